Background: an optimization exercise with open tools, aiming at small area, a short achievable clock period and few clock cycles per item. Do not read the settings as production practice. Only simulation tests tie the RTL to the original design; equivalence was not proved. Runs are listed by start time; runs that overlapped did not see each other's results, and the first one shown may already differ from the original design. Not every run is shown, and edits may drop behaviour that the tests do not exercise.

$ cat run.sh
#!/bin/bash
# synth_recipe.tcl (not shown) runs the flow's synth.tcl, then flattens the netlist and writes it again
# the make line also repeats each setting of config.mk as NAME=value (left out here)
make -C /OpenROAD-flow-scripts/flow DESIGN_CONFIG=/design/flow/config.mk WORK_HOME=/design/flow/orfs CLKGATE_MAP_FILE= SYNTH_SCRIPT=/design/flow/synth_recipe.tcl finish
$ cat config.mk
export PLATFORM = sky130hd
export DESIGN_NAME = JAM
export DESIGN_NICKNAME = JAM
export VERILOG_FILES = /design/flow/design.v
export SDC_FILE = /design/flow/constraint.sdc
export NUM_CORES = 4
export LEC_CHECK = 0
export CAP_MARGIN = 20
export CORE_MARGIN = 2
export CORE_UTILIZATION = 40
export SLEW_MARGIN = 20
$ cat constraint.sdc
create_clock -name core_clock -period 6.0 [get_ports {CLK}]
set_input_delay 1.2000 -clock core_clock [delete_from_list [all_inputs] [get_ports {CLK}]]
set_output_delay 1.2000 -clock core_clock [all_outputs]
set_load 0.01 [all_outputs]
$ cat design.v
module JAM (
input CLK,
input RST,
output reg [2:0] W,
output reg [2:0] J,
input [6:0] Cost,
output reg [3:0] MatchCount,
output reg [9:0] MinCost,
output reg Valid );
localparam IDLE = 2'D0, SORT = 2'D2, OUTPUT = 2'D3;
localparam get_com = 2'D0, get_cost = 2'D1,comp_cost = 2'd2; 
integer map_i,i,j;
reg [1:0]top_state,top_state_n;
reg access_finish,sort_finish,access_finish_n,sort_finish_n;
reg [2:0]W_n,J_n;
reg [1:0]sort_state,sort_state_n;
reg comb_finish,comb_finish_n;
reg [2:0]combination[0:7];
reg [2:0]combination_n[0:7];
reg [9:0]now_cost, now_cost_n;
reg [9:0]MinCost_n;
reg [3:0]MatchCount_n;
reg [2:0]cost_cnt,cost_cnt_n;
reg first_perm;  
always@* begin
    case(top_state)
    IDLE: begin    
        top_state_n = SORT;
    end
    SORT: begin
        if(~sort_finish) begin
            top_state_n = SORT;
        end 
        else begin
            top_state_n = OUTPUT;
        end 
    end
    OUTPUT: begin
        top_state_n = OUTPUT; 
    end
    default: begin
        top_state_n = IDLE;
    end
    endcase
end
always@(posedge CLK) begin
    if(RST) begin
        top_state <= IDLE;
    end    
    else begin
        top_state <= top_state_n;
    end    
end
always @* begin
    case(top_state)
    SORT: begin
        case(sort_state)
        get_com: begin
            sort_state_n = get_cost; 
            cost_cnt_n = 0;
            sort_finish_n = 0;
        end
        get_cost: begin
            if(cost_cnt == 7) begin
                sort_state_n = comp_cost; 
                cost_cnt_n = 0;
                sort_finish_n = 0;
            end
            else begin
                sort_state_n = sort_state; 
                cost_cnt_n = cost_cnt + 1;
                sort_finish_n = 0;
            end
        end
        comp_cost: begin
            if(comb_finish) begin 
                sort_state_n = sort_state;
                cost_cnt_n = 0;
                sort_finish_n = 1;
            end 
            else begin
                sort_state_n = get_com;
                cost_cnt_n = 0;
                sort_finish_n = 0;
            end
        end
        default: begin
            sort_state_n = get_com;
            cost_cnt_n = 0;
            sort_finish_n = 0;
        end
        endcase 
    end
    default: begin
        sort_state_n = get_com;
        cost_cnt_n = 0;
        sort_finish_n = 0;
    end
    endcase
end
always @* begin
    case(top_state)
    SORT: begin
        case(sort_state)
        get_com: begin
            if (first_perm) begin
                comb_finish_n = 0;
                for (j = 0;j < 8;j = j + 1) begin
                    combination_n[j] = combination[j];
                end
            end
            else if (combination[7] > combination[6]) begin
                comb_finish_n = 0;
                for (j = 0;j < 6;j = j + 1) begin
                    combination_n[j] = combination[j];
                end
                combination_n[6] = combination[7];
                combination_n[7] = combination[6];
            end
            else if (combination[6] > combination[5]) begin
                comb_finish_n = 0;
                for (j = 0;j < 5;j = j + 1) begin
                    combination_n[j] = combination[j];
                end
                if (combination[7] > combination[5]) begin
                    combination_n[5] = combination[7];
                    combination_n[6] = combination[5];
                    combination_n[7] = combination[6];
                end
                else begin
                    combination_n[5] = combination[6];
                    combination_n[6] = combination[7];
                    combination_n[7] = combination[5];
                end
            end
            else if (combination[5] > combination[4]) begin
                comb_finish_n = 0;
                for (j = 0;j < 4;j = j + 1) begin
                    combination_n[j] = combination[j];
                end
                if (combination[7] > combination[4]) begin
                    combination_n[4] = combination[7];
                    combination_n[5] = combination[4];
                    combination_n[6] = combination[6];
                    combination_n[7] = combination[5];
                end
                else if (combination[6] > combination[4]) begin
                    combination_n[4] = combination[6];
                    combination_n[5] = combination[7];
                    combination_n[6] = combination[4];
                    combination_n[7] = combination[5];
                end
                else begin
                    combination_n[4] = combination[5];
                    combination_n[5] = combination[7];
                    combination_n[6] = combination[6];
                    combination_n[7] = combination[4];
                end
            end
            else if (combination[4] > combination[3]) begin
                comb_finish_n = 0;
                for (j = 0;j < 3;j = j + 1) begin
                    combination_n[j] = combination[j];
                end
                if (combination[7] > combination[3]) begin
                    combination_n[3] = combination[7];
                    combination_n[4] = combination[3];
                    combination_n[5] = combination[6];
                    combination_n[6] = combination[5];
                    combination_n[7] = combination[4];
                end
                else if (combination[6] > combination[3]) begin
                    combination_n[3] = combination[6];
                    combination_n[4] = combination[7];
                    combination_n[5] = combination[3];
                    combination_n[6] = combination[5];
                    combination_n[7] = combination[4];
                end
                else if (combination[5] > combination[3]) begin
                    combination_n[3] = combination[5];
                    combination_n[4] = combination[7];
                    combination_n[5] = combination[6];
                    combination_n[6] = combination[3];
                    combination_n[7] = combination[4];
                end
                else begin
                    combination_n[3] = combination[4];
                    combination_n[4] = combination[7];
                    combination_n[5] = combination[6];
                    combination_n[6] = combination[5];
                    combination_n[7] = combination[3];
                end
            end
            else if (combination[3] > combination[2]) begin
                comb_finish_n = 0;
                for (j = 0;j < 2;j = j + 1) begin
                    combination_n[j] = combination[j];
                end
                if (combination[7] > combination[2]) begin
                    combination_n[2] = combination[7];
                    combination_n[3] = combination[2];
                    combination_n[4] = combination[6];
                    combination_n[5] = combination[5];
                    combination_n[6] = combination[4];
                    combination_n[7] = combination[3];
                end
                else if (combination[6] > combination[2]) begin
                    combination_n[2] = combination[6];
                    combination_n[3] = combination[7];
                    combination_n[4] = combination[2];
                    combination_n[5] = combination[5];
                    combination_n[6] = combination[4];
                    combination_n[7] = combination[3];
                end
                else if (combination[5] > combination[2]) begin
                    combination_n[2] = combination[5];
                    combination_n[3] = combination[7];
                    combination_n[4] = combination[6];
                    combination_n[5] = combination[2];
                    combination_n[6] = combination[4];
                    combination_n[7] = combination[3];
                end
                else if (combination[4] > combination[2]) begin
                    combination_n[2] = combination[4];
                    combination_n[3] = combination[7];
                    combination_n[4] = combination[6];
                    combination_n[5] = combination[5];
                    combination_n[6] = combination[2];
                    combination_n[7] = combination[3];
                end
                else begin
                    combination_n[2] = combination[3];
                    combination_n[3] = combination[7];
                    combination_n[4] = combination[6];
                    combination_n[5] = combination[5];
                    combination_n[6] = combination[4];
                    combination_n[7] = combination[2];
                end
            end
            else if (combination[2] > combination[1]) begin
                comb_finish_n = 0;
                combination_n[0] = combination[0];
                if (combination[7] > combination[1]) begin
                    combination_n[1] = combination[7];
                    combination_n[2] = combination[1];
                    combination_n[3] = combination[6];
                    combination_n[4] = combination[5];
                    combination_n[5] = combination[4];
                    combination_n[6] = combination[3];
                    combination_n[7] = combination[2];
                end
                else if (combination[6] > combination[1]) begin
                    combination_n[1] = combination[6];
                    combination_n[2] = combination[7];
                    combination_n[3] = combination[1];
                    combination_n[4] = combination[5];
                    combination_n[5] = combination[4];
                    combination_n[6] = combination[3];
                    combination_n[7] = combination[2];
                end
                else if (combination[5] > combination[1]) begin
                    combination_n[1] = combination[5];
                    combination_n[2] = combination[7];
                    combination_n[3] = combination[6];
                    combination_n[4] = combination[1];
                    combination_n[5] = combination[4];
                    combination_n[6] = combination[3];
                    combination_n[7] = combination[2];
                end
                else if (combination[4] > combination[1]) begin
                    combination_n[1] = combination[4];
                    combination_n[2] = combination[7];
                    combination_n[3] = combination[6];
                    combination_n[4] = combination[5];
                    combination_n[5] = combination[1];
                    combination_n[6] = combination[3];
                    combination_n[7] = combination[2];
                end
                else if (combination[3] > combination[1]) begin
                    combination_n[1] = combination[3];
                    combination_n[2] = combination[7];
                    combination_n[3] = combination[6];
                    combination_n[4] = combination[5];
                    combination_n[5] = combination[4];
                    combination_n[6] = combination[1];
                    combination_n[7] = combination[2];
                end
                else begin
                    combination_n[1] = combination[2];
                    combination_n[2] = combination[7];
                    combination_n[3] = combination[6];
                    combination_n[4] = combination[5];
                    combination_n[5] = combination[4];
                    combination_n[6] = combination[3];
                    combination_n[7] = combination[1];
                end
            end
            else if (combination[1] > combination[0]) begin
                comb_finish_n = 0;
                if (combination[7] > combination[0]) begin
                    combination_n[0] = combination[7];
                    combination_n[1] = combination[0];
                    combination_n[2] = combination[6];
                    combination_n[3] = combination[5];
                    combination_n[4] = combination[4];
                    combination_n[5] = combination[3];
                    combination_n[6] = combination[2];
                    combination_n[7] = combination[1];
                end
                else if (combination[6] > combination[0]) begin
                    combination_n[0] = combination[6];
                    combination_n[1] = combination[7];
                    combination_n[2] = combination[0];
                    combination_n[3] = combination[5];
                    combination_n[4] = combination[4];
                    combination_n[5] = combination[3];
                    combination_n[6] = combination[2];
                    combination_n[7] = combination[1];
                end
                else if (combination[5] > combination[0]) begin
                    combination_n[0] = combination[5];
                    combination_n[1] = combination[7];
                    combination_n[2] = combination[6];
                    combination_n[3] = combination[0];
                    combination_n[4] = combination[4];
                    combination_n[5] = combination[3];
                    combination_n[6] = combination[2];
                    combination_n[7] = combination[1];
                end
                else if (combination[4] > combination[0]) begin
                    combination_n[0] = combination[4];
                    combination_n[1] = combination[7];
                    combination_n[2] = combination[6];
                    combination_n[3] = combination[5];
                    combination_n[4] = combination[0];
                    combination_n[5] = combination[3];
                    combination_n[6] = combination[2];
                    combination_n[7] = combination[1];
                end
                else if (combination[3] > combination[0]) begin
                    combination_n[0] = combination[3];
                    combination_n[1] = combination[7];
                    combination_n[2] = combination[6];
                    combination_n[3] = combination[5];
                    combination_n[4] = combination[4];
                    combination_n[5] = combination[0];
                    combination_n[6] = combination[2];
                    combination_n[7] = combination[1];
                end
                else if (combination[2] > combination[0]) begin
                    combination_n[0] = combination[2];
                    combination_n[1] = combination[7];
                    combination_n[2] = combination[6];
                    combination_n[3] = combination[5];
                    combination_n[4] = combination[4];
                    combination_n[5] = combination[3];
                    combination_n[6] = combination[0];
                    combination_n[7] = combination[1];
                end
                else begin
                    combination_n[0] = combination[1];
                    combination_n[1] = combination[7];
                    combination_n[2] = combination[6];
                    combination_n[3] = combination[5];
                    combination_n[4] = combination[4];
                    combination_n[5] = combination[3];
                    combination_n[6] = combination[2];
                    combination_n[7] = combination[0];
                end
            end
            else begin
                comb_finish_n = 1;
                for (j = 0;j < 8;j = j + 1) begin
                    combination_n[j] = combination[j];
                end
            end
        end
        default: begin
            comb_finish_n = comb_finish;
            for (j = 0;j < 8;j = j + 1) begin
                combination_n[j] = combination[j];
            end
        end
        endcase
    end
    default: begin
        comb_finish_n = 0;
        for (j = 0;j < 8;j = j + 1) begin
            combination_n[j] = combination[j];
        end
    end
    endcase
end
always @* begin
    case(top_state)
    SORT: begin
        case(sort_state)
            get_com: begin
                W_n = 0;
                J_n = combination_n[0];
            end
            get_cost: begin
                if(W < 8) begin
                    W_n = W + 1;
                    J_n = combination[W_n];
                end
                else begin
                    W_n = 0;
                    J_n = combination[0];
                end
            end
            comp_cost: begin
                W_n = 0;
                J_n = combination_n[0]; 
            end
            default: begin
                W_n = 0;
                J_n = combination_n[0]; 
            end
        endcase
    end
    default: begin
        W_n = 0;
        J_n = combination_n[0];
    end
    endcase
end
always @* begin
    case(top_state)
    SORT: begin
        case(sort_state)
            get_com: begin
                now_cost_n = 0;
            end
            get_cost: begin
                now_cost_n = now_cost + Cost;
            end
            comp_cost: begin
                now_cost_n = now_cost; 
            end
            default: begin
                now_cost_n = now_cost; 
            end
        endcase
    end 
    default: begin
        now_cost_n = now_cost;
    end
    endcase
end
always @* begin
    case(top_state)
    SORT: begin
        case(sort_state)
            get_com: begin
                MinCost_n = MinCost;
                MatchCount_n = MatchCount;
            end
            get_cost: begin
                MinCost_n = MinCost;
                MatchCount_n = MatchCount;
            end
            comp_cost: begin
                if(comb_finish) begin
                    MinCost_n = MinCost;
                    MatchCount_n = MatchCount;
                end
                else if(now_cost < MinCost) begin
                    MinCost_n = now_cost;
                    MatchCount_n = 1; 
                end
                else if (now_cost == MinCost) begin
                    MinCost_n = MinCost;
                    MatchCount_n = MatchCount + 1;
                end
                else begin
                    MinCost_n = MinCost;
                    MatchCount_n = MatchCount; 
                end 
            end
            default: begin
                MinCost_n = MinCost;
                MatchCount_n = MatchCount;
            end
        endcase
    end 
    default: begin
        MinCost_n = MinCost;
        MatchCount_n = MatchCount;
    end
    endcase
end
always @(posedge CLK) begin
    if (RST) begin
        sort_state <= get_com;
        combination[0] <= 3'D0;
        combination[1] <= 3'D1;
        combination[2] <= 3'D2;
        combination[3] <= 3'D3;
        combination[4] <= 3'D4;
        combination[5] <= 3'D5;
        combination[6] <= 3'D6;
        combination[7] <= 3'D7;
        MinCost <= ~10'D0;
        MatchCount <= 0;
        comb_finish <= 0;
        first_perm <= 1'b1;
        sort_finish <= 0;
        now_cost <= 0;
        cost_cnt <= 0;
        W <= 0;
        J <= 0;
    end
    else begin
        sort_state <= sort_state_n;
        for (j = 0;j < 8;j = j + 1) begin
            combination[j] <= combination_n[j];
        end
        MinCost <= MinCost_n;
        MatchCount <= MatchCount_n;
        comb_finish <= comb_finish_n;
        if (top_state == SORT && sort_state == get_com)
            first_perm <= 1'b0;
        sort_finish <= sort_finish_n;
        now_cost <= now_cost_n;
        cost_cnt <= cost_cnt_n;
        W <= W_n;
        J <= J_n;
    end
end
always @(posedge CLK) begin
    if (RST) begin
        Valid <= 0;
    end
    else if(top_state == OUTPUT) begin
        Valid <= 1;
    end
    else begin
        Valid <= 0;
    end
end
endmodule
==> flow_metrics.py, run 1 <==
metrics = {
    "synthesis": {
        "synth_edf_count": 0,
        "ys_warn_count": 3,
        "synth_top_area_frac": 0.1900,
        "syn_area_per_cell_um2": 7.951,
        "synth.distinct_cells": 80,
        "synth_ff_type": "dfxtp_1",
        "synth_area_um2": 7179,
        "ys_ff_latch": 65,
        "synth_top_area_cell": "ha_1",
        "synth.area.top_cells": "ha_1 (19%), dfxtp_1 (18%), mux2i_1 (7.7%)",
        "yosysSeqAreaShare": 0.1812,
        "yosysMostFrequentCell": "ha_1",
        "syn_nets": 1022,
        "synth-async-reset-ratio": 0,
        "synthCells": 903,
        "ys_top_cells_by_count": "ha_1 (109), dfxtp_1 (65), o21ai_0 (62)",
    },
    "sta": {
        "rsz0062_at_grt": "no",
        "fin_crit_sh": 0.6574,
        "fmax_ghz": 0.2535,
        "final_max_slew_viol_count": 0,
        "relSlewSlack": 0.3005,
        "skew_ns": 0.006990,
        "worstMarginPinSlew_ns": 1.036,
        "finalSetupTns_ns": 0,
        "finalHoldViolations": 0,
        "finalSetupViolCount": 0,
        "fin_ws_ns": 2.055,
        "period_needed_ns": 3.945,
    },
    "cts": {
        "clockRootBuffer": "clkbuf_16",
        "postCtsResizedCells": 0,
        "cts.sinks": 65,
        "cts_setup_buffers": 0,
        "insertion_delay_ns": 0.34,
        "cts_inserted_buffers": 9,
        "cts_max_level": 3,
        "cts_tree": "yes",
        "cts_buffer_depth": 2,
        "hold_buffers": 0,
        "clk_pin_slew_ns": 0.06,
    },
    "critical_path": {
        "cpMostUsedCell": "nand2_1",
        "cp_data_arrival_time_ns": 4.18,
        "slowest_delay_ns": 0.88,
        "crit_type": "reg -> reg",
        "r2r_slack_ns": 2.06,
        "timing.critical_path.to_type": "flip-flop",
        "rr_worst_depth": 10,
        "cp_max_fo": 16,
        "crit_required_ns": 6.23,
        "path_cells": "inv_1 -> ha_1 -> a21oi_1 -> a32o_1 -> nand2_1 -> nor3_2 -> nand2_1 -> nor3_4 -> o2111ai_1 -> o211a_1",
        "slowest_stage": "dfxtp_1",
        "critPathLaunchType": "flip-flop",
    },
    "place": {
        "gp_congestion": 0.9840,
        "dp_slack_ns": 2.179,
        "io_buffers": 29,
        "place_hpwl_um": 16820,
    },
    "finish": {
        "area_growth_pct": 10.72,
        "insertedDiodeCount": 0,
        "nets": 1025,
        "multi_input_area_um2": 5475,
        "drive_gt1_frac": 0.06476,
        "fill_cells": 1764,
        "seq_area_um2": 1301,
    },
    "detailed_routing": {
        "first_pass_iters": 6,
        "ant_nets": 0,
        "viasPerCell": 6.406,
        "drc_errors": 0,
        "wirelength_um": 24110,
        "vias": 7277,
        "drt-wirelength-per-cell_um": 21.23,
        "initialDrtViolationCount": 825,
    },
    "die": {
        "rows": 48,
        "die_y_um": 138.0,
        "start_util": 0.4122,
        "ioPinCount": 30,
        "dieArea_um2": 19040,
        "coreArea_um2": 17420,
        "die_x_um": 138.0,
    },
    "global_route": {
        "grt-ovfl-total": 0,
        "grt_first_pass_wirelength_um": 37490,
        "grt_use_total": 0.2585,
        "antenna_found_initial": 0,
        "grt_max_degree": 36,
        "grt_pass1_vias": 6514,
    },
    "outcome": {
        "status": "complete, no violations",
    },
    "worst_hold_path": {
        "hold_path_depth": 1,
        "hold_path.class": "reg -> reg",
    },
    "flow_run": {
        "drv_cap": 0,
    },
}
layer usage:
layer / part of all wire / vias up / GRT usage
met5: 0 / - / 0
met2: 0.42 / 372 / 0.3718
met3: 0.091 / 58 / 0.04349
li1: - / 3460 / -
met1: 0.46 / 3387 / 0.3827
met4: 0.030 / 0 / 0.09467
stage by stage:
stage               hold WS (ns)  instances  cell area [um^2]  utilization
finish                    0.4417       1136              7949       0.4564
global route              0.4684       1136              7949       0.4564
CTS                       0.4433       1135              7934       0.4555
detailed placement        0.4360       1119              7660       0.4398
global placement          0.4292       1119              7660       0.4398
floorplan                 0.4072        903              7179            -
sequential cells by signal, summed over array words and instances (netlist names), 2 cells and up:
name	count
sort_state	2
top_state	2
combination	24
MinCost	10
now_cost	10
cost_cnt	3
J	3
W	3
MatchCount	4
final cells by class:
type / count / area share
multi-input cells: 730 / 0.6888
flip-flops and latches: 65 / 0.1637
repair buffers: 43 / 0.05068
well taps: 225 / 0.03542
clock buffers: 10 / 0.02881
inverters: 57 / 0.02692
clock inverters: 6 / 0.005667
worst max-delay path: cells and delay by family, from the launching register on:
family	cells	cell delay (ns)
AOI/OAI and AO/OA	4	1.00
adders and majority gates	1	0.44
buffers and inverters	1	0.37
DFF	1	0.88
and+or+nand+nor	4	1.15
worst paths after layout:
path                                                startpoint                      endpoint
worst max-delay path            combination[5][2]$_SDFFE_PP1P_  combination[0][0]$_SDFF_PP0_
worst min-delay path                    cost_cnt[0]$_SDFF_PP0_        cost_cnt[0]$_SDFF_PP0_
worst max register to register  combination[5][2]$_SDFFE_PP1P_  combination[0][0]$_SDFF_PP0_
worst min register to register          cost_cnt[0]$_SDFF_PP0_        cost_cnt[0]$_SDFF_PP0_
cell families after synthesis:
kind of cell               share of synthesized area
xor gates and xnor gates                     0.01098
DFF                                           0.1812
buffers and inverters                        0.05681
and+or+nand+nor                               0.1650
adders and majority gates                     0.1928
AOI/OAI and AO/OA                             0.3134
muxes                                        0.07982
layout by cell type (no fill, tap or decap), types with 6 or more instances in the layout:
cell               n
nor2b_1           19
o211ai_1          24
o31ai_1            8
and3_1             6
inv_1             57
a22oi_1           12
ha_1             109
nor2_1            59
o21ai_0           62
dfxtp_1           65
a221oi_1          13
nor3_1            15
nand3_1           31
mux2i_1           55
a211oi_1          22
o221ai_1          10
a31oi_1           12
o22ai_1            9
o21a_1            12
a311oi_1           7
buf_4             13
a21oi_1           59
clkdlybuf4s50_1   29
clkbuf_16          9
nand2_1           58
a32oi_1            6
o21ai_1            6
Testbench counts, summed over its fixed seeds: cycles 12,902,848, jobs 32.
Power of run 1 is not shown: the default activity estimate is doubtful for this run.
==> run 2: changes to the inputs <==
==> design.v (replaced) <==
module JAM (
input CLK,
input RST,
output reg [2:0] W,
output reg [2:0] J,
input [6:0] Cost,
output [3:0] MatchCount,
output reg [9:0] MinCost,
output reg Valid );
localparam ST_SCAN = 3'd0, ST_POST = 3'd1, ST_AUG = 3'd2, ST_EQ = 3'd3,
           ST_ELIM = 3'd4, ST_RYS = 3'd5, ST_FIN = 3'd6, ST_DONE = 3'd7;
integer k, m;
reg [2:0] st;
reg [7:0] p  [0:7];    
reg [7:0] K  [0:7];    
reg [2:0] way[0:7];    
reg [7:0] wayS;        
reg [2:0] pm [0:7];    
reg [7:0] matched, used;
reg [2:0] r, i0, j0, jc, j1;
reg       j0s, first, eqhead;
reg signed [9:0] U;    
reg [7:0] runmin;
reg [6:0] Dprev;
reg [7:0] Pc, Kc, Pj1;   
reg [7:0] Rm, S;   
reg [3:0] acc, prodP;
assign MatchCount = acc;
reg       parP;
reg [2:0] jq;
reg       hq;
reg [2:0] rq;    
reg [2:0] jn; reg ld, ld_corr, ld_zero;
wire [7:0] pn = p[jn];
wire [7:0] kn = K[jn];
wire [6:0] c_D = (st == ST_POST) ? runmin[6:0] : Dprev;
wire [7:0] pcor = pn + {1'b0, c_D} - kn;
wire       cpos = {1'b0, c_D} > kn;
wire [7:0] pnew = ld_zero ? 8'd0 : ((ld_corr & cpos) ? pcor : pn);
wire signed [10:0] Pc_s = {3'b0, Pc};
wire signed [10:0] U_s  = {U[9], U};
wire signed [10:0] Kc_s = {3'b0, Kc};
wire signed [10:0] rm_s = {3'b0, runmin};
wire signed [10:0] P1_s = {3'b0, Pj1};
wire signed [10:0] Q  = Pc_s - U_s;
wire signed [10:0] cs = {4'b0, Cost};
wire signed [10:0] t  = cs + Q;
wire signed [10:0] Y1 = Kc_s - Q;
wire signed [10:0] Y2 = rm_s - Q;
wire [7:0] tsat = (t[10:8] != 3'b000) ? 8'hFF : t[7:0];
wire lt  = first | (cs < Y1);
wire rmt = cs < Y2;
wire rmk = Kc < runmin;
wire rm_lt = lt ? rmt : rmk;
wire [7:0] above = ~used & (8'hFE << jq);
reg [2:0] jnext; reg has_next;
always @* begin
    jnext = 3'd0; has_next = |above;
    for (k = 7; k >= 0; k = k - 1)
        if (above[k]) jnext = k;
end
wire [7:0] used_j1 = used | (8'd1 << j1);
reg [2:0] f0r, f1r, f2r; reg h1r, h2r;
reg [2:0] g0, g1, g2; reg hg1, hg2;
always @* begin
    g0 = 3'd0;
    for (k = 7; k >= 0; k = k - 1) if (!used_j1[k]) g0 = k;
    g1 = 3'd0; hg1 = 1'b0;
    for (k = 7; k >= 0; k = k - 1) if (!used_j1[k] && k > g0) begin g1 = k; hg1 = 1'b1; end
    g2 = 3'd0; hg2 = 1'b0;
    for (k = 7; k >= 0; k = k - 1) if (!used_j1[k] && k > g1) begin g2 = k; hg2 = 1'b1; end
end
wire j1_f0 = (j1 == f0r);
wire j1_f01 = j1_f0 | (j1 == f1r);
wire [2:0] jfirst  = j1_f0 ? f1r : f0r;
wire [2:0] jsecond = j1_f01 ? f2r : f1r;
wire has_second = j1_f01 ? h2r : h1r;
wire [2:0] pm_j1 = pm[j1];
wire [2:0] way_j1 = way[j1];
wire       wayS_j1 = wayS[j1];
wire [2:0] pm_new = wayS_j1 ? r : pm[way_j1];
wire signed [10:0] U_post = cs + P1_s - rm_s;
wire [8:0] cp = {2'b0, Cost} + {1'b0, Pc};
wire       eq_wrap = (jq + 3'd1 == rq);
wire [2:0] jq_n = eq_wrap ? jq + 3'd2 : jq + 3'd1;
wire [2:0] rq_n = eq_wrap ? rq + 3'd1 : rq;
wire aug = (st == ST_POST && !matched[j1]) || st == ST_AUG;
wire phase_end = aug && wayS_j1;
always @* begin
    if (st == ST_POST) begin W = pm_j1; J = j1; end
    else begin W = i0; J = jc; end
end
reg [7:0] Af [0:7];    
reg [7:0] rowo, colo, rem;
always @* begin
    for (m = 0; m < 8; m = m + 1)
        for (k = 0; k < 8; k = k + 1)
            Af[m][k] = K[m][(k - m) & 7];
    for (m = 0; m < 8; m = m + 1) begin
        rowo[m] = 1'b0; colo[m] = 1'b0;
        for (k = 0; k < 8; k = k + 1)
            if (k != m) begin
                rowo[m] = rowo[m] | (Af[m][k] & Rm[k]);
                colo[m] = colo[m] | (Af[k][m] & Rm[k]);
            end
        rem[m] = Rm[m] & ~(rowo[m] & colo[m]);
    end
end
function [1:0] fa(input a, input b, input c);
    fa = {(a & b) | (c & (a ^ b)), a ^ b ^ c};
endfunction
function [3:0] pop8(input [7:0] x);
    reg [1:0] A, B, C, D, E, F;
    begin
        A = fa(x[0], x[1], x[2]);
        B = fa(x[3], x[4], x[5]);
        C = {x[6] & x[7], x[6] ^ x[7]};
        D = fa(A[0], B[0], C[0]);
        E = fa(A[1], B[1], C[1]);
        F = {E[0] & D[1], E[0] ^ D[1]};
        pop8 = {E[1] & F[1], E[1] ^ F[1], F[0], D[0]};
    end
endfunction
reg [3:0] rsum;
reg [7:0] rz, ra, rb0, rb1, re0, re1;
reg [3:0] ne0, ne1, nb0;
reg [4:0] esum;
reg [1:0] bb;
reg [3:0] term;
always @* begin
    for (m = 0; m < 8; m = m + 1) begin
        rsum = pop8(Af[m] & S);
        rz[m] = 1'b0; re0[m] = 1'b0; re1[m] = 1'b0; ra[m] = 1'b0; rb0[m] = 1'b0; rb1[m] = 1'b0;
        case (rsum)
        4'd0: rz[m] = 1'b1;
        4'd2: re0[m] = 1'b1;
        4'd3: begin ra[m] = 1'b1; rb0[m] = 1'b1; rb1[m] = 1'b1; end
        4'd4: re1[m] = 1'b1;
        4'd5: rb0[m] = 1'b1;
        4'd6: begin re0[m] = 1'b1; ra[m] = 1'b1; rb0[m] = 1'b1; rb1[m] = 1'b1; end
        4'd7: begin ra[m] = 1'b1; rb1[m] = 1'b1; end
        4'd8: begin re0[m] = 1'b1; re1[m] = 1'b1; end
        default: ;
        endcase
    end
    ne0 = pop8(re0 & Rm);
    ne1 = pop8(re1 & Rm);
    nb0 = pop8(rb0 & Rm);
    esum = {1'b0, ne0} + {ne1, 1'b0};
    bb = nb0[1:0] + {^(rb1 & Rm), 1'b0};
    term = {bb, 2'b01};                  
    if (^(ra & Rm)) term = 4'd0 - term;
    term = term << esum[1:0];
    if (|(rz & Rm) || esum > 5'd3) term = 4'd0;
end
wire [3:0] acc_n = parP ? acc - prodP : acc + prodP;
wire [7:0] S_n = ((S | ~Rm) + 8'd1) & Rm;
always @* begin
    jn = jq; ld = 1'b0; ld_corr = 1'b0; ld_zero = 1'b0;
    case (st)
    ST_SCAN: begin
        jn = jq; ld = hq;
        ld_corr = first & hq; ld_zero = first & hq & (r == 3'd0);
    end
    ST_POST, ST_AUG: begin
        jn = (st == ST_POST && matched[j1]) ? jfirst : jq;    
        if (st == ST_POST && matched[j1]) ld = 1'b1;
        else if (phase_end) begin ld = 1'b1; ld_corr = 1'b1; end
    end
    ST_EQ: begin
        jn = jq; ld = 1'b1; ld_corr = (rq == 3'd0);
    end
    default: ;
    endcase
end
always @(posedge CLK) begin
    if (ld_corr | ld_zero) p[jn] <= pnew;
    if (ld) begin Pc <= pnew; Kc <= kn; end
    if (RST) begin
        p[0] <= 8'd0; Pc <= 8'd0;
        st <= ST_SCAN;
        Valid <= 1'b0;
        matched <= 8'd0;
        used <= 8'd0;
        r <= 3'd0; i0 <= 3'd0; jc <= 3'd0; j0 <= 3'd0; j1 <= 3'd0; jq <= 3'd1; hq <= 1'b1;
        f0r <= 3'd0; f1r <= 3'd1; f2r <= 3'd2; h1r <= 1'b1; h2r <= 1'b1;
        j0s <= 1'b1; first <= 1'b1;
        U <= 10'sd0;
        runmin <= 8'hFF;
        Dprev <= 7'd0;
    end else begin
        case (st)
        ST_SCAN: begin
            if (lt) begin
                K[jc] <= tsat;
                way[jc] <= j0;
                wayS[jc] <= j0s;
            end
            if (rm_lt) begin
                runmin <= lt ? tsat : Kc;
                j1 <= jc;
                Pj1 <= Pc;
            end
            if (hq) begin
                jc <= jq; jq <= jnext; hq <= has_next;
            end else begin
                st <= ST_POST; jq <= 3'd0;
            end
        end
        ST_POST, ST_AUG: begin
            if (st == ST_POST && matched[j1]) begin
                U <= U_post[9:0];
                used <= used_j1;
                i0 <= pm_j1;
                j0 <= j1; j0s <= 1'b0;
                first <= 1'b0;
                runmin <= 8'hFF;
                jc <= jfirst; jq <= jsecond; hq <= has_second;
                f0r <= g0; f1r <= g1; f2r <= g2; h1r <= hg1; h2r <= hg2;
                st <= ST_SCAN;
            end else begin
                if (st == ST_POST) Dprev <= runmin[6:0];
                pm[j1] <= pm_new;
                matched[j1] <= 1'b1;
                if (wayS_j1) begin
                    if (r == 3'd7) begin
                        st <= ST_EQ; r <= 3'd0; jc <= 3'd0; jq <= 3'd1; rq <= 3'd0;
                        i0 <= (j1 == 3'd0) ? pm_new : pm[0];
                        eqhead <= 1'b1; MinCost <= 10'd0;
                    end else begin
                        r <= r + 3'd1; i0 <= r + 3'd1;
                        j0s <= 1'b1; first <= 1'b1; U <= 10'sd0;
                        used <= 8'd0; runmin <= 8'hFF; jc <= 3'd0; jq <= 3'd1; hq <= 1'b1;
                        f0r <= 3'd0; f1r <= 3'd1; f2r <= 3'd2; h1r <= 1'b1; h2r <= 1'b1;
                        st <= ST_SCAN;
                    end
                end else begin
                    j1 <= way_j1;
                    st <= ST_AUG;
                end
            end
        end
        ST_EQ: begin
            if (eqhead) begin
                U <= {1'b0, cp};
                MinCost <= MinCost + {3'b0, Cost};
                K[r] <= {1'b1, K[r][7:1]};
                eqhead <= 1'b0;
                jc <= jq; jq <= jq_n; rq <= rq_n;
            end else begin
                K[r] <= {(cp == U[8:0]), K[r][7:1]};
                if (jc + 3'd1 == r) begin
                    if (r == 3'd7) begin
                        st <= ST_ELIM; Rm <= 8'hFF;
                    end else begin
                        r <= r + 3'd1; i0 <= pm[r + 3'd1];
                        eqhead <= 1'b1;
                        jc <= jq; jq <= jq_n; rq <= rq_n;
                    end
                end else begin
                    jc <= jq; jq <= jq_n; rq <= rq_n;
                end
            end
        end
        ST_ELIM: begin
            if (rem == 8'd0) begin
                st <= ST_RYS; S <= 8'd0; acc <= 4'd0; prodP <= 4'd0; parP <= 1'b0;
            end else begin
                Rm <= Rm & ~rem;
            end
        end
        ST_RYS: begin
            prodP <= term;
            parP <= ^(Rm ^ S);
            acc <= acc_n;
            S <= S_n;
            if (S == Rm) st <= ST_FIN;
        end
        ST_FIN: begin
            acc <= acc_n;
            Valid <= 1'b1;
            st <= ST_DONE;
        end
        default: ;
        endcase
    end
end
endmodule
==> flow_metrics.py, run 2 <==
metrics = {
    "cts": {
        "cts_tree": "yes",
        "hold_buffers": 0,
        "cts_max_level": 2,
        "clockRootBuffer": "clkbuf_16",
        "cts_inserted_buffers": 38,
        "cts_buffer_depth": 3,
        "cts.sinks": 329,
        "clk_pin_slew_ns": 0.06,
        "insertion_delay_ns": 0.58,
    },
    "sta": {
        "period_needed_ns": 5.781,
        "relSlewSlack": 0.3126,
        "rsz0062_at_grt": "yes",
        "finalHoldViolations": 0,
        "worstMarginPinSlew_ns": 1.031,
        "skew_ns": 0.02206,
        "finalSetupViolCount": 0,
        "fmax_ghz": 0.1730,
        "fin_crit_sh": 0.9635,
        "fin_ws_ns": 0.2191,
        "final_max_slew_viol_count": 0,
    },
    "synthesis": {
        "synthCells": 2364,
        "synth_ff_type": "edfxtp_1",
        "synth_edf_count": 231,
        "syn_nets": 2624,
        "ys_warn_count": 2,
        "synth_top_area_frac": 0.2948,
        "synth_top_area_cell": "edfxtp_1",
        "ys_top_cells_by_count": "edfxtp_1 (231), inv_1 (204), nor2_1 (195)",
        "synth.distinct_cells": 80,
        "yosysSeqAreaShare": 0.3782,
        "syn_area_per_cell_um2": 9.953,
        "synth-async-reset-ratio": 0,
        "synth.area.top_cells": "edfxtp_1 (29%), ha_1 (9.8%), dfxtp_1 (8.3%)",
        "synth_area_um2": 23530,
        "yosysMostFrequentCell": "edfxtp_1",
        "ys_ff_latch": 329,
    },
    "die": {
        "die_x_um": 246.5,
        "coreArea_um2": 57920,
        "rows": 88,
        "start_util": 0.4063,
        "die_y_um": 246.5,
        "dieArea_um2": 60780,
        "ioPinCount": 30,
    },
    "finish": {
        "drive_gt1_frac": 0.1343,
        "area_growth_pct": 14.85,
        "reg_top3": "K (64), p (64)",
        "multi_input_area_um2": 13600,
        "mostFrequentLayoutCells": "edfxtp_1 (231), inv_1 (203), nor2_1 (193), nand2_1 (193), ha_1 (178)",
        "seq_area_um2": 8900,
        "fill_cells": 5407,
        "final_common_cell": "edfxtp_1",
        "nets": 2747,
    },
    "detailed_routing": {
        "drc_errors": 0,
        "ant_nets": 0,
        "first_pass_iters": 11,
        "drt-wirelength-per-cell_um": 23.15,
        "viasPerCell": 5.888,
        "vias": 19320,
        "initialDrtViolationCount": 1831,
        "wirelength_um": 75990,
    },
    "global_route": {
        "grt_max_degree": 81,
        "grt_first_pass_wirelength_um": 116100,
        "grt_use_total": 0.2503,
        "grt_pass1_vias": 19190,
        "antenna_found_initial": 1,
        "grt-ovfl-total": 0,
    },
    "critical_path": {
        "crit_type": "reg -> reg",
        "cp-startpoint": "j1[2]$_SDFFE_PP0P_",
        "timing.critical_path.to_type": "flip-flop",
        "critPathLaunchType": "flip-flop",
        "crit_required_ns": 6.24,
        "cp_data_arrival_time_ns": 6.02,
        "r2r-start": "j1[2]$_SDFFE_PP0P_",
        "cp_max_fo": 15,
    },
    "outcome": {
        "status": "complete, no violations",
    },
    "worst_hold_path": {
        "hold_path.class": "reg -> reg",
        "min-delay-start": "p[0][3]$_SDFFE_PP0P_",
    },
    "place": {
        "io_buffers": 29,
        "gp_congestion": 0.9533,
        "place_hpwl_um": 58830,
        "dp_slack_ns": -0.06999,
    },
    "flow_run": {
        "drv_cap": 0,
    },
}
-- run 2: changes by cell type in the layout (fill, tap and decap cells not counted), sizes merged, moves of 61 or more --
cell,previous run,this run
a21oi,59,143
and2,6,67
buf,14,155
edfxtp,0,231
fa,1,66
ha,109,185
inv,57,204
nand2,59,193
nor2,59,195
-- run 2: through the flow --
stage	instances	hold WS [ns]	area (um^2)	util	setup TNS, ns
after floorplan	2364	0.4205	23530	-	0
after global placement	3199	0.4427	25440	0.4393	0
after detailed placement	3199	0.4487	25440	0.4393	-0.07450
after CTS	3271	0.4575	26780	0.4624	0
after global routing	3281	0.4715	27020	0.4665	-1.123
final	3282	0.4571	27020	0.4666	0
-- run 2: logic make-up after synthesis --
family / after synthesis / synth area share
buffers and inverters: 305 / 0.05100
DFF: 329 / 0.3782
and+or+nand+nor: 722 / 0.1486
adders and majority gates: 251 / 0.1545
xor gates and xnor gates: 104 / 0.03871
muxes: 124 / 0.07865
AOI/OAI and AO/OA: 529 / 0.1503
-- run 2: worst max-delay path, stage by stage (launching register included) --
cell,delay (ns)
dfxtp_1,0.56
mux2_2,0.39
o22a_1,0.23
and3_4,0.27
mux2_2,0.54
buf_4,0.25
mux4_2,0.51
nand2_1,0.08
and2_1,0.26
ha_1,0.21
nand3_1,0.11
o21bai_1,0.16
a21boi_0,0.16
o21ai_0,0.10
a211oi_1,0.27
and3_1,0.20
o21ai_2,0.18
mux2i_1,0.65
nor2_1,0.29
-- run 2: area by class of cell --
cell class,count,area share
multi-input cells,1730,0.5034
clock buffers,49,0.03903
diodes,1,0.00009261
clock inverters,20,0.009353
well taps,765,0.03542
inverters,205,0.02848
repair buffers,183,0.05487
flip-flops and latches,329,0.3294
-- run 2: layer usage --
layer / routed length, um / track usage / up-vias
li1: - / - / 8812
met1: 31370 / 0.3283 / 9505
met2: 35800 / 0.4139 / 825
met3: 5855 / 0.04510 / 182
met4: 2967 / 0.08912 / 0
met5: 0 / 0 / -
-- run 2: timing repair --
item,CTS,global route
pin swaps,1,12
cloned,0,0
buffers inserted,3,10
setup endpoints to repair,10,60
hold endpoints to repair,0,0
resized for setup,1,36
-- run 2: path summary, 6_finish.rpt --
| path | to | cells after the start | slack, ns |
|---|---|---|---|
| max | p[4][4]$_DFFE_PP_ | 18 | 0.22 |
| min | p[0][3]$_SDFFE_PP0P_ | 2 | 0.46 |
| max reg2reg | p[4][4]$_DFFE_PP_ | 18 | 0.22 |
| min reg2reg | p[0][3]$_SDFFE_PP0P_ | 2 | 0.46 |
Testbench counts for the RTL of run 2, summed over its fixed seeds: cycles 7,721, jobs 32.
Power of run 2 is not shown: the default activity estimate is doubtful for this run.
==> run 3: changes to the inputs <==
==> design.v (replaced) <==
module JAM (
input CLK,
input RST,
output reg [2:0] W,
output reg [2:0] J,
input [6:0] Cost,
output [3:0] MatchCount,
output reg [9:0] MinCost,
output reg Valid );
localparam ST_SCAN = 4'd0, ST_POST = 4'd1, ST_AUG = 4'd2, ST_EQ = 4'd3,
           ST_ELIM = 4'd4, ST_RYS = 4'd5, ST_FIN = 4'd6, ST_DONE = 4'd7,
           ST_PREP = 4'd8;
integer k, m, n;
reg [3:0] st;
reg [7:0] p  [0:7];    
reg [7:0] K  [0:7];    
reg [2:0] way[0:7];    
reg [7:0] wayS;        
reg [2:0] pm [0:7];    
reg [7:0] matched, used;
reg [2:0] r, i0, j0, jc, j1;
reg       j0s, first, eqhead;
reg signed [9:0] U;    
reg [7:0] runmin;
reg [6:0] Dprev;
reg [7:0] Pc, Kc, Pj1;   
reg signed [10:0] Qr, Y1r;   
reg [7:0] Rm, S;   
reg [3:0] acc, prodP;
assign MatchCount = acc;
reg       parP;
reg [2:0] jq;
reg [7:0] jqh;   
reg       hq;
reg [2:0] rq;    
reg [2:0] jn; reg ld, ld_corr, ld_zero;
reg [7:0] pn, kn;
always @* begin
    pn = 8'd0; kn = 8'd0;
    for (k = 0; k < 8; k = k + 1) begin
        pn = pn | ({8{jqh[k]}} & p[k]);
        kn = kn | ({8{jqh[k]}} & K[k]);
    end
end
wire [6:0] c_D = (st == ST_POST) ? runmin[6:0] : Dprev;
wire [7:0] pcor = pn + {1'b0, c_D} - kn;
wire       cpos = {1'b0, c_D} > kn;
wire [7:0] pnew = ld_zero ? 8'd0 : ((ld_corr & cpos) ? pcor : pn);
wire signed [10:0] pn_s = {3'b0, pn};
wire signed [10:0] kn_s = {3'b0, kn};
wire signed [10:0] pnew_s = {3'b0, pnew};
reg ldq, ldq_first;
wire signed [10:0] Pc_s = {3'b0, Pc};
wire signed [10:0] U_s  = {U[9], U};
wire signed [10:0] Kc_s = {3'b0, Kc};
wire signed [10:0] rm_s = {3'b0, runmin};
wire signed [10:0] P1_s = {3'b0, Pj1};
wire signed [10:0] cs = {4'b0, Cost};
wire signed [10:0] t  = cs + Qr;
wire signed [10:0] Y2 = rm_s - Qr;
wire [7:0] tsat = (t[10:8] != 3'b000) ? 8'hFF : t[7:0];
wire lt  = first | (cs < Y1r);
wire rmt = cs < Y2;
wire rmk = Kc < runmin;
wire rm_lt = lt ? rmt : rmk;
wire [7:0] above = ~used & (8'hFE << jq);
reg [2:0] jnext; reg has_next;
always @* begin
    jnext = 3'd0; has_next = |above;
    for (k = 7; k >= 0; k = k - 1)
        if (above[k]) jnext = k;
end
wire [7:0] used_j1 = used | (8'd1 << j1);
reg [2:0] jfirst;
always @* begin
    jfirst = 3'd0;
    for (k = 7; k >= 0; k = k - 1) if (!used_j1[k]) jfirst = k;
end
wire [2:0] pm_j1 = pm[j1];
wire [2:0] way_j1 = way[j1];
wire       wayS_j1 = wayS[j1];
wire [2:0] pm_new = wayS_j1 ? r : pm[way_j1];
wire signed [10:0] U_post = cs + P1_s - rm_s;
wire [8:0] cp = {2'b0, Cost} + {1'b0, Pc};
wire       eq_wrap = (jq + 3'd1 == rq);
wire [2:0] jq_n = eq_wrap ? jq + 3'd2 : jq + 3'd1;
wire [2:0] rq_n = eq_wrap ? rq + 3'd1 : rq;
wire aug = (st == ST_POST && !matched[j1]) || st == ST_AUG;
wire phase_end = aug && wayS_j1;
always @* begin
    if (st == ST_POST) begin W = pm_j1; J = j1; end
    else begin W = i0; J = jc; end
end
reg [7:0] Af [0:7];    
reg [7:0] rowo, colo, rem;
always @* begin
    for (m = 0; m < 8; m = m + 1)
        for (k = 0; k < 8; k = k + 1)
            Af[m][k] = K[m][(k - m) & 7];
    for (m = 0; m < 8; m = m + 1) begin
        rowo[m] = 1'b0; colo[m] = 1'b0;
        for (k = 0; k < 8; k = k + 1)
            if (k != m) begin
                rowo[m] = rowo[m] | (Af[m][k] & Rm[k]);
                colo[m] = colo[m] | (Af[k][m] & Rm[k]);
            end
        rem[m] = Rm[m] & ~(rowo[m] & colo[m]);
    end
end
function [1:0] fa(input a, input b, input c);
    fa = {(a & b) | (c & (a ^ b)), a ^ b ^ c};
endfunction
function [3:0] pop8(input [7:0] x);
    reg [1:0] A, B, C, D, E, F;
    begin
        A = fa(x[0], x[1], x[2]);
        B = fa(x[3], x[4], x[5]);
        C = {x[6] & x[7], x[6] ^ x[7]};
        D = fa(A[0], B[0], C[0]);
        E = fa(A[1], B[1], C[1]);
        F = {E[0] & D[1], E[0] ^ D[1]};
        pop8 = {E[1] & F[1], E[1] ^ F[1], F[0], D[0]};
    end
endfunction
reg [31:0] rs;         
reg [7:0] G;
reg       parG, vP;
reg [7:0] fl;           
reg [7:0] rz, ra, rb0, rb1, re0, re1;
reg [3:0] rn;
reg [3:0] ne0, ne1, nb0;
reg [4:0] esum;
reg [1:0] bb;
reg [3:0] term;
always @* begin
    fl = 8'd0;
    for (k = 7; k >= 0; k = k - 1) if (Rm[k] && !S[k]) fl = 8'd1 << k;
end
wire fl_on = ~|(G & fl);
always @* begin
    for (m = 0; m < 8; m = m + 1) begin
        rn = rs[4*m +: 4];
        rz[m]  = (rn == 4'd0);
        re0[m] = (rn == 4'd2) | (rn == 4'd6) | (rn == 4'd8);
        re1[m] = (rn == 4'd4) | (rn == 4'd8);
        ra[m]  = (rn == 4'd3) | (rn == 4'd6) | (rn == 4'd7);
        rb0[m] = (rn == 4'd3) | (rn == 4'd5) | (rn == 4'd6);
        rb1[m] = (rn == 4'd3) | (rn == 4'd6) | (rn == 4'd7);
    end
    ne0 = pop8(re0 & Rm);
    ne1 = pop8(re1 & Rm);
    nb0 = pop8(rb0 & Rm);
    esum = {1'b0, ne0} + {ne1, 1'b0};
    bb = nb0[1:0] + {^(rb1 & Rm), 1'b0};
    term = {bb, 2'b01};                  
    if (^(ra & Rm)) term = 4'd0 - term;
    term = term << esum[1:0];
    if (|(rz & Rm) || esum > 5'd3) term = 4'd0;
end
wire [3:0] acc_n = !vP ? acc : parP ? acc - prodP : acc + prodP;
wire [7:0] S_n = ((S | ~Rm) + 8'd1) & Rm;
always @* begin
    jn = jq; ld = 1'b0; ld_corr = 1'b0; ld_zero = 1'b0; ldq = 1'b0; ldq_first = first;
    case (st)
    ST_SCAN: begin
        jn = jq; ld = hq; ldq = hq;
        ld_corr = first & hq; ld_zero = first & hq & (r == 3'd0);
    end
    ST_POST, ST_AUG: begin
        if (phase_end) begin ld = 1'b1; ld_corr = 1'b1; ldq = 1'b1; ldq_first = 1'b1; end
    end
    ST_EQ: begin
        jn = jq; ld = 1'b1; ld_corr = (rq == 3'd0);
    end
    ST_PREP: begin
        ld = 1'b1; ldq = 1'b1; ldq_first = 1'b0;
    end
    default: ;
    endcase
end
always @(posedge CLK) begin
    if (ld_corr | ld_zero) p[jn] <= pnew;
    if (ld) begin Pc <= pnew; Kc <= kn; end
    if (ldq) begin
        Qr  <= ldq_first ? pnew_s : pn_s - U_s;
        Y1r <= kn_s - pn_s + U_s;
    end
    if (RST) begin
        p[0] <= 8'd0; Pc <= 8'd0; Qr <= 11'sd0;
        st <= ST_SCAN;
        Valid <= 1'b0;
        matched <= 8'd0;
        used <= 8'd0;
        r <= 3'd0; i0 <= 3'd0; jc <= 3'd0; j0 <= 3'd0; j1 <= 3'd0; jq <= 3'd1; jqh <= 8'd1 << (3'd1); hq <= 1'b1;
        j0s <= 1'b1; first <= 1'b1;
        U <= 10'sd0;
        runmin <= 8'hFF;
        Dprev <= 7'd0;
    end else begin
        case (st)
        ST_SCAN: begin
            if (lt) begin
                K[jc] <= tsat;
                way[jc] <= j0;
                wayS[jc] <= j0s;
            end
            if (rm_lt) begin
                runmin <= lt ? tsat : Kc;
                j1 <= jc;
                Pj1 <= Pc;
            end
            if (hq) begin
                jc <= jq; jq <= jnext; jqh <= 8'd1 << (jnext); hq <= has_next;
            end else begin
                st <= ST_POST; jq <= 3'd0; jqh <= 8'd1 << (3'd0);
            end
        end
        ST_POST, ST_AUG: begin
            if (st == ST_POST && matched[j1]) begin
                U <= U_post[9:0];
                used <= used_j1;
                i0 <= pm_j1;
                j0 <= j1; j0s <= 1'b0;
                first <= 1'b0;
                runmin <= 8'hFF;
                jq <= jfirst; jqh <= 8'd1 << (jfirst); hq <= 1'b1;
                st <= ST_PREP;
            end else begin
                if (st == ST_POST) Dprev <= runmin[6:0];
                pm[j1] <= pm_new;
                matched[j1] <= 1'b1;
                if (wayS_j1) begin
                    if (r == 3'd7) begin
                        st <= ST_EQ; r <= 3'd0; jc <= 3'd0; jq <= 3'd1; jqh <= 8'd1 << (3'd1); rq <= 3'd0;
                        i0 <= (j1 == 3'd0) ? pm_new : pm[0];
                        eqhead <= 1'b1; MinCost <= 10'd0;
                    end else begin
                        r <= r + 3'd1; i0 <= r + 3'd1;
                        j0s <= 1'b1; first <= 1'b1; U <= 10'sd0;
                        used <= 8'd0; runmin <= 8'hFF; jc <= 3'd0; jq <= 3'd1; jqh <= 8'd1 << (3'd1); hq <= 1'b1;
                        st <= ST_SCAN;
                    end
                end else begin
                    j1 <= way_j1;
                    st <= ST_AUG;
                end
            end
        end
        ST_PREP: begin
            jc <= jq; jq <= jnext; jqh <= 8'd1 << (jnext); hq <= has_next;
            st <= ST_SCAN;
        end
        ST_EQ: begin
            if (eqhead) begin
                U <= {1'b0, cp};
                MinCost <= MinCost + {3'b0, Cost};
                K[r] <= {1'b1, K[r][7:1]};
                eqhead <= 1'b0;
                jc <= jq; jq <= jq_n; jqh <= 8'd1 << (jq_n); rq <= rq_n;
            end else begin
                K[r] <= {(cp == U[8:0]), K[r][7:1]};
                if (jc + 3'd1 == r) begin
                    if (r == 3'd7) begin
                        st <= ST_ELIM; Rm <= 8'hFF;
                    end else begin
                        r <= r + 3'd1; i0 <= pm[r + 3'd1];
                        eqhead <= 1'b1;
                        jc <= jq; jq <= jq_n; jqh <= 8'd1 << (jq_n); rq <= rq_n;
                    end
                end else begin
                    jc <= jq; jq <= jq_n; jqh <= 8'd1 << (jq_n); rq <= rq_n;
                end
            end
        end
        ST_ELIM: begin
            if (rem == 8'd0) begin
                st <= ST_RYS; S <= 8'd0; G <= 8'd0; acc <= 4'd0; vP <= 1'b0;
                parG <= ^Rm;
                rs <= 32'd0;
            end else begin
                Rm <= Rm & ~rem;
            end
        end
        ST_RYS: begin
            prodP <= term;
            parP <= parG;
            vP <= 1'b1;
            acc <= acc_n;
            S <= S_n;
            G <= G ^ fl;
            parG <= ~parG;
            for (n = 0; n < 8; n = n + 1)
                if (|(Af[n] & fl)) rs[4*n +: 4] <= fl_on ? rs[4*n +: 4] + 4'd1 : rs[4*n +: 4] - 4'd1;
            if (S == Rm) st <= ST_FIN;
        end
        ST_FIN: begin
            acc <= acc_n;
            Valid <= 1'b1;
            st <= ST_DONE;
        end
        default: ;
        endcase
    end
end
endmodule
==> flow_metrics.py, run 3 <==
metrics = {
    "finish": {
        "fill_cells": 5831,
        "multi_input_area_um2": 13320,
        "nets": 2626,
        "final_util": 0.4475,
        "mostFrequentLayoutCells": "edfxtp_1 (284), nor2_1 (233), ha_1 (176)",
        "seq_area_um2": 10670,
        "area_growth_pct": 10.14,
        "insertedDiodeCount": 0,
        "final_common_cell": "edfxtp_1",
        "finish.instance_area_um2": 27720,
        "drive_gt1_frac": 0.07146,
        "reg_top3": "K (64), p (64), rs (32)",
    },
    "synthesis": {
        "synth_top_area_cell": "edfxtp_1",
        "syn_area_per_cell_um2": 10.40,
        "syn_nets": 2647,
        "synth.area.top_cells": "edfxtp_1 (34%), ha_1 (8.8%), dfxtp_1 (8.5%)",
        "ys_ff_latch": 391,
        "yosysSeqAreaShare": 0.4240,
        "synth_top_area_frac": 0.3389,
        "synth.distinct_cells": 95,
        "synth-async-reset-ratio": 0,
        "synth_ff_type": "edfxtp_1",
        "synthCells": 2419,
        "yosysMostFrequentCell": "edfxtp_1",
        "synth_area_um2": 25170,
        "ys_warn_count": 2,
        "synth_edf_count": 284,
        "ys_top_cells_by_count": "edfxtp_1 (284), nor2_1 (233), ha_1 (176)",
    },
    "detailed_routing": {
        "initialDrtViolationCount": 1775,
        "ant_nets": 0,
        "drc_errors": 0,
        "drt-wirelength-per-cell_um": 24.57,
        "wirelength_um": 80400,
        "first_pass_iters": 7,
        "viasPerCell": 6.019,
        "vias": 19690,
    },
    "sta": {
        "finalSetupViolCount": 0,
        "worstMarginPinSlew_ns": 0.9766,
        "rsz0062_at_grt": "no",
        "skew_ns": 0.03545,
        "fin_crit_sh": 0.7632,
        "fin_ws_ns": 1.421,
        "final_max_slew_viol_count": 0,
        "relSlewSlack": 0.3465,
        "finalSetupTns_ns": 0,
        "fmax_ghz": 0.2184,
        "period_needed_ns": 4.579,
        "finalHoldViolations": 0,
    },
    "critical_path": {
        "cp_max_fo": 18,
        "timing.critical_path.to_type": "flip-flop",
        "critPathLaunchType": "flip-flop",
        "crit_type": "reg -> reg",
        "cp_data_arrival_time_ns": 4.85,
        "crit_required_ns": 6.27,
    },
    "global_route": {
        "grt_pass1_vias": 19530,
        "antenna_found_initial": 1,
        "use_met1": 0.3410,
        "grt_max_degree": 45,
        "met3_usage": 0.03651,
        "grt-ovfl-total": 0,
        "grt_use_total": 0.2483,
        "grt_first_pass_wirelength_um": 122400,
        "grtUsageMet2": 0.4027,
        "gr-max-usage-layer": "met2",
    },
    "die": {
        "die_y_um": 254.8,
        "ioPinCount": 30,
        "die_x_um": 254.8,
        "rows": 91,
        "coreArea_um2": 61940,
        "start_util": 0.4063,
        "dieArea_um2": 64940,
    },
    "place": {
        "dpl_cell_area_um2": 26210,
        "dp_slack_ns": 0.8770,
        "io_buffers": 29,
        "place_hpwl_um": 59590,
        "gp_congestion": 0.9910,
    },
    "cts": {
        "insertion_delay_ns": 0.60,
        "cts_inserted_buffers": 47,
        "cts.sinks": 391,
        "cts_max_level": 2,
        "cts_setup_buffers": 0,
        "clockRootBuffer": "clkbuf_16",
        "postCtsResizedCells": 0,
        "clk_pin_slew_ns": 0.07,
        "hold_buffers": 0,
        "cts_tree": "yes",
        "cts_buffer_depth": 3,
    },
    "outcome": {
        "status": "complete, no violations",
    },
    "worst_hold_path": {
        "hold_path.class": "reg -> reg",
    },
    "flow_run": {
        "drv_cap": 0,
    },
}
## run 3: logic make-up (layout without fill, tap and decap cells)
group,count (synthesis),after routing,synth area share
buffers and inverters,307,323,0.04768
XOR/XNOR,142,142,0.05002
AO/OA/AOI/OAI,619,619,0.1760
multiplexers,88,88,0.05658
adder cells (fa/ha/maj),220,220,0.1221
flip-flops,391,391,0.4240
AND/OR/NAND/NOR,652,652,0.1237
## run 3: layout make-up
type / instances / area share
clock buffers: 59 / 0.04555
clock inverters: 27 / 0.008713
inverters: 178 / 0.02411
multi-input cells: 1721 / 0.4805
flip-flops and latches: 391 / 0.3850
well taps: 837 / 0.03778
repair buffers: 59 / 0.01842
## run 3: path summary, 6_finish.rpt
check / startpoint / end / slack, ns / cells past startpoint
max: st[3]$_SDFFE_PP0P_ / p[2][7]$_DFFE_PP_ / 1.42 / 13
min: parG$_DFFE_PP_ / parP$_DFFE_PP_ / 0.45 / 0
max reg2reg: st[3]$_SDFFE_PP0P_ / p[2][7]$_DFFE_PP_ / 1.42 / 13
min reg2reg: parG$_DFFE_PP_ / parP$_DFFE_PP_ / 0.45 / 0
## run 3: routing by layer
metal	vias up	wire (um)
met5	-	12
met4	2	2658
met3	168	5169
met2	759	37170
met1	9769	35390
li1	8996	-
## run 3: worst max-delay path, stage by stage, from the launching register on
cell and delay (ns):
dfxtp_1 0.56, nor4b_2 0.45, buf_4 0.26, mux2_2 0.41
fa_1 0.52, ha_1 0.30, a21o_1 0.17, a211oi_1 0.22
nor2_1 0.10, o41ai_1 0.51, xnor2_1 0.19, nand2_1 0.10
o211ai_1 0.24, inv_1 0.22
## run 3: metrics by stage
stage	std cells	hold slack, ns
floorplan	2419	0.4267
CTS	3272	0.4574
detailed placement	3186	0.4528
finish	3272	0.4538
global route	3272	0.4654
global placement	3186	0.4406
Testbench counts for the RTL of run 3, summed over its fixed seeds: cycles 8,077, jobs 32.
Power of run 3 is not shown: the default activity estimate is doubtful for this run.
==> run 4: changes to the inputs <==
--- a/design.v
+++ b/design.v
@@ -25,8 +25,8 @@
 reg [6:0] Dprev;
 reg [7:0] Pc, Kc, Pj1;   
 reg signed [10:0] Qr, Y1r;   
-reg [7:0] Rm, S;   
-reg [3:0] acc, prodP;
+reg [7:0] Rm;   
+reg [3:0] acc;
 assign MatchCount = acc;
 reg       parP;
 reg [2:0] jq;
@@ -42,7 +42,7 @@
         kn = kn | ({8{jqh[k]}} & K[k]);
     end
 end
-wire [6:0] c_D = (st == ST_POST) ? runmin[6:0] : Dprev;
+wire [6:0] c_D = Dprev;    
 wire [7:0] pcor = pn + {1'b0, c_D} - kn;
 wire       cpos = {1'b0, c_D} > kn;
 wire [7:0] pnew = ld_zero ? 8'd0 : ((ld_corr & cpos) ? pcor : pn);
@@ -122,43 +122,37 @@
         pop8 = {E[1] & F[1], E[1] ^ F[1], F[0], D[0]};
     end
 endfunction
-reg [31:0] rs;         
-reg [7:0] G;
-reg       parG, vP;
-reg [7:0] fl;           
-reg [7:0] rz, ra, rb0, rb1, re0, re1;
-reg [3:0] rn;
-reg [3:0] ne0, ne1, nb0;
-reg [4:0] esum;
-reg [1:0] bb;
-reg [3:0] term;
+reg       bt;
+reg [3:0] lo;
+reg [7:0] drow, cand, uc, nxm, prm;
+reg [2:0] chp, cc, nxt, prv;
+reg [3:0] lo_e;
+reg       has_c, has_n, has_p;
 always @* begin
-    fl = 8'd0;
-    for (k = 7; k >= 0; k = k - 1) if (Rm[k] && !S[k]) fl = 8'd1 << k;
+    drow = 8'd0;
+    for (k = 0; k < 8; k = k + 1) drow = drow | ({8{jqh[k]}} & Af[k]);
+    chp = pn[2:0];
+    lo_e = bt ? {1'b0, chp} + 4'd1 : lo;
+    uc = bt ? (used & ~(8'd1 << chp)) : used;
+    cand = drow & Rm & ~uc & (8'hFF << lo_e);
+    if (lo_e[3]) cand = 8'd0;
+    has_c = |cand;
+    cc = 3'd0;
+    for (k = 7; k >= 0; k = k - 1) if (cand[k]) cc = k;
+    nxm = Rm & (8'hFE << jq);
+    prm = Rm & ~(8'hFF << jq);
+    has_n = |nxm; has_p = |prm;
+    nxt = 3'd0;
+    for (k = 7; k >= 0; k = k - 1) if (nxm[k]) nxt = k;
+    prv = 3'd0;
+    for (k = 0; k < 8; k = k + 1) if (prm[k]) prv = k;
 end
-wire fl_on = ~|(G & fl);
+wire dfs_down = (st == ST_RYS) && has_c && has_n;
+reg [2:0] d0;
 always @* begin
-    for (m = 0; m < 8; m = m + 1) begin
-        rn = rs[4*m +: 4];
-        rz[m]  = (rn == 4'd0);
-        re0[m] = (rn == 4'd2) | (rn == 4'd6) | (rn == 4'd8);
-        re1[m] = (rn == 4'd4) | (rn == 4'd8);
-        ra[m]  = (rn == 4'd3) | (rn == 4'd6) | (rn == 4'd7);
-        rb0[m] = (rn == 4'd3) | (rn == 4'd5) | (rn == 4'd6);
-        rb1[m] = (rn == 4'd3) | (rn == 4'd6) | (rn == 4'd7);
-    end
-    ne0 = pop8(re0 & Rm);
-    ne1 = pop8(re1 & Rm);
-    nb0 = pop8(rb0 & Rm);
-    esum = {1'b0, ne0} + {ne1, 1'b0};
-    bb = nb0[1:0] + {^(rb1 & Rm), 1'b0};
-    term = {bb, 2'b01};                  
-    if (^(ra & Rm)) term = 4'd0 - term;
-    term = term << esum[1:0];
-    if (|(rz & Rm) || esum > 5'd3) term = 4'd0;
+    d0 = 3'd0;
+    for (k = 7; k >= 0; k = k - 1) if (Rm[k]) d0 = k;
 end
-wire [3:0] acc_n = !vP ? acc : parP ? acc - prodP : acc + prodP;
-wire [7:0] S_n = ((S | ~Rm) + 8'd1) & Rm;
 always @* begin
     jn = jq; ld = 1'b0; ld_corr = 1'b0; ld_zero = 1'b0; ldq = 1'b0; ldq_first = first;
     case (st)
@@ -180,6 +174,7 @@
 end
 always @(posedge CLK) begin
     if (ld_corr | ld_zero) p[jn] <= pnew;
+    if (dfs_down) p[jq] <= {5'd0, cc};
     if (ld) begin Pc <= pnew; Kc <= kn; end
     if (ldq) begin
         Qr  <= ldq_first ? pnew_s : pn_s - U_s;
@@ -212,6 +207,7 @@
             if (hq) begin
                 jc <= jq; jq <= jnext; jqh <= 8'd1 << (jnext); hq <= has_next;
             end else begin
+                Dprev <= rm_lt ? (lt ? tsat[6:0] : Kc[6:0]) : runmin[6:0];
                 st <= ST_POST; jq <= 3'd0; jqh <= 8'd1 << (3'd0);
             end
         end
@@ -226,7 +222,6 @@
                 jq <= jfirst; jqh <= 8'd1 << (jfirst); hq <= 1'b1;
                 st <= ST_PREP;
             end else begin
-                if (st == ST_POST) Dprev <= runmin[6:0];
                 pm[j1] <= pm_new;
                 matched[j1] <= 1'b1;
                 if (wayS_j1) begin
@@ -274,29 +269,30 @@
         end
         ST_ELIM: begin
             if (rem == 8'd0) begin
-                st <= ST_RYS; S <= 8'd0; G <= 8'd0; acc <= 4'd0; vP <= 1'b0;
-                parG <= ^Rm;
-                rs <= 32'd0;
+                acc <= 4'd0; used <= 8'd0; lo <= 4'd0; bt <= 1'b0;
+                jq <= d0; jqh <= 8'd1 << d0;
+                if (Rm == 8'd0) begin
+                    acc <= 4'd1; Valid <= 1'b1; st <= ST_DONE;
+                end else st <= ST_RYS;
             end else begin
                 Rm <= Rm & ~rem;
             end
         end
         ST_RYS: begin
-            prodP <= term;
-            parP <= parG;
-            vP <= 1'b1;
-            acc <= acc_n;
-            S <= S_n;
-            G <= G ^ fl;
-            parG <= ~parG;
-            for (n = 0; n < 8; n = n + 1)
-                if (|(Af[n] & fl)) rs[4*n +: 4] <= fl_on ? rs[4*n +: 4] + 4'd1 : rs[4*n +: 4] - 4'd1;
-            if (S == Rm) st <= ST_FIN;
-        end
-        ST_FIN: begin
-            acc <= acc_n;
-            Valid <= 1'b1;
-            st <= ST_DONE;
+            if (dfs_down) begin
+                used <= uc | (8'd1 << cc);
+                jq <= nxt; jqh <= 8'd1 << nxt;
+                lo <= 4'd0; bt <= 1'b0;
+            end else begin
+                if (has_c) acc <= acc + 4'd1;
+                used <= uc;
+                bt <= 1'b1;
+                if (has_p) begin
+                    jq <= prv; jqh <= 8'd1 << prv;
+                end else begin
+                    Valid <= 1'b1; st <= ST_DONE;
+                end
+            end
         end
         default: ;
         endcase
==> flow_metrics.py, run 4 <==
metrics = {
    "critical_path": {
        "cp_max_fo": 24,
        "timing.critical_path.to_type": "flip-flop",
        "r2r_slack_ns": 1.06,
        "crit_type": "reg -> reg",
        "cp_data_arrival_time_ns": 5.42,
        "critPathLaunchType": "flip-flop",
        "crit_required_ns": 6.48,
    },
    "global_route": {
        "grt_max_degree": 54,
        "grt-ovfl-total": 0,
        "grt_first_pass_wirelength_um": 107400,
        "grt_use_total": 0.2604,
        "grt_pass1_vias": 17240,
        "antenna_found_initial": 1,
    },
    "synthesis": {
        "ys_warn_count": 2,
        "synth_simple_gate_area_frac": 0.1531,
        "syn_nets": 2309,
        "synthAdderAreaFrac": 0.09683,
        "synth-async-reset-ratio": 0,
        "ys_ff_latch": 337,
        "synth_edf_count": 230,
        "yosysMostFrequentCell": "edfxtp_1",
        "synth_ff_type": "edfxtp_1",
        "syn_area_per_cell_um2": 9.873,
        "synth_top_area_frac": 0.3255,
        "synthMuxAreaShare": 0.06228,
        "synth.distinct_cells": 92,
        "synth_area_um2": 21220,
        "synth.area.top_cells": "edfxtp_1 (33%), dfxtp_1 (10%), ha_1 (7.6%)",
        "synth_top_area_cell": "edfxtp_1",
        "synthCells": 2149,
        "synth-xor-area-share": 0.03179,
        "yosysSeqAreaShare": 0.4265,
        "ys_top_cells_by_count": "edfxtp_1 (230), nor2_1 (212), nand2_1 (209)",
        "synth_compound_area_frac": 0.1820,
        "synth_top_family_by_area": "compound AO/OA/AOI/OAI gates",
    },
    "finish": {
        "area_growth_pct": 10.79,
        "drive_gt1_frac": 0.07579,
        "multi_input_area_um2": 11170,
        "stdcell_count": 2865,
        "fill_cells": 5035,
        "insertedDiodeCount": 0,
        "seq_area_um2": 9049,
        "mostFrequentLayoutCells": "edfxtp_1 (230), nor2_1 (211), nand2_1 (209)",
        "final_common_cell": "edfxtp_1",
        "nets": 2306,
        "reg_top3": "K (64), p (64)",
    },
    "sta": {
        "finalHoldViolations": 0,
        "period_needed_ns": 4.939,
        "skew_ns": 0.05504,
        "final_max_slew_viol_count": 0,
        "relSlewSlack": 0.2969,
        "worstMarginPinSlew_ns": 1.046,
        "finalSetupViolCount": 0,
        "whs_ns": 0.4625,
        "fin_crit_sh": 0.8232,
        "rsz0062_at_grt": "no",
        "finalSetupTns_ns": 0,
        "fmax_ghz": 0.2025,
    },
    "detailed_routing": {
        "viasPerCell": 6.165,
        "wl_met2_um": 33500,
        "wirelength_um": 71940,
        "drt-wirelength-per-cell_um": 25.11,
        "highest_layer": "met4",
        "wl_met3_um": 6075,
        "drc_errors": 0,
        "first_pass_iters": 7,
        "initialDrtViolationCount": 1951,
        "m1WireLength_um": 29880,
        "vias": 17660,
        "ant_nets": 0,
    },
    "die": {
        "dieArea_um2": 54900,
        "coreArea_um2": 52550,
        "die_x_um": 234.3,
        "ioPinCount": 30,
        "rows": 84,
        "die_y_um": 234.3,
        "start_util": 0.4037,
    },
    "cts": {
        "cts.sinks": 337,
        "cts_inserted_buffers": 39,
        "cts_setup_buffers": 0,
        "cts_tree": "yes",
        "hold_buffers": 0,
        "postCtsResizedCells": 0,
        "clk_pin_slew_ns": 0.06,
        "insertion_delay_ns": 0.60,
        "clockRootBuffer": "clkbuf_16",
        "cts_buffer_depth": 3,
        "cts_max_level": 2,
    },
    "flow_run": {
        "drv_cap": 0,
    },
    "place": {
        "gp_congestion": 0.9889,
        "place_inst": 2792,
        "place_hpwl_um": 52970,
        "io_buffers": 29,
    },
    "worst_hold_path": {
        "hold_path.class": "reg -> reg",
    },
    "outcome": {
        "status": "complete, no violations",
    },
}
-- run 4: changes by cell type after synthesis, moves of 17 or more --
| cell | previous run | this run |
|---|---|---|
| a221o_1 | 26 | 1 |
| a22oi_1 | 108 | 73 |
| clkbuf_1 | 97 | 77 |
| edfxtp_1 | 284 | 230 |
| fa_1 | 43 | 22 |
| ha_1 | 176 | 129 |
| inv_1 | 174 | 151 |
| nand2_1 | 131 | 209 |
| nand4_1 | 21 | 38 |
| nor2_1 | 233 | 212 |
| xnor2_1 | 101 | 54 |
| xor2_1 | 40 | 23 |
-- run 4: cell families after synthesis --
logic type | after synthesis
multiplexers | 88
XOR/XNOR | 77
adder cells (fa/ha/maj) | 151
AND/OR/NAND/NOR | 688
AO/OA/AOI/OAI | 549
flip-flops | 337
buffers and inverters | 259
-- run 4: per-layer routing --
metal / vias up / track usage
li1: 7959 / -
met1: 8736 / 0.3398
met2: 803 / 0.4283
met3: 164 / 0.05472
met4: 0 / 0.09061
met5: - / 0
-- run 4: layout make-up --
cell class              count  area share
clock buffers              48     0.04429
flip-flops and latches    337      0.3849
well taps                 688     0.03662
repair buffers             62     0.02268
inverters                 153     0.02443
multi-input cells        1553      0.4751
clock inverters            24     0.01192
-- run 4: stage by stage --
stage	area, um^2	utilization	setup WS [ns]
6_report	23510	0.4473	1.061
5_1_grt	23510	0.4473	0.8294
4_1_cts	23500	0.4471	0.9990
3_5_place_dp	22180	0.4220	0.7807
3_3_place_gp	22180	0.4220	0.8291
2_1_floorplan	21220	-	1.948
-- run 4: path summary, 6_finish.rpt --
check / startpoint / endpoint / cells past startpoint
max: jqh[0]$_SDFFE_PP0P_ / jqh[4]$_SDFFE_PP0P_ / 14
min: Pc[5]$_SDFFE_PP0P_ / Pj1[5]$_DFFE_PP_ / 0
max reg2reg: jqh[0]$_SDFFE_PP0P_ / jqh[4]$_SDFFE_PP0P_ / 14
min reg2reg: Pc[5]$_SDFFE_PP0P_ / Pj1[5]$_DFFE_PP_ / 0
-- run 4: worst max-delay path, stage by stage (launching register included) --
cell,delay (ns)
dfxtp_1,0.30
buf_4,0.22
a22oi_1,0.22
nand4_1,0.42
inv_1,0.44
ha_1,0.21
nand2_1,0.10
o21ai_0,0.42
nor4b_2,0.43
a211oi_1,0.17
a21oi_1,0.18
buf_4,0.22
o311a_1,0.75
o311ai_0,0.40
o221a_1,0.31
Testbench counts for the RTL of run 4, summed over its fixed seeds: cycles 11,963, jobs 32.
Power of run 4 is not shown: the default activity estimate is doubtful for this run.
==> run 5: changes to the inputs <==
--- a/config.mk
+++ b/config.mk
@@ -8,4 +8,5 @@
 export CAP_MARGIN = 20
 export CORE_MARGIN = 2
 export CORE_UTILIZATION = 40
+export SETUP_SLACK_MARGIN = 2.0
 export SLEW_MARGIN = 20
==> flow_metrics.py, run 5 <==
metrics = {
    "synthesis": {
        "yosysSeqAreaShare": 0.4265,
        "syn_area_per_cell_um2": 9.873,
        "synth-async-reset-ratio": 0,
        "ys_warn_count": 2,
        "synth_edf_count": 230,
        "ys_top_cells_by_count": "edfxtp_1 (230), nor2_1 (212), nand2_1 (209)",
        "synth.distinct_cells": 92,
        "synth_area_um2": 21220,
        "yosysMostFrequentCell": "edfxtp_1",
        "synth_top_area_cell": "edfxtp_1",
        "syn_nets": 2309,
        "synth_ff_type": "edfxtp_1",
        "synthCells": 2149,
        "synth_top_area_frac": 0.3255,
        "ys_ff_latch": 337,
        "synth.area.top_cells": "edfxtp_1 (33%), dfxtp_1 (10%), ha_1 (7.6%)",
    },
    "detailed_routing": {
        "wl_met2_um": 32930,
        "wirelength_um": 72470,
        "initialDrtViolationCount": 2353,
        "wl_met3_um": 5426,
        "m1WireLength_um": 30760,
        "drt-wirelength-per-cell_um": 24.85,
        "highest_layer": "met4",
        "viasPerCell": 6.158,
        "first_pass_iters": 9,
        "vias": 17960,
        "ant_nets": 0,
        "drc_errors": 0,
    },
    "die": {
        "die_y_um": 234.3,
        "dieArea_um2": 54900,
        "start_util": 0.4037,
        "coreArea_um2": 52550,
        "die_x_um": 234.3,
        "ioPinCount": 30,
        "rows": 84,
    },
    "critical_path": {
        "crit_type": "reg -> reg",
        "cp_max_fo": 11,
        "critPathLaunchType": "flip-flop",
        "timing.critical_path.to_type": "flip-flop",
        "crit_required_ns": 6.49,
        "cp_data_arrival_time_ns": 4.51,
    },
    "sta": {
        "skew_ns": 0.02524,
        "finalHoldViolations": 0,
        "period_needed_ns": 4.019,
        "relSlewSlack": 0.2761,
        "finalSetupTns_ns": 0,
        "fin_crit_sh": 0.6698,
        "worstMarginPinSlew_ns": 1.076,
        "rsz0062_at_grt": "yes",
        "final_max_slew_viol_count": 0,
        "finalSetupViolCount": 0,
        "fmax_ghz": 0.2488,
    },
    "cts": {
        "cts_inserted_buffers": 40,
        "cts_max_level": 2,
        "cts_tree": "yes",
        "insertion_delay_ns": 0.58,
        "hold_buffers": 0,
        "clockRootBuffer": "clkbuf_16",
        "cts.sinks": 337,
        "clk_pin_slew_ns": 0.07,
        "cts_buffer_depth": 3,
    },
    "global_route": {
        "grt_max_degree": 58,
        "grt_pass1_vias": 17000,
        "antenna_found_initial": 0,
        "grt-ovfl-total": 0,
        "grt_use_total": 0.2589,
        "grt_first_pass_wirelength_um": 106400,
    },
    "place": {
        "place_hpwl_um": 52750,
        "io_buffers": 29,
        "gp_congestion": 1.008,
    },
    "finish": {
        "final_util": 0.4644,
        "seq_area_um2": 9061,
        "fill_cells": 4945,
        "reg_top3": "K (64), p (64)",
        "multi_input_area_um2": 11520,
        "final_common_cell": "edfxtp_1",
        "drive_gt1_frac": 0.1316,
        "nets": 2354,
        "area_growth_pct": 15.02,
        "mostFrequentLayoutCells": "edfxtp_1 (230), nand2_1 (205), nor2_1 (198)",
    },
    "outcome": {
        "status": "complete, no violations",
    },
    "flow_run": {
        "drv_cap": 0,
    },
    "worst_hold_path": {
        "hold_path.class": "reg -> reg",
    },
}
-- run 5: cell counts after synthesis --
No cell type changed its count.
-- run 5: what timing repair did --
action | in CTS | in global routing
setup endpoints to repair | 318 | 226
cloned | 1 | 0
buffers inserted | 21 | 21
pin swaps | 14 | 23
resized for setup | 67 | 54
-- run 5: kinds of logic after synthesis --
| logic type | count (synthesis) | share of synthesized area |
|---|---|---|
| simple gates | 688 | 0.1531 |
| compound gates | 549 | 0.1820 |
| flops | 337 | 0.4265 |
| buf+inv | 259 | 0.04747 |
| fa+ha+maj | 151 | 0.09683 |
| mux | 88 | 0.06227 |
| xor+xnor | 77 | 0.03179 |
-- run 5: metal layers --
metal  GRT usage  vias to the layer above
met5           0                        -
met4      0.1110                        0
met3     0.03551                      204
met2      0.4120                      902
met1      0.3534                     8792
li1            -                     8058
-- run 5: through the flow --
step / std cells / cell area [um^2] / hold slack (ns) / worst slack (ns)
global route: 2914 / 24400 / 0.4893 / 1.887
floorplan: 2149 / 21220 / 0.4321 / 2.039
detailed placement: 2797 / 22210 / 0.4628 / 0.7834
global placement: 2797 / 22210 / 0.4423 / 0.7891
finish: 2916 / 24400 / 0.4726 / 1.981
CTS: 2893 / 24020 / 0.4725 / 1.948
-- run 5: path summary, 6_finish.rpt --
check / from / endpoint / slack [ns] / cells after the start
worst min-delay path: p[0][7]$_SDFFE_PP0P_ / p[0][7]$_SDFFE_PP0P_ / 0.47 / 2
worst max register to register: jqh[3]$_SDFFE_PP0P_ / jqh[3]$_SDFFE_PP0P_ / 1.98 / 15
worst max-delay path: jqh[3]$_SDFFE_PP0P_ / jqh[3]$_SDFFE_PP0P_ / 1.98 / 15
worst min register to register: p[0][7]$_SDFFE_PP0P_ / p[0][7]$_SDFFE_PP0P_ / 0.47 / 2
-- run 5: layout make-up --
type,instances,share of cell area
Antenna cell,2,0.0002051
Clock buffer,53,0.04553
Clock inverter,21,0.01184
Inverter,153,0.02425
Multi-Input combinational cell,1553,0.4722
Sequential cell,337,0.3713
Tap cell,688,0.03527
Timing Repair Buffer,108,0.03912
Timing Repair inverter,1,0.0003076
-- run 5: worst max-delay path: stages (launching register included) --
cell and delay (ns):
dfxtp_2 0.34, buf_12 0.15, a22oi_2 0.22, nand4_4 0.23, ha_4 0.24, ha_4 0.25, nand2_2 0.05, or2_1 0.25
o221a_1 0.28, a21bo_2 0.24, a211o_1 0.37, o21ai_4 0.25, mux2i_4 0.36, a221o_1 0.31, a31oi_1 0.15, a211oi_2 0.22
Power of run 5 is not shown: the default activity estimate is doubtful for this run.
==> run 6: changes to the inputs <==
--- a/design.v
+++ b/design.v
@@ -25,8 +25,8 @@
 reg [6:0] Dprev;
 reg [7:0] Pc, Kc, Pj1;   
 reg signed [10:0] Qr, Y1r;   
-reg [7:0] Rm;   
-reg [3:0] acc;
+reg [7:0] Rm, S;   
+reg [3:0] acc, prodP;
 assign MatchCount = acc;
 reg       parP;
 reg [2:0] jq;
@@ -122,37 +122,43 @@
         pop8 = {E[1] & F[1], E[1] ^ F[1], F[0], D[0]};
     end
 endfunction
-reg       bt;
-reg [3:0] lo;
-reg [7:0] drow, cand, uc, nxm, prm;
-reg [2:0] chp, cc, nxt, prv;
-reg [3:0] lo_e;
-reg       has_c, has_n, has_p;
+reg [31:0] rs;         
+reg [7:0] G;
+reg       parG, vP;
+reg [7:0] fl;           
+reg [7:0] rz, ra, rb0, rb1, re0, re1;
+reg [3:0] rn;
+reg [3:0] ne0, ne1, nb0;
+reg [4:0] esum;
+reg [1:0] bb;
+reg [3:0] term;
 always @* begin
-    drow = 8'd0;
-    for (k = 0; k < 8; k = k + 1) drow = drow | ({8{jqh[k]}} & Af[k]);
-    chp = pn[2:0];
-    lo_e = bt ? {1'b0, chp} + 4'd1 : lo;
-    uc = bt ? (used & ~(8'd1 << chp)) : used;
-    cand = drow & Rm & ~uc & (8'hFF << lo_e);
-    if (lo_e[3]) cand = 8'd0;
-    has_c = |cand;
-    cc = 3'd0;
-    for (k = 7; k >= 0; k = k - 1) if (cand[k]) cc = k;
-    nxm = Rm & (8'hFE << jq);
-    prm = Rm & ~(8'hFF << jq);
-    has_n = |nxm; has_p = |prm;
-    nxt = 3'd0;
-    for (k = 7; k >= 0; k = k - 1) if (nxm[k]) nxt = k;
-    prv = 3'd0;
-    for (k = 0; k < 8; k = k + 1) if (prm[k]) prv = k;
+    fl = 8'd0;
+    for (k = 7; k >= 0; k = k - 1) if (Rm[k] && !S[k]) fl = 8'd1 << k;
 end
-wire dfs_down = (st == ST_RYS) && has_c && has_n;
-reg [2:0] d0;
+wire fl_on = ~|(G & fl);
 always @* begin
-    d0 = 3'd0;
-    for (k = 7; k >= 0; k = k - 1) if (Rm[k]) d0 = k;
+    for (m = 0; m < 8; m = m + 1) begin
+        rn = rs[4*m +: 4];
+        rz[m]  = (rn == 4'd0);
+        re0[m] = (rn == 4'd2) | (rn == 4'd6) | (rn == 4'd8);
+        re1[m] = (rn == 4'd4) | (rn == 4'd8);
+        ra[m]  = (rn == 4'd3) | (rn == 4'd6) | (rn == 4'd7);
+        rb0[m] = (rn == 4'd3) | (rn == 4'd5) | (rn == 4'd6);
+        rb1[m] = (rn == 4'd3) | (rn == 4'd6) | (rn == 4'd7);
+    end
+    ne0 = pop8(re0 & Rm);
+    ne1 = pop8(re1 & Rm);
+    nb0 = pop8(rb0 & Rm);
+    esum = {1'b0, ne0} + {ne1, 1'b0};
+    bb = nb0[1:0] + {^(rb1 & Rm), 1'b0};
+    term = {bb, 2'b01};                  
+    if (^(ra & Rm)) term = 4'd0 - term;
+    term = term << esum[1:0];
+    if (|(rz & Rm) || esum > 5'd3) term = 4'd0;
 end
+wire [3:0] acc_n = !vP ? acc : parP ? acc - prodP : acc + prodP;
+wire [7:0] S_n = ((S | ~Rm) + 8'd1) & Rm;
 always @* begin
     jn = jq; ld = 1'b0; ld_corr = 1'b0; ld_zero = 1'b0; ldq = 1'b0; ldq_first = first;
     case (st)
@@ -174,7 +180,6 @@
 end
 always @(posedge CLK) begin
     if (ld_corr | ld_zero) p[jn] <= pnew;
-    if (dfs_down) p[jq] <= {5'd0, cc};
     if (ld) begin Pc <= pnew; Kc <= kn; end
     if (ldq) begin
         Qr  <= ldq_first ? pnew_s : pn_s - U_s;
@@ -269,30 +274,29 @@
         end
         ST_ELIM: begin
             if (rem == 8'd0) begin
-                acc <= 4'd0; used <= 8'd0; lo <= 4'd0; bt <= 1'b0;
-                jq <= d0; jqh <= 8'd1 << d0;
-                if (Rm == 8'd0) begin
-                    acc <= 4'd1; Valid <= 1'b1; st <= ST_DONE;
-                end else st <= ST_RYS;
+                st <= ST_RYS; S <= 8'd0; G <= 8'd0; acc <= 4'd0; vP <= 1'b0;
+                parG <= ^Rm;
+                rs <= 32'd0;
             end else begin
                 Rm <= Rm & ~rem;
             end
         end
         ST_RYS: begin
-            if (dfs_down) begin
-                used <= uc | (8'd1 << cc);
-                jq <= nxt; jqh <= 8'd1 << nxt;
-                lo <= 4'd0; bt <= 1'b0;
-            end else begin
-                if (has_c) acc <= acc + 4'd1;
-                used <= uc;
-                bt <= 1'b1;
-                if (has_p) begin
-                    jq <= prv; jqh <= 8'd1 << prv;
-                end else begin
-                    Valid <= 1'b1; st <= ST_DONE;
-                end
-            end
+            prodP <= term;
+            parP <= parG;
+            vP <= 1'b1;
+            acc <= acc_n;
+            S <= S_n;
+            G <= G ^ fl;
+            parG <= ~parG;
+            for (n = 0; n < 8; n = n + 1)
+                if (|(Af[n] & fl)) rs[4*n +: 4] <= fl_on ? rs[4*n +: 4] + 4'd1 : rs[4*n +: 4] - 4'd1;
+            if (S == Rm) st <= ST_FIN;
+        end
+        ST_FIN: begin
+            acc <= acc_n;
+            Valid <= 1'b1;
+            st <= ST_DONE;
         end
         default: ;
         endcase
--- a/config.mk
+++ b/config.mk
@@ -8,5 +8,5 @@
 export CAP_MARGIN = 20
 export CORE_MARGIN = 2
 export CORE_UTILIZATION = 40
-export SETUP_SLACK_MARGIN = 2.0
+export SETUP_SLACK_MARGIN = 2.5
 export SLEW_MARGIN = 20
==> flow_metrics.py, run 6 <==
metrics = {
    "outcome": {
        "status": "complete, no violations",
    },
    "synthesis": {
        "synth_area_um2": 25190,
        "synth_top_family_by_area": "compound AO/OA/AOI/OAI gates",
        "synth_simple_gate_area_frac": 0.1304,
        "ys_warn_count": 2,
        "synthCells": 2421,
        "syn_area_per_cell_um2": 10.40,
        "synth.distinct_cells": 99,
        "yosysSeqAreaShare": 0.4236,
        "ys_ff_latch": 391,
        "syn_nets": 2645,
        "synth_edf_count": 284,
        "synth_compound_area_frac": 0.1694,
        "synth_top_area_frac": 0.3386,
        "synth.area.top_cells": "edfxtp_1 (34%), ha_1 (8.5%), dfxtp_1 (8.5%)",
        "synthMuxAreaShare": 0.06169,
        "synth-async-reset-ratio": 0,
        "synth_ff_type": "edfxtp_1",
        "synthAdderAreaFrac": 0.1196,
        "synth_top_area_cell": "edfxtp_1",
        "synth-xor-area-share": 0.04833,
        "yosysMostFrequentCell": "edfxtp_1",
        "ys_top_cells_by_count": "edfxtp_1 (284), nor2_1 (230), inv_1 (173)",
    },
    "sta": {
        "fmax_ghz": 0.2697,
        "skew_ns": 0.03291,
        "relSlewSlack": 0.2284,
        "finalSetupTns_ns": 0,
        "finalHoldViolations": 0,
        "final_max_slew_viol_count": 0,
        "period_needed_ns": 3.708,
        "rsz0062_at_grt": "yes",
        "worstMarginPinSlew_ns": 1.153,
        "finalSetupViolCount": 0,
        "fin_crit_sh": 0.6180,
    },
    "critical_path": {
        "timing.critical_path.to_type": "flip-flop",
        "slowest_delay_ns": 0.51,
        "crit_type": "reg -> reg",
        "crit_required_ns": 6.29,
        "r2r-start": "K[0][1]$_DFFE_PP_",
        "cp_max_fo": 7,
        "slowest_stage": "edfxtp_1",
        "cp_data_arrival_time_ns": 4.00,
        "critPathLaunchType": "flip-flop",
        "r2r_slack_ns": 2.29,
        "path_buf_inv": 4,
        "path_cells": "a22oi_1 -> and4_4 -> buf_4 -> buf_6 -> fa_2 -> buf_6 -> ha_1 -> a21o_1 -> a21oi_2 -> o21ai_2 -> a21o_1 -> a21oi_2 -> xnor2_1 -> mux2i_2 -> buf_4 -> nor2_4",
        "crit_family": "compound AO/OA/AOI/OAI gates",
        "rr_worst_depth": 16,
        "r2r_end": "p[6][7]$_DFFE_PP_",
    },
    "detailed_routing": {
        "first_pass_iters": 10,
        "wirelength_um": 85600,
        "ant_nets": 0,
        "drc_errors": 0,
        "drt-wirelength-per-cell_um": 24.45,
        "vias": 21020,
        "initialDrtViolationCount": 1970,
        "viasPerCell": 6.005,
    },
    "worst_hold_path": {
        "hold_path.class": "reg -> reg",
        "hold_path_depth": 2,
        "min-delay-start": "matched[3]$_SDFFE_PP0P_",
        "holdPathEnd": "matched[3]$_SDFFE_PP0P_",
    },
    "finish": {
        "reg_top3": "K (64), p (64), rs (32)",
        "area_growth_pct": 23.39,
        "final_common_cell": "edfxtp_1",
        "fill_cells": 5568,
        "nets": 2850,
        "drive_gt1_frac": 0.2452,
        "finish.instance_area_um2": 31080,
        "mostFrequentLayoutCells": "edfxtp_1 (284), nor2_1 (208), buf_4 (202)",
    },
    "global_route": {
        "grt_use_total": 0.2575,
        "antenna_found_initial": 1,
        "grt-ovfl-total": 0,
        "grt_pass1_vias": 20620,
        "grt_first_pass_wirelength_um": 126300,
        "grt_max_degree": 56,
    },
    "cts": {
        "clockRootBuffer": "clkbuf_16",
        "cts.sinks": 391,
        "cts_tree": "yes",
        "clk_pin_slew_ns": 0.06,
        "cts_max_level": 2,
        "cts_buffer_depth": 3,
        "cts_inserted_buffers": 45,
        "insertion_delay_ns": 0.61,
        "hold_buffers": 0,
    },
    "die": {
        "rows": 91,
        "start_util": 0.4067,
        "die_x_um": 254.9,
        "ioPinCount": 30,
        "die_y_um": 254.9,
        "coreArea_um2": 61940,
        "dieArea_um2": 65000,
    },
    "place": {
        "io_buffers": 29,
        "gp_congestion": 0.9632,
        "dpl_cell_area_um2": 26270,
        "place_hpwl_um": 57400,
    },
    "flow_run": {
        "drv_cap": 0,
    },
}
[run 6: changes by cell type in the layout (fill, tap and decap cells not counted), sizes merged, moves of 21 or more]
| cell | previous run | this run |
|---|---|---|
| nand2 | 209 | 138 |
| and3 | 11 | 35 |
| a22oi | 81 | 111 |
| a221o | 1 | 23 |
| nor2 | 212 | 233 |
| fa | 22 | 43 |
| xnor2 | 54 | 100 |
| nand4 | 40 | 19 |
| buf | 80 | 254 |
| edfxtp | 230 | 284 |
| ha | 129 | 172 |
[run 6: layout make-up]
| class | instances | area [um^2] | share of cell area |
|---|---|---|---|
| diodes | 1 | 2.502 | 0.00008052 |
| clock buffers | 59 | 1230 | 0.03957 |
| clock inverters | 25 | 235.2 | 0.007568 |
| inverters | 174 | 671.9 | 0.02162 |
| multi-input cells | 1734 | 14650 | 0.4713 |
| flip-flops and latches | 391 | 10750 | 0.3458 |
| well taps | 837 | 1047 | 0.03370 |
| repair buffers | 280 | 2500 | 0.08043 |
[run 6: kinds of logic after synthesis]
family / Yosys count
XOR/XNOR: 139
AND/OR/NAND/NOR: 675
adder cells (fa/ha/maj): 215
AO/OA/AOI/OAI: 594
buffers and inverters: 297
flip-flops: 391
multiplexers: 110
[run 6: metrics by stage]
stage          cells  utilization  setup WS, ns  hold WS [ns]
2_1_floorplan   2421            -         2.502        0.4267
3_3_place_gp    3188       0.4241         1.229        0.4450
4_1_cts         3423       0.4817         2.375        0.4666
6_report        3501       0.5018         2.292        0.4651
5_1_grt         3500       0.5017         2.198        0.4827
3_5_place_dp    3188       0.4241         1.030        0.4472
[run 6: metal layers]
layer  global-route usage  part of all wire  up-vias
met4               0.1079             0.046        0
met5                    0                 0        -
met2               0.4242              0.47      986
li1                     -                 -     9429
met3              0.04709             0.074      246
met1               0.3333              0.41    10360
[run 6: repair_timing]
action,in CTS,in global routing
buffers inserted,148,75
resized for setup,247,147
pin swaps,83,102
setup endpoints to repair,389,290
gates cloned,3,2
[run 6: tightest hold or removal path, cell delays in order, from the launching register on]
cell,delay [ns]
dfxtp_1,0.32
a31oi_1,0.04
nor2_1,0.07
[run 6: how the worst max path moves through the flow]
stage,startpoint,endpoint,slack (ns),depth (start not counted)
6_report,K[0][1]$_DFFE_PP_,p[6][7]$_DFFE_PP_,2.29,16
5_1_grt,K[0][1]$_DFFE_PP_,Y1r[9]$_DFFE_PP_,2.20,16
4_1_cts,K[0][0]$_DFFE_PP_,Y1r[9]$_DFFE_PP_,2.38,18
3_5_place_dp,Cost[5],K[1][7]$_DFFE_PP_,1.03,10
3_3_place_gp,Cost[5],K[0][7]$_DFFE_PP_,1.23,10
2_1_floorplan,Cost[0],K[0][7]$_DFFE_PP_,2.50,12
Testbench counts for the RTL of run 6, summed over its fixed seeds: cycles 8,077, jobs 32.
Power of run 6 is not shown: the default activity estimate is doubtful for this run.
==> run 7: changes to the inputs <==
--- a/config.mk
+++ b/config.mk
@@ -8,5 +8,5 @@
 export CAP_MARGIN = 20
 export CORE_MARGIN = 2
 export CORE_UTILIZATION = 40
-export SETUP_SLACK_MARGIN = 2.5
+export SETUP_SLACK_MARGIN = 3.3
 export SLEW_MARGIN = 20
==> flow_metrics.py, run 7 <==
metrics = {
    "detailed_routing": {
        "drc_errors": 0,
        "first_pass_iters": 7,
        "wirelength_um": 90420,
        "vias": 22100,
        "viasPerCell": 6.065,
        "ant_nets": 0,
        "initialDrtViolationCount": 2567,
        "drt-wirelength-per-cell_um": 24.81,
    },
    "synthesis": {
        "synthCells": 2421,
        "yosysMostFrequentCell": "edfxtp_1",
        "synth_edf_count": 284,
        "synth_compound_area_frac": 0.1694,
        "ys_ff_latch": 391,
        "yosysSeqAreaShare": 0.4236,
        "syn_nets": 2645,
        "synth_top_area_cell": "edfxtp_1",
        "syn_area_per_cell_um2": 10.40,
        "ys_warn_count": 2,
        "synth_area_um2": 25190,
        "synthAdderAreaFrac": 0.1196,
        "synth-async-reset-ratio": 0,
        "synth.area.top_cells": "edfxtp_1 (34%), ha_1 (8.5%), dfxtp_1 (8.5%)",
        "synth.distinct_cells": 99,
        "synth-xor-area-share": 0.04833,
        "synthMuxAreaShare": 0.06169,
        "ys_top_cells_by_count": "edfxtp_1 (284), nor2_1 (230), inv_1 (173)",
        "synth_ff_type": "edfxtp_1",
        "synth_top_family_by_area": "compound AO/OA/AOI/OAI gates",
        "synth_top_area_frac": 0.3386,
        "synth_simple_gate_area_frac": 0.1304,
    },
    "worst_hold_path": {
        "hold_path_depth": 2,
        "hold_path.class": "reg -> reg",
        "holdPathEnd": "matched[3]$_SDFFE_PP0P_",
        "min-delay-start": "matched[3]$_SDFFE_PP0P_",
    },
    "cts": {
        "cts_tree": "yes",
        "cts_inserted_buffers": 45,
        "cts_buffer_depth": 3,
        "clk_pin_slew_ns": 0.06,
        "insertion_delay_ns": 0.61,
        "cts.sinks": 391,
        "hold_buffers": 0,
        "clockRootBuffer": "clkbuf_16",
        "cts_max_level": 2,
    },
    "place": {
        "place_hpwl_um": 57880,
        "gp_congestion": 0.9903,
        "io_buffers": 29,
    },
    "critical_path": {
        "crit_type": "reg -> reg",
        "critPathLaunchType": "flip-flop",
        "timing.critical_path.to_type": "flip-flop",
        "r2r_slack_ns": 2.38,
        "rr_worst_depth": 19,
        "crit_required_ns": 6.35,
        "r2r_end": "Pj1[0]$_DFFE_PP_",
        "cp_max_fo": 5,
        "r2r-start": "runmin[0]$_SDFFE_PP1P_",
        "cp_data_arrival_time_ns": 3.96,
    },
    "die": {
        "ioPinCount": 30,
        "dieArea_um2": 65000,
        "die_y_um": 254.9,
        "coreArea_um2": 61940,
        "die_x_um": 254.9,
        "start_util": 0.4067,
        "rows": 91,
    },
    "finish": {
        "multi_input_area_um2": 16440,
        "mostFrequentLayoutCells": "edfxtp_1 (284), buf_4 (245), nor2_1 (191)",
        "area_growth_pct": 37.73,
        "nets": 2994,
        "final_common_cell": "edfxtp_1",
        "drive_gt1_frac": 0.3712,
        "seq_area_um2": 10780,
        "insertedDiodeCount": 0,
        "fill_cells": 5121,
        "reg_top3": "K (64), p (64), rs (32)",
    },
    "sta": {
        "finalSetupTns_ns": 0,
        "fmax_ghz": 0.2766,
        "skew_ns": 0.04638,
        "finalSetupViolCount": 0,
        "finalHoldViolations": 0,
        "worstMarginPinSlew_ns": 1.139,
        "fin_crit_sh": 0.6025,
        "relSlewSlack": 0.2377,
        "period_needed_ns": 3.615,
        "final_max_slew_viol_count": 0,
        "rsz0062_at_grt": "yes",
    },
    "global_route": {
        "grt-ovfl-total": 0,
        "grt_first_pass_wirelength_um": 133600,
        "grt_use_total": 0.2716,
        "grt_max_degree": 55,
        "grt_pass1_vias": 21540,
        "antenna_found_initial": 1,
    },
    "flow_run": {
        "drv_cap": 0,
    },
    "outcome": {
        "status": "complete, no violations",
    },
}
run 7: what timing repair did:
item	CTS	global route
endpoints found under the setup margin	590	533
pin swaps	174	149
setup buffers	282	79
hold endpoints to repair	0	0
cloned	5	1
gates resized for setup	510	208
run 7: routing by layer:
layer,vias to the layer above,global-route usage,part of all wire
met4,0,0.1153,0.045
met3,281,0.05054,0.084
met5,-,0,0
met2,1142,0.4394,0.46
li1,9716,-,-
met1,10960,0.3571,0.41
run 7: final cells by class:
type | instances | share of cell area
inverter | 174 | 0.01998
timing repair buffer | 421 | 0.1191
sequential | 391 | 0.3106
multi-input combinational | 1737 | 0.4740
tap | 837 | 0.03019
clock buffer | 57 | 0.03592
clock inverter | 27 | 0.01028
run 7: worst max path at each step:
stage	start	end	cells past startpoint
2_1_floorplan	rs[20]$_SDFFCE_PN0P_	prodP[3]$_SDFFCE_PP0P_	11
3_3_place_gp	Cost[1]	runmin[6]$_SDFFE_PP1P_	11
3_5_place_dp	Cost[1]	runmin[6]$_SDFFE_PP1P_	11
4_1_cts	jqh[0]$_SDFFE_PP0P_	Y1r[9]$_DFFE_PP_	20
5_1_grt	jqh[2]$_SDFFE_PP0P_	Y1r[9]$_DFFE_PP_	18
6_report	runmin[0]$_SDFFE_PP1P_	Pj1[0]$_DFFE_PP_	19
run 7: per-stage QoR:
step / setup WS (ns) / util / hold WS (ns) / std cells / cell area [um^2]
3_5_place_dp: 0.8788 / 0.4399 / 0.4524 / 3193 / 27250
5_1_grt: 2.276 / 0.5601 / 0.4856 / 3644 / 34690
6_report: 2.385 / 0.5601 / 0.4674 / 3644 / 34690
4_1_cts: 2.404 / 0.5346 / 0.4745 / 3564 / 33120
2_1_floorplan: 2.593 / - / 0.4267 / 2421 / 26470
3_3_place_gp: 1.036 / 0.4399 / 0.4470 / 3193 / 27250
run 7: cells by family after synthesis:
family | Yosys count
buf+inv | 297
compound gates | 594
flops | 391
xor+xnor | 139
simple gates | 675
fa+ha+maj | 215
mux | 110
run 7: worst max-delay path: stages, from the launching register on:
cell	delay, ns
dfxtp_4	0.37
inv_2	0.06
ha_4	0.12
inv_2	0.03
fa_2	0.37
a211oi_2	0.22
o21bai_1	0.13
a21oi_2	0.15
xor2_1	0.09
ha_2	0.33
o21a_1	0.14
o21ai_2	0.06
nor4_2	0.27
a41oi_2	0.17
buf_6	0.16
o21ai_4	0.24
buf_12	0.15
nor2_4	0.04
buf_6	0.14
buf_12	0.12
Power of run 7 is not shown: the default activity estimate is doubtful for this run.
==> run 8: changes to the inputs <==
--- a/design.v
+++ b/design.v
@@ -25,7 +25,7 @@
 reg [6:0] Dprev;
 reg [7:0] Pc, Kc, Pj1;   
 reg signed [10:0] Qr, Y1r;   
-reg [7:0] Rm, S;   
+wire [7:0] Rm = matched;   
 reg [3:0] acc, prodP;
 assign MatchCount = acc;
 reg       parP;
@@ -123,7 +123,14 @@
     end
 endfunction
 reg [31:0] rs;         
-reg [7:0] G;
+reg [7:0] G, S;
+always @* begin
+    for (m = 0; m < 8; m = m + 1) begin
+        rs[4*m +: 4] = p[m][3:0];
+        S[m] = p[m][4];
+        G[m] = p[m][5];
+    end
+end
 reg       parG, vP;
 reg [7:0] fl;           
 reg [7:0] rz, ra, rb0, rb1, re0, re1;
@@ -158,7 +165,21 @@
     if (|(rz & Rm) || esum > 5'd3) term = 4'd0;
 end
 wire [3:0] acc_n = !vP ? acc : parP ? acc - prodP : acc + prodP;
-wire [7:0] S_n = ((S | ~Rm) + 8'd1) & Rm;
+reg [7:0] fl_ge;
+always @* begin
+    fl_ge[0] = fl[0];
+    for (k = 1; k < 8; k = k + 1) fl_ge[k] = fl_ge[k-1] | fl[k];
+end
+wire [7:0] S_n = Rm & ((S & fl_ge & ~fl) | fl);
+function [3:0] step4(input [3:0] x, input up);
+    reg c1, c2, c3;
+    begin
+        c1 = up ? x[0] : ~x[0];
+        c2 = c1 & (up ? x[1] : ~x[1]);
+        c3 = c2 & (up ? x[2] : ~x[2]);
+        step4 = {x[3] ^ c3, x[2] ^ c2, x[1] ^ c1, ~x[0]};
+    end
+endfunction
 always @* begin
     jn = jq; ld = 1'b0; ld_corr = 1'b0; ld_zero = 1'b0; ldq = 1'b0; ldq_first = first;
     case (st)
@@ -261,7 +282,7 @@
                 K[r] <= {(cp == U[8:0]), K[r][7:1]};
                 if (jc + 3'd1 == r) begin
                     if (r == 3'd7) begin
-                        st <= ST_ELIM; Rm <= 8'hFF;
+                        st <= ST_ELIM;
                     end else begin
                         r <= r + 3'd1; i0 <= pm[r + 3'd1];
                         eqhead <= 1'b1;
@@ -274,11 +295,11 @@
         end
         ST_ELIM: begin
             if (rem == 8'd0) begin
-                st <= ST_RYS; S <= 8'd0; G <= 8'd0; acc <= 4'd0; vP <= 1'b0;
+                st <= ST_RYS; acc <= 4'd0; vP <= 1'b0;
                 parG <= ^Rm;
-                rs <= 32'd0;
+                for (n = 0; n < 8; n = n + 1) p[n][5:0] <= 6'd0;
             end else begin
-                Rm <= Rm & ~rem;
+                matched <= matched & ~rem;
             end
         end
         ST_RYS: begin
@@ -286,11 +307,13 @@
             parP <= parG;
             vP <= 1'b1;
             acc <= acc_n;
-            S <= S_n;
-            G <= G ^ fl;
+            for (n = 0; n < 8; n = n + 1) begin
+                p[n][4] <= S_n[n];
+                p[n][5] <= G[n] ^ fl[n];
+            end
             parG <= ~parG;
             for (n = 0; n < 8; n = n + 1)
-                if (|(Af[n] & fl)) rs[4*n +: 4] <= fl_on ? rs[4*n +: 4] + 4'd1 : rs[4*n +: 4] - 4'd1;
+                if (|(Af[n] & fl)) p[n][3:0] <= step4(rs[4*n +: 4], fl_on);
             if (S == Rm) st <= ST_FIN;
         end
         ST_FIN: begin
--- a/config.mk
+++ b/config.mk
@@ -8,5 +8,5 @@
 export CAP_MARGIN = 20
 export CORE_MARGIN = 2
 export CORE_UTILIZATION = 40
-export SETUP_SLACK_MARGIN = 3.3
+export SETUP_SLACK_MARGIN = 2.5
 export SLEW_MARGIN = 20
==> flow_metrics.py, run 8 <==
metrics = {
    "synthesis": {
        "synth-async-reset-ratio": 0,
        "synth_edf_count": 230,
        "synthAdderAreaFrac": 0.1112,
        "ys_warn_count": 2,
        "yosysSeqAreaShare": 0.3813,
        "synth_ff_type": "edfxtp_1",
        "ys_ff_latch": 335,
        "synth_simple_gate_area_frac": 0.1457,
        "yosysMostFrequentCell": "edfxtp_1",
        "synth.area.top_cells": "edfxtp_1 (29%), dfxtp_1 (8.9%), ha_1 (8.2%)",
        "synth_area_um2": 23630,
        "synth_top_family_by_area": "compound AO/OA/AOI/OAI gates",
        "syn_nets": 2694,
        "ys_top_cells_by_count": "edfxtp_1 (230), nand2_1 (200), inv_1 (190), nor2_1 (190), ha_1 (154)",
        "synth_top_area_cell": "edfxtp_1",
        "syn_area_per_cell_um2": 9.465,
        "synth.distinct_cells": 87,
        "synth-xor-area-share": 0.05550,
        "synth_compound_area_frac": 0.1988,
        "synth_top_area_frac": 0.2923,
        "synthCells": 2496,
        "synthMuxAreaShare": 0.05211,
    },
    "die": {
        "rows": 89,
        "die_x_um": 247.0,
        "start_util": 0.4026,
        "dieArea_um2": 61020,
        "coreArea_um2": 58690,
        "die_y_um": 247.0,
        "ioPinCount": 30,
    },
    "detailed_routing": {
        "ant_nets": 0,
        "initialDrtViolationCount": 3272,
        "drc_errors": 0,
        "vias": 22100,
        "drt-wirelength-per-cell_um": 26.02,
        "wirelength_um": 90330,
        "first_pass_iters": 6,
        "viasPerCell": 6.365,
    },
    "sta": {
        "relSlewSlack": 0.2405,
        "final_max_slew_viol_count": 0,
        "fmax_ghz": 0.2662,
        "finalSetupViolCount": 0,
        "rsz0062_at_grt": "yes",
        "period_needed_ns": 3.757,
        "worstMarginPinSlew_ns": 1.127,
        "skew_ns": 0.03677,
        "finalHoldViolations": 0,
        "fin_crit_sh": 0.6262,
        "finalSetupTns_ns": 0,
    },
    "global_route": {
        "grt_first_pass_wirelength_um": 131600,
        "grt_use_total": 0.2881,
        "grt-ovfl-total": 0,
        "grt_pass1_vias": 20840,
        "antenna_found_initial": 2,
        "grt_max_degree": 55,
    },
    "finish": {
        "fill_cells": 5232,
        "drive_gt1_frac": 0.2386,
        "stdcell_count": 3472,
        "nets": 2868,
        "reg_top3": "K (64), p (64)",
        "multi_input_area_um2": 14630,
        "mostFrequentLayoutCells": "edfxtp_1 (230), nand2_1 (194), buf_4 (191)",
        "final_common_cell": "edfxtp_1",
        "area_growth_pct": 23.88,
        "seq_area_um2": 9086,
        "insertedDiodeCount": 0,
    },
    "critical_path": {
        "crit_type": "reg -> reg",
        "timing.critical_path.to_type": "flip-flop",
        "r2r_end": "p[5][5]$_DFFE_PP_",
        "slowest_stage": "edfxtp_1",
        "r2r_slack_ns": 2.24,
        "crit_family": "compound AO/OA/AOI/OAI gates",
        "crit_required_ns": 6.31,
        "path_buf_inv": 6,
        "cp-startpoint": "p[1][1]$_DFFE_PP_",
        "cp_max_fo": 5,
        "cp_data_arrival_time_ns": 4.07,
        "r2r-start": "p[1][1]$_DFFE_PP_",
        "critPathLaunchType": "flip-flop",
        "rr_worst_depth": 18,
        "cpMostUsedCell": "buf_6",
        "path_cells": "buf_4 -> a22oi_2 -> nand4_1 -> buf_6 -> inv_8 -> fa_1 -> inv_2 -> ha_4 -> a21o_1 -> a211oi_2 -> nor2_2 -> or3_4 -> nand3_4 -> nor3_4 -> a31oi_4 -> buf_6 -> buf_12 -> o21ai_1",
        "path_depth": 18,
        "slowest_delay_ns": 0.46,
    },
    "cts": {
        "cts_inserted_buffers": 39,
        "cts_tree": "yes",
        "insertion_delay_ns": 0.58,
        "clockRootBuffer": "clkbuf_16",
        "hold_buffers": 0,
        "cts_max_level": 2,
        "cts_buffer_depth": 3,
        "clk_pin_slew_ns": 0.07,
        "cts.sinks": 335,
    },
    "worst_hold_path": {
        "holdPathEnd": "p[0][7]$_SDFFE_PP0P_",
        "hold_path.class": "reg -> reg",
        "hold_path_depth": 2,
        "min-delay-start": "p[0][7]$_SDFFE_PP0P_",
    },
    "place": {
        "place_hpwl_um": 61710,
        "io_buffers": 29,
        "gp_congestion": 0.9612,
        "place_inst": 3187,
    },
    "flow_run": {
        "drv_cap": 0,
    },
    "outcome": {
        "status": "complete, no violations",
    },
}
==> run 8: cell types whose count changed after synthesis, sizes merged, moves of 25 or more <==
cell / change
a21oi: +25
nor3: +30
o22ai: +36
edfxtp: -54
nand2: +66
clkbuf: +26
nor2: -43
and3: -27
o21ai: +34
mux2i: -39
==> run 8: through the flow <==
step | setup slack [ns] | hold WS (ns) | utilization | area (um^2)
floorplan | 2.502 | 0.4267 | - | 23790
global placement | 1.122 | 0.4771 | 0.4203 | 24660
detailed placement | 1.042 | 0.4879 | 0.4203 | 24660
CTS | 2.292 | 0.4770 | 0.4807 | 28210
global route | 2.034 | 0.4911 | 0.4987 | 29270
finish | 2.243 | 0.4953 | 0.4987 | 29270
==> run 8: routing by layer <==
metal / GRT usage / routed length, um
met1: 0.3904 / 36130
met2: 0.4358 / 39350
met3: 0.05600 / 9705
met4: 0.1488 / 5134
met5: 0 / 12
==> run 8: cell type report <==
| type | count | share of cell area |
|---|---|---|
| clock buffers | 55 | 0.03788 |
| clock inverters | 15 | 0.006669 |
| inverters | 191 | 0.02557 |
| multi-input cells | 1828 | 0.4999 |
| flip-flops and latches | 335 | 0.3105 |
| well taps | 773 | 0.03305 |
| repair buffers | 275 | 0.08649 |
==> run 8: tightest hold or removal path, stage by stage (launching register included) <==
cell	delay, ns
dfxtp_1	0.33
nand3_1	0.07
o21ai_1	0.05
==> run 8: worst max path at each step <==
stage | end | slack, ns
2_1_floorplan | K[0][7]$_DFFE_PP_ | 2.50
3_3_place_gp | K[0][7]$_DFFE_PP_ | 1.12
3_5_place_dp | K[5][7]$_DFFE_PP_ | 1.04
4_1_cts | prodP[1]$_SDFFCE_PP0P_ | 2.29
5_1_grt | prodP[1]$_SDFFCE_PP0P_ | 2.03
6_report | p[5][5]$_DFFE_PP_ | 2.24
==> run 8: timing repair <==
action / in CTS / in global routing
buffers inserted: 153 / 53
pin swaps: 79 / 103
resized for setup: 263 / 156
endpoints found under the setup margin: 382 / 284
gates cloned: 6 / 1
==> run 8: cell families after synthesis <==
kind of cell / count (synthesis)
buffers and inverters: 334
AOI/OAI and AO/OA: 700
xor gates and xnor gates: 148
and+or+nand+nor: 718
muxes: 72
adders and majority gates: 189
DFF: 335
Testbench counts for the RTL of run 8, summed over its fixed seeds: cycles 8,077, jobs 32.
Power of run 8 is not shown: the default activity estimate is doubtful for this run.
==> run 9: changes to the inputs <==
--- a/config.mk
+++ b/config.mk
@@ -7,6 +7,6 @@
 export LEC_CHECK = 0
 export CAP_MARGIN = 20
 export CORE_MARGIN = 2
-export CORE_UTILIZATION = 40
+export CORE_UTILIZATION = 60
 export SETUP_SLACK_MARGIN = 2.5
 export SLEW_MARGIN = 20
==> flow_metrics.py, run 9 <==
metrics = {
    "detailed_routing": {
        "viasPerCell": 6.932,
        "drt-wirelength-per-cell_um": 26.35,
        "drc_errors": 0,
        "initialDrtViolationCount": 3181,
        "wirelength_um": 84180,
        "first_pass_iters": 9,
        "vias": 22150,
        "ant_nets": 0,
    },
    "finish": {
        "final_common_cell": "edfxtp_1",
        "mostFrequentLayoutCells": "edfxtp_1 (230), nand2_1 (197), nor2_1 (177)",
        "drive_gt1_frac": 0.2167,
        "nets": 2843,
        "area_growth_pct": 20.79,
        "reg_top3": "K (64), p (64)",
    },
    "sta": {
        "worstMarginPinSlew_ns": 1.246,
        "finalHoldViolations": 0,
        "finalSetupViolCount": 0,
        "relSlewSlack": 0.1663,
        "finalSetupTns_ns": 0,
        "rsz0062_at_grt": "yes",
        "fmax_ghz": 0.2605,
        "period_needed_ns": 3.838,
        "skew_ns": 0.02092,
        "fin_crit_sh": 0.6397,
        "final_max_slew_viol_count": 0,
    },
    "synthesis": {
        "syn_area_per_cell_um2": 9.465,
        "yosysMostFrequentCell": "edfxtp_1",
        "synth_edf_count": 230,
        "synth.distinct_cells": 87,
        "synth_area_um2": 23630,
        "syn_nets": 2694,
        "synth_top_area_frac": 0.2923,
        "ys_warn_count": 2,
        "yosysSeqAreaShare": 0.3813,
        "ys_ff_latch": 335,
        "synth_ff_type": "edfxtp_1",
        "synth_top_area_cell": "edfxtp_1",
        "synth.area.top_cells": "edfxtp_1 (29%), dfxtp_1 (8.9%), ha_1 (8.2%)",
        "synthCells": 2496,
        "ys_top_cells_by_count": "edfxtp_1 (230), nand2_1 (200), inv_1 (190), nor2_1 (190), ha_1 (154)",
        "synth-async-reset-ratio": 0,
    },
    "cts": {
        "insertion_delay_ns": 0.58,
        "hold_buffers": 0,
        "cts_tree": "yes",
        "clockRootBuffer": "clkbuf_16",
        "cts_buffer_depth": 3,
        "cts_inserted_buffers": 39,
        "clk_pin_slew_ns": 0.06,
        "cts.sinks": 335,
        "cts_max_level": 2,
    },
    "die": {
        "rows": 72,
        "coreArea_um2": 38740,
        "ioPinCount": 30,
        "dieArea_um2": 40980,
        "start_util": 0.6099,
        "die_y_um": 202.4,
        "die_x_um": 202.4,
    },
    "critical_path": {
        "rr_worst_depth": 15,
        "crit_family": "adder cells",
        "path_depth": 15,
        "slowest_delay_ns": 0.58,
        "critPathLaunchType": "flip-flop",
        "path_cells": "inv_2 -> nor3_2 -> a21oi_1 -> nor2_2 -> fa_2 -> inv_2 -> fa_2 -> inv_2 -> ha_4 -> ha_4 -> fa_2 -> xor2_1 -> a2111oi_2 -> nand2_2 -> a211oi_2",
        "crit_type": "reg -> reg",
        "crit_required_ns": 6.41,
        "slowest_stage": "fa_2",
        "cp_data_arrival_time_ns": 4.25,
        "path_buf_inv": 3,
        "timing.critical_path.to_type": "flip-flop",
        "cp_max_fo": 4,
    },
    "place": {
        "io_buffers": 29,
        "gp_congestion": 0.9947,
        "place_hpwl_um": 57860,
    },
    "global_route": {
        "grt_pass1_vias": 20960,
        "grt_use_total": 0.3998,
        "use_met1": 0.5229,
        "grt_first_pass_wirelength_um": 124500,
        "grt-ovfl-total": 0,
        "gr-max-usage-layer": "met2",
        "grt_max_degree": 44,
        "antenna_found_initial": 2,
        "grtUsageMet2": 0.6125,
        "met3_usage": 0.1137,
    },
    "flow_run": {
        "drv_cap": 0,
    },
    "worst_hold_path": {
        "hold_path_depth": 2,
        "hold_path.class": "reg -> reg",
    },
    "outcome": {
        "status": "complete, no violations",
    },
}
==> run 9: cell counts after synthesis <==
Identical to the previous run, type by type.
==> run 9: final timing paths <==
| kind | end | start | slack [ns] |
|---|---|---|---|
| worst min-delay path | p[0][6]$_SDFFE_PP0P_ | p[0][6]$_SDFFE_PP0P_ | 0.48 |
| worst max-delay path | prodP[1]$_SDFFCE_PP0P_ | p[2][3]$_DFFE_PP_ | 2.16 |
| worst max register to register | prodP[1]$_SDFFCE_PP0P_ | p[2][3]$_DFFE_PP_ | 2.16 |
| worst min register to register | p[0][6]$_SDFFE_PP0P_ | p[0][6]$_SDFFE_PP0P_ | 0.48 |
==> run 9: kinds of logic (layout without fill, tap and decap cells) <==
kind of cell             after synthesis  in the layout  synth area share
multiplexers                          72             72           0.05211
other                                  0              1                 0
adder cells (fa/ha/maj)              189            189            0.1112
AO/OA/AOI/OAI                        700            700            0.1988
XOR/XNOR                             148            148           0.05550
AND/OR/NAND/NOR                      718            718            0.1457
buffers and inverters                334            514           0.05534
flip-flops                           335            335            0.3813
==> run 9: cell type report <==
class / instances / area, um^2
antenna: 1 / 2.502
clock buffer: 50 / 1059
clock inverter: 22 / 269.0
fill: 2632 / 10200
inverter: 191 / 729.5
multi-input combinational: 1827 / 14450
sequential: 335 / 9090
tap: 518 / 648.1
timing repair buffer: 251 / 2286
==> run 9: routing by layer <==
| metal | share of wire | up-vias |
|---|---|---|
| met4 | 0.061 | 0 |
| met2 | 0.44 | 1560 |
| met1 | 0.38 | 10610 |
| met3 | 0.12 | 376 |
| met5 | 0 | - |
| li1 | - | 9599 |
==> run 9: repair_timing <==
item / 4_1_cts / 5_1_grt
resized for setup: 213 / 142
cloned: 3 / 1
setup buffers: 140 / 36
setup endpoints to repair: 406 / 352
pin swaps: 62 / 81
==> run 9: metrics by stage <==
step	setup WS (ns)	area (um^2)	hold WS, ns	util	instances
after detailed placement	1.160	24410	0.4866	0.6303	2942
after CTS	2.292	27670	0.4978	0.7142	3157
after global routing	2.091	28530	0.5036	0.7366	3194
after floorplan	2.502	23790	0.4267	-	2496
after global placement	1.098	24400	0.4722	0.6299	2940
final	2.162	28540	0.4839	0.7367	3195
==> run 9: worst reg2reg max path, stage by stage, from the launching register on <==
cell and delay (ns):
edfxtp_1 0.42, inv_2 0.12, nor3_2 0.06, a21oi_1 0.23, nor2_2 0.09, fa_2 0.58
inv_2 0.04, fa_2 0.33, inv_2 0.08, ha_4 0.14, ha_4 0.21, fa_2 0.38
xor2_1 0.16, a2111oi_2 0.39, nand2_2 0.17, a211oi_2 0.27
Power of run 9 is not shown: the default activity estimate is doubtful for this run.
==> run 10: changes to the inputs <==
--- a/config.mk
+++ b/config.mk
@@ -5,8 +5,9 @@
 export SDC_FILE = /design/flow/constraint.sdc
 export NUM_CORES = 4
 export LEC_CHECK = 0
+export ABC_CLOCK_PERIOD_IN_PS = 3000
 export CAP_MARGIN = 20
 export CORE_MARGIN = 2
-export CORE_UTILIZATION = 60
+export CORE_UTILIZATION = 40
 export SETUP_SLACK_MARGIN = 2.5
 export SLEW_MARGIN = 20
==> flow_metrics.py, run 10 <==
metrics = {
    "detailed_routing": {
        "wirelength_um": 90330,
        "ant_nets": 0,
        "first_pass_iters": 6,
        "drc_errors": 0,
        "viasPerCell": 6.365,
        "initialDrtViolationCount": 3272,
        "drt-wirelength-per-cell_um": 26.02,
        "vias": 22100,
    },
    "sta": {
        "fin_crit_sh": 0.6262,
        "worstMarginPinSlew_ns": 1.127,
        "final_max_slew_viol_count": 0,
        "finalSetupTns_ns": 0,
        "rsz0062_at_grt": "yes",
        "finalSetupViolCount": 0,
        "whs_ns": 0.4953,
        "skew_ns": 0.03677,
        "period_needed_ns": 3.757,
        "finalHoldViolations": 0,
        "relSlewSlack": 0.2405,
        "fmax_ghz": 0.2662,
    },
    "critical_path": {
        "critPathLaunchType": "flip-flop",
        "crit_required_ns": 6.31,
        "slowest_delay_ns": 0.46,
        "timing.critical_path.to_type": "flip-flop",
        "crit_family": "compound AO/OA/AOI/OAI gates",
        "crit_type": "reg -> reg",
        "slowest_stage": "edfxtp_1",
        "cp_max_fo": 5,
        "cpMostUsedCell": "buf_6",
        "path_buf_inv": 6,
        "cp_data_arrival_time_ns": 4.07,
        "path_cells": "buf_4 -> a22oi_2 -> nand4_1 -> buf_6 -> inv_8 -> fa_1 -> inv_2 -> ha_4 -> a21o_1 -> a211oi_2 -> nor2_2 -> or3_4 -> nand3_4 -> nor3_4 -> a31oi_4 -> buf_6 -> buf_12 -> o21ai_1",
    },
    "finish": {
        "reg_top3": "K (64), p (64)",
        "mostFrequentLayoutCells": "edfxtp_1 (230), nand2_1 (194), buf_4 (191)",
        "nets": 2868,
        "multi_input_area_um2": 14630,
        "insertedDiodeCount": 0,
        "final_common_cell": "edfxtp_1",
        "area_growth_pct": 23.88,
        "seq_area_um2": 9086,
        "finish.instance_area_um2": 29270,
        "stdcell_count": 3472,
        "fill_cells": 5232,
        "drive_gt1_frac": 0.2386,
    },
    "cts": {
        "clockRootBuffer": "clkbuf_16",
        "insertion_delay_ns": 0.58,
        "clk_pin_slew_ns": 0.07,
        "cts_inserted_buffers": 39,
        "cts_max_level": 2,
        "cts_tree": "yes",
        "cts.sinks": 335,
        "cts_buffer_depth": 3,
    },
    "synthesis": {
        "synth.distinct_cells": 87,
        "syn_area_per_cell_um2": 9.465,
        "synth-async-reset-ratio": 0,
        "synth_area_um2": 23630,
        "synth.area.top_cells": "edfxtp_1 (29%), dfxtp_1 (8.9%), ha_1 (8.2%)",
        "ys_warn_count": 2,
        "yosysMostFrequentCell": "edfxtp_1",
        "ys_ff_latch": 335,
        "ys_top_cells_by_count": "edfxtp_1 (230), nand2_1 (200), inv_1 (190), nor2_1 (190), ha_1 (154)",
        "synth_top_area_cell": "edfxtp_1",
        "synth_edf_count": 230,
        "synth_top_area_frac": 0.2923,
        "synth_ff_type": "edfxtp_1",
        "synthCells": 2496,
        "yosysSeqAreaShare": 0.3813,
        "syn_nets": 2694,
    },
    "worst_hold_path": {
        "hold_path.class": "reg -> reg",
    },
    "place": {
        "io_buffers": 29,
        "place_hpwl_um": 61710,
        "gp_congestion": 0.9612,
        "dpl_cell_area_um2": 24660,
        "place_inst": 3187,
    },
    "flow_run": {
        "drv_cap": 0,
    },
    "global_route": {
        "grtUsageMet2": 0.4358,
        "use_met1": 0.3904,
        "antenna_found_initial": 2,
        "grt_use_total": 0.2881,
        "grt_pass1_vias": 20840,
        "met3_usage": 0.05600,
        "grt_first_pass_wirelength_um": 131600,
        "gr-max-usage-layer": "met2",
        "grt-ovfl-total": 0,
        "grt_max_degree": 55,
    },
    "die": {
        "die_x_um": 247.0,
        "die_y_um": 247.0,
        "rows": 89,
        "coreArea_um2": 58690,
        "start_util": 0.4026,
        "dieArea_um2": 61020,
        "ioPinCount": 30,
    },
    "outcome": {
        "status": "complete, no violations",
    },
}
[run 10: cell counts after synthesis]
Identical to the previous run, type by type.
[run 10: worst paths after layout]
check	end	depth (start not counted)	slack, ns	from
setup / recovery	p[5][5]$_DFFE_PP_	18	2.24	p[1][1]$_DFFE_PP_
hold / removal	p[0][7]$_SDFFE_PP0P_	2	0.50	p[0][7]$_SDFFE_PP0P_
setup reg to reg	p[5][5]$_DFFE_PP_	18	2.24	p[1][1]$_DFFE_PP_
hold reg to reg	p[0][7]$_SDFFE_PP0P_	2	0.50	p[0][7]$_SDFFE_PP0P_
[run 10: per-stage QoR]
stage                     setup WS (ns)  utilization
after floorplan                   2.502            -
after CTS                         2.292       0.4807
after global placement            1.122       0.4203
after global routing              2.034       0.4987
after detailed placement          1.042       0.4203
final                             2.243       0.4987
[run 10: what timing repair did]
| item | 4_1_cts | 5_1_grt |
|---|---|---|
| gates cloned | 6 | 1 |
| pin swaps | 79 | 103 |
| resized for setup | 263 | 156 |
| setup buffers | 153 | 53 |
| hold buffers | 0 | 0 |
| setup endpoints to repair | 382 | 284 |
[run 10: cells by family after synthesis]
family	after synthesis	share of synthesized area
AOI/OAI and AO/OA	700	0.1988
xor gates and xnor gates	148	0.05550
adders and majority gates	189	0.1112
buffers and inverters	334	0.05534
DFF	335	0.3813
muxes	72	0.05211
and+or+nand+nor	718	0.1457
[run 10: routing by layer]
| metal | share of wire | wire [um] | up-vias |
|---|---|---|---|
| met5 | 0.00013 | 12 | - |
| met4 | 0.057 | 5134 | 2 |
| met3 | 0.11 | 9705 | 287 |
| met2 | 0.44 | 39350 | 1411 |
| met1 | 0.40 | 36130 | 10750 |
| li1 | - | - | 9644 |
[run 10: final cells by class]
class / count / share of cell area
sequential: 335 / 0.3105
clock buffer: 55 / 0.03788
multi-input combinational: 1828 / 0.4999
tap: 773 / 0.03305
timing repair buffer: 275 / 0.08649
inverter: 191 / 0.02557
clock inverter: 15 / 0.006669
[run 10: tightest hold or removal path, cell delays in order, from the launching register on]
cell and delay [ns]:
dfxtp_1 0.33, nand3_1 0.07, o21ai_1 0.05
Power of run 10 is not shown: the default activity estimate is doubtful for this run.
==> run 11: changes to the inputs <==
==> config.mk (replaced) <==
export PLATFORM = sky130hd
export DESIGN_NAME = JAM
export DESIGN_NICKNAME = JAM
export VERILOG_FILES = /design/flow/design.v
export SDC_FILE = /design/flow/constraint.sdc
export NUM_CORES = 4
export LEC_CHECK = 0
export CAP_MARGIN = 20
export CORE_MARGIN = 2
export CORE_UTILIZATION = 40
export SETUP_SLACK_MARGIN = 2.0
export SLEW_MARGIN = 20
==> flow_metrics.py, run 11 <==
metrics = {
    "cts": {
        "cts_tree": "yes",
        "insertion_delay_ns": 0.59,
        "cts_buffer_depth": 3,
        "cts_max_level": 2,
        "cts_inserted_buffers": 41,
        "cts.sinks": 335,
        "clockRootBuffer": "clkbuf_16",
        "clk_pin_slew_ns": 0.07,
    },
    "synthesis": {
        "yosysSeqAreaShare": 0.3813,
        "yosysMostFrequentCell": "edfxtp_1",
        "syn_nets": 2694,
        "synth_area_um2": 23630,
        "ys_top_cells_by_count": "edfxtp_1 (230), nand2_1 (200), inv_1 (190), nor2_1 (190), ha_1 (154)",
        "ys_ff_latch": 335,
        "syn_area_per_cell_um2": 9.465,
        "synth_edf_count": 230,
        "synth.area.top_cells": "edfxtp_1 (29%), dfxtp_1 (8.9%), ha_1 (8.2%)",
        "synth_top_area_cell": "edfxtp_1",
        "synth-async-reset-ratio": 0,
        "synth_top_area_frac": 0.2923,
        "synth_ff_type": "edfxtp_1",
        "ys_warn_count": 2,
        "synthCells": 2496,
        "synth.distinct_cells": 87,
    },
    "detailed_routing": {
        "first_pass_iters": 8,
        "vias": 21260,
        "drc_errors": 0,
        "viasPerCell": 6.330,
        "drt-wirelength-per-cell_um": 25.41,
        "wirelength_um": 85320,
        "initialDrtViolationCount": 3006,
        "ant_nets": 0,
    },
    "place": {
        "io_buffers": 29,
        "gp_congestion": 0.9916,
        "place_hpwl_um": 61300,
    },
    "die": {
        "coreArea_um2": 58690,
        "die_x_um": 247.0,
        "die_y_um": 247.0,
        "ioPinCount": 30,
        "dieArea_um2": 61020,
        "start_util": 0.4026,
        "rows": 89,
    },
    "finish": {
        "drive_gt1_frac": 0.1458,
        "mostFrequentLayoutCells": "edfxtp_1 (230), nand2_1 (199), nor2_1 (183)",
        "final_common_cell": "edfxtp_1",
        "insertedDiodeCount": 0,
        "nets": 2750,
        "area_growth_pct": 15.41,
        "fill_cells": 5454,
        "reg_top3": "K (64), p (64)",
    },
    "outcome": {
        "status": "complete, no violations",
    },
    "global_route": {
        "grt-ovfl-total": 0,
        "antenna_found_initial": 2,
        "met3_usage": 0.05177,
        "gr-max-usage-layer": "met2",
        "grt_first_pass_wirelength_um": 126700,
        "grt_max_degree": 43,
        "grt_pass1_vias": 20410,
        "use_met1": 0.3789,
        "grtUsageMet2": 0.4213,
        "grt_use_total": 0.2744,
    },
    "sta": {
        "fmax_ghz": 0.2518,
        "skew_ns": 0.02556,
        "period_needed_ns": 3.972,
        "worstMarginPinSlew_ns": 1.135,
        "final_max_slew_viol_count": 0,
        "relSlewSlack": 0.2219,
        "finalHoldViolations": 0,
        "finalSetupTns_ns": 0,
        "fin_crit_sh": 0.6620,
        "finalSetupViolCount": 0,
        "rsz0062_at_grt": "yes",
    },
    "critical_path": {
        "cp_data_arrival_time_ns": 4.36,
        "cp_max_fo": 4,
        "rr_worst_depth": 14,
        "crit_required_ns": 6.39,
        "critPathLaunchType": "flip-flop",
        "crit_type": "reg -> reg",
        "timing.critical_path.to_type": "flip-flop",
    },
    "flow_run": {
        "drv_cap": 0,
    },
    "worst_hold_path": {
        "hold_path.class": "reg -> reg",
        "hold_path_depth": 2,
    },
}
## run 11: cell counts after synthesis
Identical to the previous run, type by type.
## run 11: logic make-up after synthesis
logic type                 Yosys count  synth area share
xor gates and xnor gates           148           0.05550
adders and majority gates          189            0.1112
AOI/OAI and AO/OA                  700            0.1988
and+or+nand+nor                    718            0.1457
buffers and inverters              334           0.05534
DFF                                335            0.3813
muxes                               72           0.05211
## run 11: repair_timing
action	in CTS	in global routing
endpoints found under the setup margin	179	206
pin swaps	9	25
setup buffers	52	29
hold buffers	0	0
gates resized for setup	48	80
## run 11: critical path, stage by stage, from the launching register on
cell,delay (ns)
edfxtp_1,0.42
buf_4,0.15
buf_4,0.14
xnor2_2,0.17
nor3_2,0.07
fa_1,0.41
fa_1,0.50
ha_4,0.19
ha_1,0.31
ha_4,0.29
a21oi_2,0.05
xnor2_1,0.14
a2111oi_2,0.38
nand2_2,0.22
a211oi_4,0.33
## run 11: path summary, 6_finish.rpt
check	from	slack [ns]	endpoint
min	p[0][7]$_SDFFE_PP0P_	0.50	p[0][7]$_SDFFE_PP0P_
min reg2reg	p[0][7]$_SDFFE_PP0P_	0.50	p[0][7]$_SDFFE_PP0P_
max	p[2][3]$_DFFE_PP_	2.03	prodP[1]$_SDFFCE_PP0P_
max reg2reg	p[2][3]$_DFFE_PP_	2.03	prodP[1]$_SDFFCE_PP0P_
## run 11: layout make-up
| cell class | instances | area [um^2] | area share |
|---|---|---|---|
| clock buffers | 53 | 1185 | 0.04346 |
| multi-input cells | 1827 | 13730 | 0.5034 |
| clock inverters | 23 | 319.1 | 0.01170 |
| repair buffers | 156 | 1315 | 0.04823 |
| well taps | 773 | 967.2 | 0.03547 |
| inverters | 191 | 718.2 | 0.02634 |
| flip-flops and latches | 335 | 9036 | 0.3314 |
## run 11: through the flow
step	util	area (um^2)	instances	hold WS, ns	setup WS, ns
floorplan	-	23630	2496	0.4267	2.096
global placement	0.4200	24640	3201	0.4859	1.202
detailed placement	0.4200	24640	3201	0.4899	1.095
CTS	0.4553	26720	3329	0.5003	2.003
global route	0.4646	27270	3358	0.5355	1.875
finish	0.4646	27270	3358	0.5046	2.028
## run 11: per-layer routing
metal / wire, um / part of all wire
met1: 35370 / 0.41
met3: 8718 / 0.10
met2: 37340 / 0.44
met4: 3851 / 0.045
met5: 27 / 0.00032
Power of run 11 is not shown: the default activity estimate is doubtful for this run.

[port drivers added, routing unchanged]
In the flow no input, the clock included, has a driving cell. The finished layouts below were timed again as built, in two steps.
Step 1: set_driving_cell puts a clkbuf_16 on CLK and a buf_2 on each other input, an assumption about the parent block.
Step 2 moves the port delays by t, midway between the first and last clock arrival at a register: inputs arrive t later, outputs are due t later. That takes back most of the time a late clock gives input paths.
a / b / c = ideal ports / drivers / drivers and shift; a / b = the first two.
run	t, ns	setup WS [ns]	hold WS [ns]	pins driven straight from the clock port
run 1	0.379	2.055 / 2.055 / 2.055	0.442 / 0.442 / 0.442	1
run 2	0.626	0.219 / 0.219 / 0.219	0.457 / 0.457 / 0.457	1
run 3	0.648	1.421 / 1.421 / 0.889	0.454 / 0.454 / 0.454	1
run 4	0.629	1.061 / 1.061 / 0.688	0.462 / 0.462 / 0.462	1
run 5	0.622	1.981 / 1.981 / 1.628	0.473 / 0.473 / 0.473	1
run 6	0.653	2.292 / 2.292 / 1.935	0.465 / 0.465 / 0.465	1
run 7	0.648	2.385 / 2.385 / 2.223	0.467 / 0.467 / 0.467	1
run 8	0.625	2.243 / 2.243 / 1.976	0.495 / 0.495 / 0.495	1
run 9	0.627	2.162 / 2.162 / 1.833	0.484 / 0.484 / 0.484	1
run 10	0.625	2.243 / 2.243 / 1.976	0.495 / 0.495 / 0.495	1
run 11	0.633	2.028 / 2.028 / 1.556	0.505 / 0.505 / 0.505	1
After both steps setup and hold are still met in every run listed. For run 3, which loses most, drivers alone change the setup slack by 0.000 ns; drivers and shift together by -0.532 ns.
